This design comes from an exercise in tuning for a short achievable clock period and few clock cycles on the open sky130 flow, not from production work. At most, simulation tests tie the RTL to the original design; equivalence was not proved. The runs stand in the order in which they began. Some may have run side by side, so a run need not build on the results above it, and the first need not be the original design. Not every run is shown, and edits may drop behaviour that the tests do not exercise. Function not checked in run 2: the RTL went through the layout flow alone. Power figures rest on the tool's default switching activity, not on a simulated workload.

--- design/flow/design.v ---
module mux (a,b,s,c);
    input [31:0] a,b;
    input s;
    output [31:0] c;
    assign c = (~s) ? a : b;
endmodule
module mux_3_by_1(a,b,c,s,d);
    input [31:0] a,b,c;
    input [1:0] s;
    output [31:0] d;
    assign d = (s == 2'b00) ? a : (s == 2'b01) ? b : (s == 2'b10) ? c : 32'h00000000;
endmodule
module pc_adder(a,b,c);
    input [31:0] a,b;
    output  [31:0] c;
    assign c = a + b;
endmodule
module program_counter(PC_NEXT, clk, PC, rst, EN);
    input clk, rst, EN;
    input [31:0] PC_NEXT;
    output reg [31:0] PC;
    always @(posedge clk or negedge rst) begin
        if (rst == 1'b0) begin
            PC <= 32'h00000000;
        end
        else if (EN) begin
            PC <= PC_NEXT;
        end
    end
endmodule
 module alu(A,B,ALUControl,Result,Zero,N,V,C);
      input [31:0] A,B;
      input [3:0]ALUControl;  
      output [31:0] Result;
      output Zero,N,V,C;
      wire [31:0] A_or_B;
      wire [31:0] A_and_B;
      wire [31:0] not_B;
      wire [31:0] mux_1;
      wire [31:0] sum;
      wire [31:0] mux_2;
      wire [31:0] slt;
      wire [31:0] sltu;
      wire cout;
      wire [31:0] A_xor_B;
      wire [31:0] sll;
      wire [31:0] srl;
      wire [31:0] sra;
      assign A_or_B = A | B;
      assign A_and_B = A & B;
      assign not_B = ~B;
      assign mux_1 = (ALUControl[0] == 1'b0) ? B : not_B;
      assign A_xor_B = A ^ B;
      assign sll = A << B[4:0];
      assign srl = A >> B[4:0];
      assign sra = $signed(A) >>> B[4:0];
      assign {cout,sum} = A + mux_1 + {31'b0,ALUControl[0]};
      assign slt = {31'b0, sum[31] ^ V};  
      assign sltu = {31'b0, ~cout};       
      assign mux_2 = (ALUControl[3:0] == 4'b0000) ? sum : 
                    (ALUControl[3:0] == 4'b0001) ? sum : 
                    (ALUControl[3:0] == 4'b0010) ? A_and_B :
                    (ALUControl[3:0] == 4'b0011) ? A_or_B :
                    (ALUControl[3:0] == 4'b0101) ? slt :
                    (ALUControl[3:0] == 4'b0111) ? sltu :
                    (ALUControl[3:0] == 4'b0100) ? A_xor_B : 
                    (ALUControl[3:0] == 4'b0110) ? sll :
                    (ALUControl[3:0] == 4'b1001) ? srl :
                    (ALUControl[3:0] == 4'b1010) ? sra : 32'h00000000;  
      assign Result = mux_2;               
      assign Zero = ~(|sum);  
      assign N = sum[31];  
      assign C = cout;  
      assign V = (A[31] ^ sum[31]) & (~(ALUControl[0] ^ A[31] ^ B[31]));  
  endmodule
module alu_decoder (
    input [6:0] op, 
    input [6:0] func7, 
    input [2:0] func3, 
    input [1:0] ALUOp, 
    output reg [3:0] ALUControl
);
    always @(*) begin
        case(ALUOp)
            2'b00: ALUControl = 4'b0000;   
            2'b01: ALUControl = 4'b0001;   
            default: begin   
                case(func3)
                    3'b000: ALUControl = ({ALUOp[0], func7[5]} == 2'b01) ? 4'b0001 : 4'b0000;  
                    3'b010: ALUControl = 4'b0101;   
                    3'b011: ALUControl = 4'b0111;   
                    3'b100: ALUControl = 4'b0100;   
                    3'b110: ALUControl = 4'b0011;   
                    3'b111: ALUControl = 4'b0010;   
                    3'b001: ALUControl = 4'b0110;   
                    3'b101: begin
                        if ((func7[5] == 1'b0)) 
                            ALUControl = 4'b1001;   
                        else 
                            ALUControl = 4'b1010;   
                    end
                    default: ALUControl = 4'b0000;   
                endcase
            end
        endcase
    end
endmodule
module main_decoder(op,RegWrite,MemWrite,ResultSrc, ALUSrc, ImmSrc, ALUOp,Branch,Jump,JumpR,func3,Load,Store);
    input [6:0] op;
    input [2:0] func3;
    output RegWrite,ALUSrc,MemWrite,Jump,JumpR;
    output [1:0] ImmSrc,ALUOp;
    output [1:0] ResultSrc;
    output reg [5:0] Branch;
    output reg [4:0] Load;
    output reg [2:0] Store;
    parameter BEQ  = 3'b000;
    parameter BNE  = 3'b001;
    parameter BLT  = 3'b100;
    parameter BGE  = 3'b101;
    parameter BLTU = 3'b110;
    parameter BGEU = 3'b111;
    parameter LB  = 3'b000;
    parameter LH  = 3'b001;
    parameter LW  = 3'b010;
    parameter LBU  = 3'b100;
    parameter LHU = 3'b101;
    parameter SB  = 3'b000;
    parameter SH  = 3'b001;
    parameter SW  = 3'b010;
    assign RegWrite = (op == 7'b0000011 | op == 7'b0110011 | op == 7'b0010011 | op == 7'b1101111 | op == 7'b1100111) ? 1'b1 : 1'b0;
    assign MemWrite = (op == 7'b0100011) ? 1'b1 : 1'b0;
    assign ResultSrc = (op == 7'b0000011) ? 2'b01 : (op == 7'b1101111 | op == 7'b1100111) ? 2'b10 : 2'b00;
    assign ALUSrc = (op == 7'b0000011 | op == 7'b0100011 | op == 7'b0010011 | op == 7'b1100111) ? 1'b1 : 1'b0;
    assign ImmSrc = (op == 7'b0100011) ? 2'b01 : (op == 7'b1100011) ? 2'b10 : (op == 7'b1101111) ? 2'b11 : 2'b00;
    assign ALUOp = (op == 7'b0110011) ? 2'b10 : (op == 7'b0010011) ? 2'b11 : (op == 7'b1100011) ? 2'b01 : 2'b00;
    assign Jump = (op == 7'b1101111) ? 1'b1 : 1'b0;
    assign JumpR = (op == 7'b1100111) ? 1'b1 : 1'b0;
  always @(*) begin
      Branch = 6'b000000;
      if (op == 7'b1100011) begin  
         case (func3)
              BEQ:  Branch[0] = 1'b1;   
              BNE:  Branch[1] = 1'b1;   
              BLT:  Branch[2] = 1'b1;   
              BGE:  Branch[3] = 1'b1;   
              BLTU: Branch[4] = 1'b1;   
              BGEU: Branch[5] = 1'b1;   
              default: Branch = 6'b000000;  
          endcase
      end
  end
  always @(*) begin
      Load = 5'b00000;
      if (op == 7'b0000011) begin  
         case (func3)
              LB:  Load[0] = 1'b1;   
              LH:  Load[1] = 1'b1;   
              LW:  Load[2] = 1'b1;   
              LBU: Load[3] = 1'b1;   
              LHU: Load[4] = 1'b1;   
              default: Load = 5'b00000;  
          endcase
      end
  end  
  always @(*) begin
      Store = 3'b000;
      if (op == 7'b0100011) begin  
         case (func3)
              SB:  Store[0] = 1'b1;   
              SH:  Store[1] = 1'b1;   
              SW:  Store[2] = 1'b1;   
              default: Store = 3'b000;  
          endcase
      end
  end
endmodule
module control_unit_top(op,RegWrite,MemWrite,ResultSrc,ALUSrc,Branch,ImmSrc,func3,func7,ALUControl,Jump,JumpR,Load,Store);
    input [6:0]op,func7;
    input [2:0]func3;
    output RegWrite,ALUSrc,MemWrite,Jump,JumpR;
    output [1:0]ImmSrc,ResultSrc;
    output [3:0]ALUControl;
    output [5:0] Branch;
    output [4:0] Load;
    output [2:0] Store;
    wire [1:0] ALUOp;
    main_decoder main (
                    .op(op),
                    .RegWrite(RegWrite),
                    .MemWrite(MemWrite),
                    .ResultSrc(ResultSrc),
                    .ALUSrc(ALUSrc), 
                    .ImmSrc(ImmSrc),
                    .ALUOp(ALUOp), 
                    .Branch(Branch),
                    .Jump(Jump),
                    .JumpR(JumpR),
                    .func3(func3),
                    .Load(Load),
                    .Store(Store)
    );
    alu_decoder alu(
                    .func3(func3),
                    .func7(func7),
                    .ALUOp(ALUOp),
                    .ALUControl(ALUControl),
                    .op(op)
    );
endmodule
module register_file(clk,rst,A1,A2,A3,WD3,WE3,RD1,RD2);
    input clk,rst,WE3;
    input [4:0] A1,A2,A3;
    input [31:0] WD3;
    output [31:0] RD1,RD2;
    reg [31:0] Registers [31:0];
    assign RD1 = (rst==1'b0) ? 32'd0 : (A1 == 5'h00) ? 32'd0 : (WE3 & (A1 == A3)) ? WD3 : Registers[A1];
    assign RD2 = (rst==1'b0) ? 32'd0 : (A2 == 5'h00) ? 32'd0 : (WE3 & (A2 == A3)) ? WD3 : Registers[A2];
    always @ (posedge clk)
    begin
        if(WE3 & (A3 != 5'h00))
            Registers[A3] <= WD3;
    end
endmodule
module sign_extend(In, ImmSrc, Imm_Ext);
    input [31:0] In;           
    input [1:0] ImmSrc;       
    output reg [31:0] Imm_Ext;  
    always @(*) begin
        case (ImmSrc)
            2'b00: Imm_Ext = {{20{In[31]}}, In[31:20]};                           
            2'b01: Imm_Ext = {{20{In[31]}}, In[31:25], In[11:7]};                 
            2'b10: Imm_Ext = {{20{In[31]}}, In[7], In[30:25], In[11:8], 1'b0};  
            2'b11: Imm_Ext = {{12{In[31]}},In[19:12],In[20],In[30:21],1'b0};     
            default: Imm_Ext = 32'b0;  
        endcase
    end
endmodule
module fetch_cycle(clk, rst, PCSrcE, PCTargetE, InstrD, PCD, PCPlus4D,EN1,EN2,FlushD,InstrAddr,InstrRData);
    input clk, rst,EN1,EN2,FlushD;
    input PCSrcE;
    input [31:0] PCTargetE;
    output [31:0] InstrD;
    output [31:0] PCD, PCPlus4D;
    output [31:0] InstrAddr;
    input [31:0] InstrRData;
    wire [31:0] PC_F, PCF, PCPlus4F;
    wire [31:0] InstrF;
    reg [31:0] InstrF_reg;
    reg [31:0] PCF_reg, PCPlus4F_reg;
    mux PC_mux (
        .a(PCPlus4F),
        .b(PCTargetE),
        .s(PCSrcE),
        .c(PC_F)
    );
    program_counter pc_reg(
        .PC_NEXT(PC_F),
        .clk(clk),
        .PC(PCF),
        .rst(rst),
        .EN(EN1)   
    );
    assign InstrAddr = PCF;
    assign InstrF = (rst == 1'b0) ? 32'h00000000 : InstrRData;
    pc_adder pc(
        .a(PCF),
        .b(32'h00000004),
        .c(PCPlus4F)
    );
    always @(posedge clk or negedge rst) begin
        if (rst == 1'b0) begin
            InstrF_reg <= 32'h00000000;
            PCF_reg <= 32'h00000000;
            PCPlus4F_reg <= 32'h00000000;
        end
        else if (FlushD) begin
            InstrF_reg <= 32'h00000000;
            PCF_reg <= 32'h00000000;
            PCPlus4F_reg <= 32'h00000000;
        end
        else if (EN2) begin   
            InstrF_reg <= InstrF;
            PCF_reg <= PCF;
            PCPlus4F_reg <= PCPlus4F;
        end
    end    
    assign InstrD = (rst == 1'b0) ? 32'h00000000 : InstrF_reg;
    assign PCD = (rst == 1'b0) ? 32'h00000000 : PCF_reg;
    assign PCPlus4D = (rst == 1'b0) ? 32'h00000000 : PCPlus4F_reg;
endmodule
module decode_cycle (clk,rst,RS1_D,RS2_D,InstrD,PCD,PCPlus4D,RegWriteW,RD_W,ResultW,RegWriteE,MemWriteE,ResultSrcE,ALUSrcE,Branch,ALUControlE,RD1_E,RD2_E,Imm_Ext_E,RD_E,PCE,PCPlus4E,RS1_E,RS2_E,FlushE,JumpE,JumpRE,LoadE,StoreE);
    input clk,FlushE,rst,RegWriteW;
    input [4:0] RD_W;
    input [31:0] InstrD,PCD,PCPlus4D,ResultW;
    input [4:0] RS1_D,RS2_D; 
    output RegWriteE,MemWriteE,ALUSrcE,JumpE,JumpRE;
    output [3:0] ALUControlE;
    output [1:0] ResultSrcE;
    output [5:0] Branch;
    output [4:0] LoadE;
    output [2:0] StoreE;
    output [4:0] RD_E,RS1_E,RS2_E;
    output [31:0] RD1_E,RD2_E,Imm_Ext_E;
    output [31:0] PCE,PCPlus4E;
    wire RegWriteD,MemWriteD,ALUSrcD,JumpD,JumpRD;
    wire [1:0] ImmSrcD,ResultSrcD;
    wire [3:0] ALUControlD;
    wire [31:0] RD1_D, RD2_D,Imm_Ext_D;
    wire [5:0] BranchD;
    wire [4:0] LoadD;
    wire [2:0] StoreD;
    reg RegWriteD_r,MemWriteD_r,ALUSrcD_r,JumpD_r,JumpRD_r;
    reg [3:0] ALUControlD_r;
    reg [1:0] ResultSrcD_r;
    reg [4:0] RD_r,RS1_D_r,RS2_D_r;
    reg [31:0] RD1_D_r,RD2_D_r,Imm_Ext_D_r;
    reg [31:0] PCD_r,PCPlus4D_r; 
    reg [5:0] BranchD_r;
    reg [4:0] LoadD_r;
    reg [2:0] StoreD_r;
    control_unit_top control (
                        .op(InstrD[6:0]),
                        .RegWrite(RegWriteD),
                        .MemWrite(MemWriteD),
                        .ResultSrc(ResultSrcD),
                        .ALUSrc(ALUSrcD),
                        .Branch(BranchD),
                        .ImmSrc(ImmSrcD),
                        .func3(InstrD[14:12]),
                        .func7(InstrD[31:25]),
                        .ALUControl(ALUControlD),
                        .Jump(JumpD),
                        .JumpR(JumpRD),
                        .Load(LoadD),
                        .Store(StoreD)                      
    );
    register_file register (
                        .clk(clk),
                        .rst(rst),
                        .A1(InstrD[19:15]),
                        .A2(InstrD[24:20]),
                        .A3(RD_W),
                        .WD3(ResultW),
                        .WE3(RegWriteW),
                        .RD1(RD1_D),
                        .RD2(RD2_D)
    );
    sign_extend sign(
                        .In(InstrD[31:0]),
                        .ImmSrc(ImmSrcD),
                        .Imm_Ext(Imm_Ext_D)
    );
    always @(posedge clk or negedge rst) begin
        if(rst == 1'b0) begin
                RegWriteD_r <= 1'b0;
                MemWriteD_r <= 1'b0;
                ResultSrcD_r <= 2'b00;
                ALUSrcD_r <= 1'b0;
                BranchD_r <= 6'b000000;
                ALUControlD_r <= 4'b0000;
                JumpD_r <= 1'b0;
                JumpRD_r <= 1'b0;
                RD1_D_r <= 32'h00000000;
                RD2_D_r <= 32'h00000000;
                Imm_Ext_D_r <= 32'h00000000;     
                RD_r <= 5'h00;               
                PCD_r <= 32'h00000000;
                PCPlus4D_r <= 32'h00000000;
                RS1_D_r <= 5'h00;
                RS2_D_r <= 5'h00;
                LoadD_r <= 5'b00000;
                StoreD_r <= 3'b000;
        end
        else if (FlushE) begin
                RegWriteD_r <= 1'b0;
                MemWriteD_r <= 1'b0;
                ResultSrcD_r <= 2'b00;
                ALUSrcD_r <= 1'b0;
                BranchD_r <= 6'b000000;
                ALUControlD_r <= 4'b0000;
                JumpD_r <= 1'b0;
                JumpRD_r <= 1'b0;
                RD1_D_r <= 32'h00000000;
                RD2_D_r <= 32'h00000000;
                Imm_Ext_D_r <= 32'h00000000;     
                RD_r <= 5'h00;               
                PCD_r <= 32'h00000000;
                PCPlus4D_r <= 32'h00000000;
                RS1_D_r <= 5'h00;
                RS2_D_r <= 5'h00;
                LoadD_r <= 5'b00000;
                StoreD_r <= 3'b000;
        end
        else begin
                RegWriteD_r <= RegWriteD;
                MemWriteD_r <= MemWriteD;
                ResultSrcD_r <= ResultSrcD;
                ALUSrcD_r <= ALUSrcD;
                BranchD_r <= BranchD;
                JumpD_r <= JumpD;
                JumpRD_r <= JumpRD;
                ALUControlD_r <= ALUControlD;
                RD1_D_r <= RD1_D;
                RD2_D_r <= RD2_D;
                Imm_Ext_D_r <= Imm_Ext_D;     
                RD_r <= InstrD[11:7];               
                PCD_r <= PCD;
                PCPlus4D_r <= PCPlus4D; 
                RS1_D_r <= InstrD[19:15];
                RS2_D_r <= InstrD[24:20];
                LoadD_r <= LoadD;
                StoreD_r <= StoreD;
        end
    end 
    assign RegWriteE = RegWriteD_r;
    assign MemWriteE = MemWriteD_r;
    assign ResultSrcE = ResultSrcD_r;
    assign ALUSrcE = ALUSrcD_r;
    assign Branch = BranchD_r;
    assign JumpE = JumpD_r;
    assign JumpRE = JumpRD_r;
    assign ALUControlE = ALUControlD_r;
    assign RD1_E = RD1_D_r;
    assign RD2_E = RD2_D_r;
    assign Imm_Ext_E = Imm_Ext_D_r;     
    assign RD_E = RD_r;               
    assign PCE = PCD_r;
    assign PCPlus4E = PCPlus4D_r;
    assign RS1_E = RS1_D_r;
    assign RS2_E = RS2_D_r;
    assign LoadE = LoadD_r;
    assign StoreE = StoreD_r;
endmodule
module execute_cycle(clk,rst,RegWriteE,MemWriteE,ResultSrcE,ALUSrcE,Branch,ALUControlE,RD1_E,RD2_E,Imm_Ext_E,RD_E,PCE,PCSrcE,PCPlus4E,PCTargetE,RegWriteM,MemWriteM,ResultSrcM,RD_M,WriteDataM,ALU_ResultM,ResultW,ForwardAE,ForwardBE,JumpE,JumpRE,LoadE,StoreE,LoadM,StoreM);
    input clk,rst,RegWriteE,MemWriteE,ALUSrcE,JumpE,JumpRE;
    input [3:0] ALUControlE;
    input [4:0] RD_E;
    input [31:0] RD1_E,RD2_E,Imm_Ext_E;
    input [31:0] PCE,PCPlus4E;
    input [31:0] ResultW;
    input [1:0] ForwardAE,ForwardBE,ResultSrcE;
    input [5:0] Branch;
    input [4:0] LoadE;
    input [2:0] StoreE;
    output RegWriteM,MemWriteM; 
    output [4:0] RD_M;
    output [31:0] ALU_ResultM,WriteDataM;
    output [31:0] PCTargetE;
    output [1:0] ResultSrcM;
    output [4:0] LoadM;
    output [2:0] StoreM;
    output reg PCSrcE;
    wire [31:0] Scr_A,Scr_B,Scr_B_interim;
    wire [31:0] Result_E;   
    wire [31:0] BranchTargetE;
    wire ZeroE,N,C,V;
    reg RegWriteE_r,MemWriteE_r;
    reg [1:0] ResultSrcE_r;
    reg [4:0] RD_E_r;
    reg [31:0] RD2_E_r,Result_E_r;   
    reg [4:0] LoadE_r;
    reg [2:0] StoreE_r;
    mux_3_by_1 srcA (
                .a(RD1_E),
                .b(ResultW),
                .c(ALU_ResultM),
                .s(ForwardAE),
                .d(Scr_A)
    );
    mux_3_by_1 srcB (
                .a(RD2_E),
                .b(ResultW),
                .c(ALU_ResultM),
                .s(ForwardBE),
                .d(Scr_B_interim)
    );
    mux alu_src_mux (
                .a(Scr_B_interim),
                .b(Imm_Ext_E),
                .s(ALUSrcE),
                .c(Scr_B)
    );
    alu alu (
                .A(Scr_A),
                .B(Scr_B),
                .ALUControl(ALUControlE),
                .Result(Result_E),
                .Zero(ZeroE),
                .N(N),
                .V(V),
                .C(C)
    );
    pc_adder branch_adder (
                .a(PCE),
                .b(Imm_Ext_E),
                .c(BranchTargetE)
    );
    assign PCTargetE = JumpRE ? {Result_E[31:1], 1'b0} : BranchTargetE;
    always @ (posedge clk or negedge rst) begin
        if (rst == 1'b0) begin
                RegWriteE_r <= 1'b0;
                MemWriteE_r <= 1'b0;
                ResultSrcE_r <= 2'b00;
                RD_E_r  <= 5'h00;
                RD2_E_r <= 32'h00000000;
                Result_E_r <= 32'h00000000;    
                LoadE_r <= 5'b00000;
                StoreE_r <= 3'b000;
        end
        else begin
                RegWriteE_r <= RegWriteE;
                MemWriteE_r <= MemWriteE;
                ResultSrcE_r <= ResultSrcE;
                RD_E_r  <= RD_E;
                RD2_E_r <= Scr_B_interim;
                Result_E_r <= (ResultSrcE == 2'b10) ? PCPlus4E : Result_E; 
                LoadE_r <= LoadE;
                StoreE_r <= StoreE;
        end
    end
always @(*) begin
    PCSrcE = 1'b0; 
    case (Branch)
        6'b000001:  
            if (ZeroE == 1'b1)
                PCSrcE = 1'b1;
        6'b000010:  
            if (ZeroE == 1'b0)
                PCSrcE = 1'b1;
        6'b000100:  
            if ((N ^ V) == 1'b1)  
                PCSrcE = 1'b1;
        6'b001000:  
            if ((N ^ V) == 1'b0)  
                PCSrcE = 1'b1;
        6'b010000:  
            if (C == 1'b0)  
                PCSrcE = 1'b1;
        6'b100000:  
            if (C == 1'b1) 
                PCSrcE = 1'b1;
        default: PCSrcE = 1'b0;
    endcase
    if (JumpE | JumpRE) begin
        PCSrcE = 1'b1; 
    end
end
    assign RegWriteM = RegWriteE_r;
    assign MemWriteM = MemWriteE_r;
    assign ResultSrcM = ResultSrcE_r; 
    assign RD_M  = RD_E_r;
    assign WriteDataM = RD2_E_r;
    assign ALU_ResultM = Result_E_r; 
    assign LoadM = LoadE_r;
    assign StoreM = StoreE_r;
endmodule
module memory_cycle(clk,rst,RegWriteM,MemWriteM,ResultSrcM,RD_M,ALU_ResultM,WriteDataM,LoadM,StoreM,RegWriteW,ResultSrcW,RD_W,ALU_ResultW,ReadDataW,LoadW,DataAddr,DataWData,DataWStrb,DataRData);
    input clk,rst,RegWriteM,MemWriteM;
    input [4:0] RD_M;
    input [31:0] ALU_ResultM,WriteDataM;
    input [1:0] ResultSrcM;
    input [4:0] LoadM;
    input [2:0] StoreM;
    output RegWriteW;
    output [4:0] RD_W;
    output[31:0] ALU_ResultW,ReadDataW;
    output [1:0] ResultSrcW;
    output [4:0] LoadW;
    output [31:0] DataAddr,DataWData;
    output [3:0] DataWStrb;
    input [31:0] DataRData;
    wire [31:0] ReadDataM;
    reg [3:0] StrbM;
    reg [31:0] WDataM;
    reg RegWriteM_r;
    reg [4:0] RD_M_r;
    reg [31:0] ALU_ResultM_r,ReadDataM_r;
    reg [1:0] ResultSrcM_r;
    reg [4:0] LoadM_r;
    always @(*) begin
        StrbM = 4'b0000;
        WDataM = WriteDataM;
        if (StoreM[0]) begin
            StrbM = 4'b0001 << ALU_ResultM[1:0];
            WDataM = {4{WriteDataM[7:0]}};
        end
        else if (StoreM[1]) begin
            StrbM = ALU_ResultM[1] ? 4'b1100 : 4'b0011;
            WDataM = {2{WriteDataM[15:0]}};
        end
        else if (StoreM[2]) begin
            StrbM = 4'b1111;
        end
    end
    assign DataAddr = ALU_ResultM;
    assign DataWData = WDataM;
    assign DataWStrb = MemWriteM ? StrbM : 4'b0000;
    assign ReadDataM = DataRData;
    always @ (posedge clk or negedge rst) begin
        if (rst == 1'b0) begin
            RegWriteM_r <= 1'b0;
            ResultSrcM_r <= 2'b00;
            RD_M_r <= 5'h00;
            ALU_ResultM_r <= 32'h00000000;
            ReadDataM_r <= 32'h00000000;
            LoadM_r <= 5'b00000;
        end
        else begin
            RegWriteM_r <= RegWriteM;
            ResultSrcM_r <= ResultSrcM;
            RD_M_r <= RD_M;
            ALU_ResultM_r <= ALU_ResultM;
            ReadDataM_r <= ReadDataM;
            LoadM_r <= LoadM;
        end
    end
    assign RegWriteW = RegWriteM_r;
    assign ResultSrcW = ResultSrcM_r;
    assign RD_W = RD_M_r;
    assign ALU_ResultW = ALU_ResultM_r;
    assign ReadDataW = ReadDataM_r;
    assign LoadW = LoadM_r;
endmodule
module write_cycle(clk,rst,ResultSrcW,ALU_ResultW,ReadDataW,LoadW,ResultW);
input clk,rst;
input [31:0] ALU_ResultW,ReadDataW;
input [1:0] ResultSrcW;
input [4:0] LoadW;
output [31:0] ResultW;
wire [31:0] ByteSel,HalfSel;
reg [31:0] LoadDataW;
assign ByteSel = ReadDataW >> {ALU_ResultW[1:0], 3'b000};
assign HalfSel = ReadDataW >> {ALU_ResultW[1], 4'b0000};
always @(*) begin
    case (LoadW)
        5'b00001: LoadDataW = {{24{ByteSel[7]}}, ByteSel[7:0]};    
        5'b00010: LoadDataW = {{16{HalfSel[15]}}, HalfSel[15:0]};  
        5'b01000: LoadDataW = {24'h000000, ByteSel[7:0]};          
        5'b10000: LoadDataW = {16'h0000, HalfSel[15:0]};           
        default:  LoadDataW = ReadDataW;                           
    endcase
end
mux_3_by_1 mux (
                .a(ALU_ResultW),
                .b(LoadDataW),
                .c(ALU_ResultW),
                .s(ResultSrcW),
                .d(ResultW)
);
endmodule
module hazard_unit(rst,RegWriteM,RegWriteW,RD_M,RD_W,RS1_E,RS2_E,ForwardAE,ForwardBE);
    input rst,RegWriteM,RegWriteW;
    input [4:0] RD_M,RD_W,RS1_E,RS2_E;
    output [1:0] ForwardAE,ForwardBE;
    assign ForwardAE = (rst == 1'b0) ? 2'b00 :
                       ((RegWriteM == 1) & (RD_M != 5'h00) & (RD_M == RS1_E)) ? 2'b10 : 
                       ((RegWriteW == 1) & (RD_W != 5'h00) & (RD_W == RS1_E)) ? 2'b01 : 2'b00;
    assign ForwardBE = (rst == 1'b0) ? 2'b00 :
                       ((RegWriteM == 1) & (RD_M != 5'h00) & (RD_M == RS2_E)) ? 2'b10 : 
                       ((RegWriteW == 1) & (RD_W != 5'h00) & (RD_W == RS2_E)) ? 2'b01 : 2'b00;
endmodule
 module stalls_hazard(ResultSrcE,RS1_D,RS2_D,RD_E,StallF,StallD);
    input [4:0] RD_E;
    input [4:0] RS1_D,RS2_D;
    output StallF,StallD;
    input [1:0] ResultSrcE;
    wire lwStall;
    assign lwStall = (ResultSrcE == 2'b01) & ((RS1_D == RD_E) | (RS2_D == RD_E));
    assign StallF = lwStall;
    assign StallD = lwStall;
endmodule
module branch_hazard(ResultSrcE,PCSrcE,RD_E,RS1_D,RS2_D,FlushD,FlushE);
    input [1:0] ResultSrcE;  
    input PCSrcE;    
    input [4:0] RD_E;  
    input [4:0] RS1_D, RS2_D;  
    output FlushD, FlushE;  
    wire lwStall;
    assign lwStall = (ResultSrcE == 2'b01) & ((RS1_D == RD_E) | (RS2_D == RD_E));
    assign FlushD = PCSrcE;
    assign FlushE = lwStall | PCSrcE;
endmodule    
module pipeline_top(clk,rst,imem_addr,imem_rdata,dmem_addr,dmem_wdata,dmem_wstrb,dmem_rdata);
    input clk,rst;
    output [31:0] imem_addr;
    input [31:0] imem_rdata;
    output [31:0] dmem_addr,dmem_wdata;
    output [3:0] dmem_wstrb;
    input [31:0] dmem_rdata;
    wire PCSrcE,RegWriteW,RegWriteE,ALUSrcE,MemWriteE,RegWriteM,MemWriteM,JumpE,JumpRE;
    wire [3:0] ALUControlE;
    wire [4:0] RD_E,RD_M,RD_W;
    wire [31:0] PCTargetE, InstrD,PCD,PCPlus4D,ResultW,RD1_E,RD2_E,Imm_Ext_E,PCE,PCPlus4E,WriteDataM,ALU_ResultM;
    wire [31:0] ALU_ResultW,ReadDataW;
    wire [4:0] RS1_E,RS2_E;
    wire [1:0] ForwardAE,ForwardBE,ResultSrcE,ResultSrcM,ResultSrcW;
    wire [5:0] Branch;
    wire [4:0] LoadE,LoadM,LoadW;
    wire [2:0] StoreE,StoreM;
    wire [4:0] RS1_D = InstrD[19:15];
    wire [4:0] RS2_D = InstrD[24:20];
    wire StallF,StallD,FlushE,FlushD;
    fetch_cycle fetch   (
                    .clk(clk),
                    .rst(rst),
                    .PCSrcE(PCSrcE),
                    .PCTargetE(PCTargetE),
                    .InstrD(InstrD),
                    .PCD(PCD),
                    .PCPlus4D(PCPlus4D),
                    .EN1(~StallF),
                    .EN2(~StallD),
                    .FlushD(FlushD),
                    .InstrAddr(imem_addr),
                    .InstrRData(imem_rdata)
    );
    decode_cycle decode  (
                    .clk(clk),
                    .rst(rst),
                    .InstrD(InstrD),
                    .PCD(PCD),
                    .PCPlus4D(PCPlus4D),
                    .RegWriteW(RegWriteW),
                    .RD_W(RD_W),
                    .ResultW(ResultW),
                    .RegWriteE(RegWriteE),
                    .MemWriteE(MemWriteE),
                    .ResultSrcE(ResultSrcE),
                    .ALUSrcE(ALUSrcE),
                    .Branch(Branch),
                    .ALUControlE(ALUControlE),
                    .RD1_E(RD1_E),
                    .RD2_E(RD2_E),
                    .Imm_Ext_E(Imm_Ext_E),
                    .RD_E(RD_E),
                    .PCE(PCE),
                    .PCPlus4E(PCPlus4E),
                    .RS1_E(RS1_E),
                    .RS2_E(RS2_E),
                    .RS1_D(RS1_D),
                    .RS2_D(RS2_D),
                    .FlushE(FlushE),
                    .JumpE(JumpE),
                    .JumpRE(JumpRE),
                    .LoadE(LoadE),
                    .StoreE(StoreE)
);
execute_cycle execute  (
                    .clk(clk),
                    .rst(rst),
                    .RegWriteE(RegWriteE),
                    .MemWriteE(MemWriteE),
                    .ResultSrcE(ResultSrcE),
                    .ALUSrcE(ALUSrcE),
                    .Branch(Branch),
                    .ALUControlE(ALUControlE),
                    .RD1_E(RD1_E),
                    .RD2_E(RD2_E),
                    .Imm_Ext_E(Imm_Ext_E),
                    .RD_E(RD_E),
                    .PCE(PCE),
                    .PCSrcE(PCSrcE),
                    .PCPlus4E(PCPlus4E),
                    .PCTargetE(PCTargetE),
                    .RegWriteM(RegWriteM),
                    .MemWriteM(MemWriteM),
                    .ResultSrcM(ResultSrcM),
                    .RD_M(RD_M),
                    .WriteDataM(WriteDataM),
                    .ALU_ResultM(ALU_ResultM),
                    .ResultW(ResultW),
                    .ForwardAE(ForwardAE),
                    .ForwardBE(ForwardBE),
                    .JumpE(JumpE),
                    .JumpRE(JumpRE),
                    .LoadE(LoadE),
                    .StoreE(StoreE),
                    .LoadM(LoadM),
                    .StoreM(StoreM)
);
memory_cycle memory   (
                    .clk(clk),
                    .rst(rst),
                    .RegWriteM(RegWriteM),
                    .MemWriteM(MemWriteM),
                    .ResultSrcM(ResultSrcM),
                    .RD_M(RD_M),
                    .ALU_ResultM(ALU_ResultM),
                    .WriteDataM(WriteDataM),
                    .LoadM(LoadM),
                    .StoreM(StoreM),
                    .RegWriteW(RegWriteW),
                    .ResultSrcW(ResultSrcW),
                    .RD_W(RD_W),
                    .ALU_ResultW(ALU_ResultW),
                    .ReadDataW(ReadDataW),
                    .LoadW(LoadW),
                    .DataAddr(dmem_addr),
                    .DataWData(dmem_wdata),
                    .DataWStrb(dmem_wstrb),
                    .DataRData(dmem_rdata)
);
write_cycle write   (
                    .clk(clk),
                    .rst(rst),
                    .ResultSrcW(ResultSrcW),
                    .ALU_ResultW(ALU_ResultW),
                    .ReadDataW(ReadDataW),
                    .LoadW(LoadW),
                    .ResultW(ResultW)
);
hazard_unit  Forwarding_block(
                    .rst(rst),
                    .RegWriteM(RegWriteM),
                    .RegWriteW(RegWriteW),
                    .RD_M(RD_M),
                    .RD_W(RD_W),
                    .RS1_E(RS1_E),
                    .RS2_E(RS2_E),
                    .ForwardAE(ForwardAE),
                    .ForwardBE(ForwardBE)
);
stalls_hazard stall (
                    .ResultSrcE(ResultSrcE),
                    .RS1_D(RS1_D),
                    .RS2_D(RS2_D),
                    .RD_E(RD_E),
                    .StallF(StallF),
                    .StallD(StallD)
);
branch_hazard branch(
                        .ResultSrcE(ResultSrcE),  
                        .PCSrcE(PCSrcE),  
                        .RD_E(RD_E),  
                        .RS1_D(RS1_D),
                        .RS2_D(RS2_D),  
                        .FlushD(FlushD),
                        .FlushE(FlushE)  
); 
endmodule
--- design/flow/run.sh ---
#!/bin/bash
# synth_recipe.tcl (not shown) runs the flow's synth.tcl, then flattens the netlist and writes it again
# the make line also repeats each setting of config.mk as NAME=value (left out here)
make -C /OpenROAD-flow-scripts/flow DESIGN_CONFIG=/design/flow/config.mk WORK_HOME=/design/flow/orfs CLKGATE_MAP_FILE= SYNTH_SCRIPT=/design/flow/synth_recipe.tcl finish
--- design/flow/config.mk ---
export PLATFORM = sky130hd
export DESIGN_NAME = pipeline_top
export DESIGN_NICKNAME = pipeline_top
export VERILOG_FILES = /design/flow/design.v
export SDC_FILE = /design/flow/constraint.sdc
export NUM_CORES = 4
export LEC_CHECK = 0
export CAP_MARGIN = 20
export CORE_MARGIN = 2
export CORE_UTILIZATION = 40
export SLEW_MARGIN = 20
--- design/flow/constraint.sdc ---
create_clock -name core_clock -period 10.0 [get_ports {clk}]
set_input_delay 2.0000 -clock core_clock [delete_from_list [all_inputs] [get_ports {clk}]]
set_output_delay 2.0000 -clock core_clock [all_outputs]
set_load 0.01 [all_outputs]
==> run_results.csv, run 1 <==
group,metric,value,unit
status,status,"finished clean",
clock_tree,path_clk_slew,0.06,ns
synthesis,synth_top_area_cell,"edfxtp_1",
synthesis,synth-seq-cells,1495,
setup_path,critPathRequiredTime,10.67,ns
routing,wire_per_inst,33.21,um
sta,maxSlewHeadroom,0.1386,
floorplan,ios,166,
clock_tree,cts.repair.resized,0,
power_and_ir_drop,ir_drop,0.0002047,V
sta,skew,0.07817,ns
sta,tightestPinTransition,1.260,ns
routing,post-route-drc-count,0,
routing,viasPerCell,6.470,
power_and_ir_drop,p_per_area,189.0,nW/um2
setup_path,cp.arrival,9.92,ns
global_route,grt_pass1_vias,57970,
sta,hold_viol,0,
synthesis,seq_area_frac_synth,0.5433,
routing,ant_nets,0,
clock_tree,clock_latency,0.86,ns
global_route,grt_pass1_wl,436600,um
setup_path,path_cells,"or4b_1, a21oi_1, a21oi_2, a211oi_1, clkinv_1, a21boi_0, inv_1, ha_1, nor2_1, o31ai_1, a21o_1, a21oi_1, a21oi_1, xnor2_1, nand3_1, a2111oi_2, nand4_1, nor4_2, and4_1, or3_4, buf_4, nand2_1, mux2_2",
setup_path,critPathCaptureType,"register",
clock_tree,post-cts-setup-buffer-count,0,
finish,largest_reg_flops,1024,
floorplan,die_area,199300,um2
synthesis,synth_edf_count,1024,
sta,clock.fmax,0.1081,GHz
global_route,antenna_found_initial,20,
finish,max_flop_register,"decode.register.Registers",
setup_path,critPathKind,"register to register",
clock_tree,cts.sinks,1495,
clock_tree,cts-buffers-inserted,162,
synthesis,dominantRegCellSynth,"edfxtp_1",
sta,worst_slack,0.7532,ns
setup_path,startpoint_type,"register",
finish,final_cells,9325,
setup_path,crit_top_cell,"a21oi_1",
routing,routed_wl,309700,um
floorplan,die_x,446.4,um
setup_path,slowest_delay,1.07,ns
finish,syn2layout_area_growth,13.58,%
clock_tree,cts_buffer_depth,3,
synthesis,ys_types,96,
sta,setup_viol,0,
synthesis,syn_area,78290,um2
placed_design,dpl.cell_count,9022,
placed_design,pre_cts_ws,0.7994,ns
finish,finalNetCount,6759,
clock_tree,htreeDepth,4,
synthesis,synth_warnings,10,
placed_design,portBuffers,165,
floorplan,die_h,446.4,um
routing,vias,60330,
clock_tree,cts_root_buf,"clkbuf_16",
sta,holdWs,0.3389,ns
setup_path,crit_fanout,84,
floorplan,rows,162,
placed_design,place_congestion,1.087,
global_route,grt_max_degree,150,
clock_tree,ctsHoldBuffers,0,
routing,firstDrtPassIters,10,
power_and_ir_drop,power_leakage,33.24,nW
synthesis,synth.avg_cell_area,12.01,um2
sta,period_share,0.9247,
sta,finalCriticalPeriod,9.247,ns
clock_tree,cts_tree,"built",
global_route,grtUsageTotal,0.3056,
placed_design,hpwl,203900,um
min_path,hp-class,"register to register",
finish,fill_cells,17610,
finish,drive_above_1_share,0.1693,
floorplan,core_area,194800,um2
sta,rsz0062_at_grt,"false",
global_route,grt-ovfl-total,0,
setup_path,slowest_stage,"a21boi_0",
synthesis,yosysTopAreaCellShare,0.3928,
routing,drtIter0Drc,8758,
sta,final-max-slew-violation-count,0,
sta,finalSetupTns,0,ns
synthesis,yosys-top-cells-area,"edfxtp_1 39%, dfrtp_1 15%, mux4_2 8.2%",
power_and_ir_drop,total_power,16.80,mW
synthesis,netlist_instances,6519,
synthesis,synthArstFlopShare,0.3151,
floorplan,start_util,0.4019,
run,maxCapViolCount,0,
[report_power, final]
group / total [mW] / leakage [nW] / internal, mW / switching (mW)
registers: 7.57 / 15.2 / 7.20 / 0.371
logic: 3.20 / 15.4 / 1.06 / 2.14
clock network: 6.03 / 2.58 / 3.41 / 2.62
total: 16.8 / 33.2 / 11.7 / 5.13
[cell type report]
class                   instances  area, um2  area share
multi-input cells            4389      33830      0.3805
repair buffers                385       3441     0.03870
diodes                          8      20.02   0.0002251
inverters                     130      488.0    0.005488
well taps                    2624       3283     0.03692
clock buffers                 211       4432     0.04984
flip-flops and latches       1495      42550      0.4786
clock inverters                83      870.8    0.009794
[path summary, 6_finish.rpt]
| path | start | endpoint | slack (ns) | cells past startpoint |
|---|---|---|---|---|
| max in group asynchronous | rst | fetch.PCPlus4F_reg[14] | 5.40 | 5 |
| max reg2reg | memory.LoadM_r[1] | fetch.pc_reg.PC[1] | 0.75 | 23 |
| min | execute.LoadE_r[0] | memory.LoadM_r[0] | 0.34 | 0 |
| max | memory.LoadM_r[1] | fetch.pc_reg.PC[1] | 0.75 | 23 |
| min in group asynchronous | rst | execute.RD2_E_r[2] | 0.98 | 1 |
| min reg2reg | execute.LoadE_r[0] | memory.LoadM_r[0] | 0.34 | 0 |
[cells in the final DEF, fill, tap and decap left out, types with 118 or more instances in the layout]
cell type	Yosys	layout
edfxtp_1	1024	1024
nand2_1	617	606
dfrtp_1	471	465
a21oi_1	438	434
nor2_1	467	432
o21ai_0	416	411
mux4_2	286	286
mux2_2	272	272
a222oi_1	214	214
buf_4	10	209
clkbuf_16	0	165
clkdlybuf4s50_1	0	164
mux2i_1	153	152
ha_1	128	128
and3_1	119	119
nand3_1	120	118
[layer usage]
metal	GRT usage	share of wire	wire length, um	vias up
li1	-	-	-	25270
met3	0.07604	0.11	33440	722
met1	0.4088	0.39	120800	30510
met5	0	0.00058	181	-
met2	0.4519	0.44	135200	3806
met4	0.1752	0.065	20050	28
[stage by stage]
stage	utilization	cell area (um2)
2_1_floorplan	-	78400
4_1_cts	0.4562	88870
6_report	0.4565	88920
3_3_place_gp	0.4289	83550
3_5_place_dp	0.4290	83570
5_1_grt	0.4564	88900
[synthesized netlist by cell type, drive strengths merged, types with 15 or more instances]
cell     instances
mux4           286
nand2b          28
nor2b           26
a311oi          20
and3           119
mux2           272
o211ai          92
a222oi         214
inv            126
a31oi           35
o21a            37
mux2i          153
a21boi          15
o21ai          422
and2            97
dfrtp          471
a21o            42
a22oi           49
nor2           467
buf            147
nand3          120
o22ai           28
nor3            60
nor4            17
ha             128
a221oi          36
o2111ai         18
edfxtp        1024
a211oi          93
a21oi          441
a221o           35
clkbuf         389
nand4           22
or3             15
nand2          617
xor2            60
xnor2           89
[critical path: cells and delay by family (launching register included)]
family          cells  cell delay [ns]
compound gates      9             3.37
simple gates        8             2.26
buf+inv             3             1.73
flops               1             0.56
fa+ha+maj           1             0.55
mux                 1             0.34
xor+xnor            1             0.23
[cells by family after synthesis]
family | share of synthesized area
other | 0.00004790
XOR/XNOR | 0.01667
multiplexers | 0.1410
AND/OR/NAND/NOR | 0.09522
buffers and inverters | 0.03281
flip-flops | 0.5433
adder cells (fa/ha/maj) | 0.02122
AO/OA/AOI/OAI | 0.1497
Testbench counts, summed over its fixed seeds: cycles 32,636.
==> run 2, diff against run 1 <==
==> design/flow/design.v (replaced) <==
module pipeline_top(clk,rst,imem_addr,imem_rdata,dmem_addr,dmem_wdata,dmem_wstrb,dmem_rdata);
    input clk,rst;
    output [31:0] imem_addr;
    input [31:0] imem_rdata;
    output [31:0] dmem_addr,dmem_wdata;
    output [3:0] dmem_wstrb;
    input [31:0] dmem_rdata;
    localparam OP_R    = 7'b0110011;
    localparam OP_I    = 7'b0010011;
    localparam OP_L    = 7'b0000011;
    localparam OP_S    = 7'b0100011;
    localparam OP_B    = 7'b1100011;
    localparam OP_JAL  = 7'b1101111;
    localparam OP_JALR = 7'b1100111;
    reg [31:0] pc_f;                         
    reg [31:0] ir_d, pc_d;                   
    reg [31:0] s1_d, s2_d;                   
    reg        v_d, pt_d;
    reg [31:0] a_x, b_x, sd_x;               
    reg [4:0]  sh_x;                         
    reg [31:0] ca_x, cb_x;                   
    reg [31:0] alt_x, link_x;                
    reg        brv_x, brlt_x, k_x, mjr_x, jr_x, lk_x, ld_x, st_x, wen_x, sub_x, sra_x;
    reg [2:0]  f3_x, aop_x;
    reg [4:0]  rd_x;
    reg [31:0] res_m, wdata_m;               
    reg [3:0]  wstrb_m;
    reg        wen_m, ld_m;
    reg [3:0]  b0_m, sg_m;                   
    reg        b1l_m, b1h_m, b1e_m, b2w_m, b2e_m;
    reg [4:0]  rd_m;
    reg [31:0] rf [0:31];                    
    wire [31:0] in_f  = imem_rdata;
    wire        f_jal = in_f[6:0] == OP_JAL;
    wire        f_bt  = (in_f[6:0] == OP_B) & (in_f[31] | (in_f[14:12] == 3'b001)) &
                        (in_f[14] | ~in_f[13]);
    wire        f_jr0 = (in_f[6:0] == OP_JALR) & (in_f[19:15] == 5'd0);
    wire [31:0] f_tj  = pc_f + {{12{in_f[31]}}, in_f[19:12], in_f[20], in_f[30:21], 1'b0};
    wire [31:0] f_tb  = pc_f + {{20{in_f[31]}}, in_f[7], in_f[30:25], in_f[11:8], 1'b0};
    wire [31:0] f_tr  = {{20{in_f[31]}}, in_f[31:21], 1'b0};
    wire [31:0] f_pc4 = pc_f + 32'd4;
    wire        f_pred = f_jal | f_bt | f_jr0;
    wire [31:0] f_next = f_jal ? f_tj : f_bt ? f_tb : f_jr0 ? f_tr : f_pc4;
    wire [31:0] f_s1  = 32'd1 << in_f[19:15];
    wire [31:0] f_s2  = 32'd1 << in_f[24:20];
    wire [6:0] op  = ir_d[6:0];
    wire [2:0] f3  = ir_d[14:12];
    wire [4:0] rs1 = ir_d[19:15];
    wire [4:0] rs2 = ir_d[24:20];
    wire [4:0] rd  = ir_d[11:7];
    wire d_r   = op == OP_R;
    wire d_i   = op == OP_I;
    wire d_l   = op == OP_L;
    wire d_s   = op == OP_S;
    wire d_b   = op == OP_B;
    wire d_jal = op == OP_JAL;
    wire d_jr  = op == OP_JALR;
    wire d_alu  = d_r | d_i;
    wire d_link = d_jal | d_jr;
    wire [31:0] immI = {{20{ir_d[31]}}, ir_d[31:20]};
    wire [31:0] immS = {{20{ir_d[31]}}, ir_d[31:25], ir_d[11:7]};
    wire [31:0] immB = {{20{ir_d[31]}}, ir_d[7], ir_d[30:25], ir_d[11:8], 1'b0};
    reg [31:0] r1, r2;
    integer i;
    always @(*) begin
        r1 = 32'd0;
        r2 = 32'd0;
        for (i = 1; i < 32; i = i + 1) begin
            r1 = r1 | ({32{s1_d[i]}} & rf[i]);
            r2 = r2 | ({32{s2_d[i]}} & rf[i]);
        end
    end
    wire [31:0] res_x;                       
    wire [31:0] res_w;                       
    wire fx1 = wen_x & (rd_x == rs1);
    wire fx2 = wen_x & (rd_x == rs2);
    wire fm1 = wen_m & (rd_m == rs1);
    wire fm2 = wen_m & (rd_m == rs2);
    wire [31:0] o1 = fx1 ? res_x : fm1 ? res_w : r1;
    wire [31:0] o2 = fx2 ? res_x : fm2 ? res_w : r2;
    wire use1  = d_r | d_i | d_l | d_s | d_b | d_jr;
    wire use2  = d_r | d_s | d_b;
    wire stall = v_d & ld_x & ((use1 & fx1) | (use2 & fx2));
    wire [31:0] bsub = sub_x ? ~b_x : b_x;
    wire [32:0] sum  = {1'b0, a_x} + {1'b0, bsub} + {32'd0, sub_x};
    wire        ltu  = ~sum[32];
    wire        lt   = (a_x[31] ^ b_x[31]) ? a_x[31] : ~sum[32];
    wire [31:0] sll  = a_x << sh_x;
    wire [31:0] srx  = $signed({sra_x & a_x[31], a_x}) >>> sh_x;
    reg  [31:0] alu;
    always @(*) begin
        case (aop_x)
            3'b000: alu = sum[31:0];
            3'b001: alu = sll;
            3'b010: alu = {31'd0, lt};
            3'b011: alu = {31'd0, ltu};
            3'b100: alu = a_x ^ b_x;
            3'b101: alu = srx;
            3'b110: alu = a_x | b_x;
            default: alu = a_x & b_x;
        endcase
    end
    assign res_x = lk_x ? link_x : alu;
    wire        c_eq  = ca_x == cb_x;
    wire        c_lt  = ca_x < cb_x;
    wire        mis   = mjr_x | (brv_x & ((brlt_x ? c_lt : c_eq) ^ k_x));
    wire [31:0] x_tgt = jr_x ? {sum[31:1], 1'b0} : alt_x;
    reg [3:0]  st_strb;
    reg [31:0] st_data;
    always @(*) begin
        case (f3_x)
            3'b000: begin st_strb = 4'b0001 << sum[1:0];            st_data = {4{sd_x[7:0]}};  end
            3'b001: begin st_strb = sum[1] ? 4'b1100 : 4'b0011;     st_data = {2{sd_x[15:0]}}; end
            3'b010: begin st_strb = 4'b1111;                        st_data = sd_x;            end
            default: begin st_strb = 4'b0000;                       st_data = sd_x;            end
        endcase
    end
    wire       lb   = ~f3_x[1] & ~f3_x[0] & ~(f3_x == 3'b110);    
    wire       lh   = ~f3_x[1] &  f3_x[0] & ~(f3_x == 3'b111);    
    wire       lsgn = ~f3_x[2];
    wire [3:0] a1h  = 4'b0001 << sum[1:0];
    wire [3:0] l_b0 = ~ld_x ? 4'b0000 : lb ? a1h : lh ? (sum[1] ? 4'b0100 : 4'b0001) : 4'b0001;
    wire [3:0] l_sg = (ld_x & lsgn & lb) ? a1h : (ld_x & lsgn & lh) ? (sum[1] ? 4'b1000 : 4'b0010) : 4'b0000;
    wire [7:0] in0 = dmem_rdata[7:0];
    wire [7:0] in1 = dmem_rdata[15:8];
    wire [7:0] in2 = dmem_rdata[23:16];
    wire [7:0] in3 = dmem_rdata[31:24];
    wire       sgn = |(sg_m & {in3[7], in2[7], in1[7], in0[7]});
    wire       rr  = ~ld_m;
    wire [7:0] w0  = ({8{b0_m[0]}} & in0) | ({8{b0_m[1]}} & in1) | ({8{b0_m[2]}} & in2) |
                     ({8{b0_m[3]}} & in3) | ({8{rr}} & res_m[7:0]);
    wire [7:0] w1  = ({8{b1l_m}} & in1) | ({8{b1h_m}} & in3) | ({8{b1e_m}} & {8{sgn}}) |
                     ({8{rr}} & res_m[15:8]);
    wire [15:0] w2 = ({16{b2w_m}} & dmem_rdata[31:16]) | ({16{b2e_m}} & {16{sgn}}) |
                     ({16{rr}} & res_m[31:16]);
    assign res_w = {w2, w1, w0};
    always @(posedge clk) begin
        if (wen_m)
            rf[rd_m] <= res_w;
    end
    wire go_d = v_d & ~stall & ~mis;         
    wire sgnb = d_b & f3[2] & ~f3[1];        
    always @(posedge clk or negedge rst) begin
        if (rst == 1'b0) begin
            pc_f    <= 32'd0;
            v_d     <= 1'b0;
            wen_x   <= 1'b0;
            brv_x   <= 1'b0;
            mjr_x   <= 1'b0;
            st_x    <= 1'b0;
            wen_m   <= 1'b0;
            wstrb_m <= 4'b0000;
        end else begin
            if (mis)
                pc_f <= x_tgt;
            else if (!stall)
                pc_f <= f_next;
            if (mis)
                v_d <= 1'b0;
            else if (!stall)
                v_d <= 1'b1;
            wen_x   <= go_d & (d_alu | d_l | d_link) & (rd != 5'd0);
            brv_x   <= go_d & d_b & (f3[2] | ~f3[1]);
            mjr_x   <= go_d & d_jr & ~pt_d;
            st_x    <= go_d & d_s;
            wen_m   <= wen_x;
            wstrb_m <= st_x ? st_strb : 4'b0000;
        end
    end
    always @(posedge clk) begin
        if (!stall) begin
            ir_d <= in_f;
            pc_d <= pc_f;
            pt_d <= f_pred;
            s1_d <= f_s1;
            s2_d <= f_s2;
        end
        a_x    <= o1;
        b_x    <= (d_r | d_b) ? o2 : d_s ? immS : immI;
        sh_x   <= d_r ? o2[4:0] : d_i ? immI[4:0] : 5'd0;
        sd_x   <= o2;
        ca_x   <= {o1[31] ^ sgnb, o1[30:0]};
        cb_x   <= {o2[31] ^ sgnb, o2[30:0]};
        alt_x  <= pt_d ? (pc_d + 32'd4) : (pc_d + immB);
        link_x <= pc_d + 32'd4;
        brlt_x <= f3[2];
        k_x    <= f3[0] ^ pt_d;
        jr_x   <= d_jr;
        lk_x   <= d_link;
        ld_x   <= go_d & d_l;
        sub_x  <= d_b | (d_alu & ((f3 == 3'b010) | (f3 == 3'b011))) | (d_r & ir_d[30] & (f3 == 3'b000));
        sra_x  <= ir_d[30];
        f3_x   <= f3;
        aop_x  <= d_alu ? f3 : 3'b000;
        rd_x   <= rd;
        res_m   <= res_x;
        wdata_m <= st_data;
        ld_m    <= ld_x;
        b0_m    <= l_b0;
        sg_m    <= l_sg;
        b1l_m   <= ld_x & ~lb & ~(lh & sum[1]);
        b1h_m   <= ld_x & lh & sum[1];
        b1e_m   <= ld_x & lb;
        b2w_m   <= ld_x & ~lb & ~lh;
        b2e_m   <= ld_x & (lb | lh);
        rd_m    <= rd_x;
    end
    assign imem_addr  = pc_f;
    assign dmem_addr  = res_m;
    assign dmem_wdata = wdata_m;
    assign dmem_wstrb = wstrb_m;
endmodule
==> design/flow/flow/run.sh (new file) <==
#!/bin/bash
set -euo pipefail
sed -i '/^export SETUP_SLACK_MARGIN/d' config.mk
echo "export SETUP_SLACK_MARGIN = 6.5" >> config.mk
bash standard.sh > flow.log 2>&1
==> design/flow/standard.sh (new file) <==
#!/bin/bash
# synth_recipe.tcl (not shown) runs the flow's synth.tcl, then flattens the netlist and writes it again
# the make line also repeats each setting of config.mk as NAME=value (left out here)
make -C /OpenROAD-flow-scripts/flow DESIGN_CONFIG=/design/flow/config.mk WORK_HOME=/design/flow/orfs CLKGATE_MAP_FILE= SYNTH_SCRIPT=/design/flow/synth_recipe.tcl "${@:-finish}"
--- a/design/flow/config.mk
+++ b/design/flow/config.mk
@@ -9,3 +9,4 @@
 export CORE_MARGIN = 2
 export CORE_UTILIZATION = 40
 export SLEW_MARGIN = 20
+export SETUP_SLACK_MARGIN = 6.5
removed: design/flow/run.sh
==> run 2 against run 1 <==
Against the previous run: still clean on timing, DRC and antenna; worst hold slack improved by 0.0096 ns; sequential cell count fell by 68; non-clock buffer count increased by 258; area after synthesis is 10% lower; die area is 10% lower; synthesized cell count down 9.6%; fmax rose by 140%; via count is 6.3% higher; clock-buffer cell count is 21 lower; final cell count decreased by 6.2%; cell area fell by 3.2%; critical path depth down 16; critical path type is now input pin to register; highest routed layer unchanged.
==> run_results.csv, run 2 <==
group,metric,value,unit
power_and_ir_drop,power_leakage,30.40,nW
synthesis,synth_warnings,1,
synthesis,yosysTopAreaCellShare,0.4780,
routing,routed_wl,364700,um
power_and_ir_drop,p_per_area,233.9,nW/um2
sta,holdWs,0.3485,ns
power_and_ir_drop,ir_drop,0.0001627,V
setup_path,critPathKind,"input pin to register",
clock_tree,htreeDepth,4,
routing,firstDrtPassIters,12,
placed_design,hpwl,216500,um
sta,skew,0.05085,ns
finish,max_flop_register,"rf",
clock_tree,cts.sinks,1427,
global_route,antenna_found_initial,23,
floorplan,die_x,423.2,um
setup_path,critPathCaptureType,"register",
clock_tree,cts_tree,"built",
synthesis,synth-seq-cells,1427,
routing,wire_per_inst,41.70,um
synthesis,synth.avg_cell_area,11.92,um2
placed_design,place_congestion,1.011,
sta,tightestPinTransition,1.348,ns
synthesis,synthArstFlopShare,0.02943,
floorplan,start_util,0.4035,
placed_design,pre_cts_ws,4.389,ns
synthesis,synth_adder_area_share,0.03709,
global_route,grt_max_degree,80,
global_route,grtUsageTotal,0.3883,
synthesis,dominantRegCellSynth,"edfxtp_1",
setup_path,cp.arrival,4.58,ns
synthesis,syn_area,70290,um2
synthesis,synth-simple-area-share,0.08994,
global_route,grt-ovfl-total,0,
setup_path,crit_fanout,33,
synthesis,synth.most_common_cell,"edfxtp_1",
sta,period_share,0.3872,
synthesis,synth_edf_count,1119,
global_route,grt.busiest_layer,"met1",
finish,finalNetCount,6564,
finish,syn2layout_area_growth,22.44,%
routing,drtIter0Drc,14280,
floorplan,rows,153,
finish,largest_reg_flops,992,
sta,maxSlewHeadroom,0.09443,
synthesis,synth_mux_area_frac,0.03740,
clock_tree,ctsHoldBuffers,0,
synthesis,synth_compound_gate_area_share,0.2093,
clock_tree,cts_buffer_depth,3,
clock_tree,cts_root_buf,"clkbuf_16",
synthesis,synth_commonest_cells,"1119 x edfxtp_1, 407 x a22oi_1, 347 x nor2_1",
sta,clock.fmax,0.2583,GHz
sta,finalSetupTns,0,ns
floorplan,die_h,423.2,um
routing,ant_nets,0,
synthesis,netlist_instances,5896,
floorplan,ios,166,
sta,setup_viol,0,
synthesis,synth_top_area_cell,"edfxtp_1",
global_route,grt_pass1_vias,58970,
run,maxCapViolCount,0,
sta,final-max-slew-violation-count,0,
placed_design,dpl.cell_count,8195,
synthesis,post_synth_xor_area_fraction,0.02430,
min_path,hp-class,"register to register",
synthesis,synth_top_family_by_area,"compound AO/OA/AOI/OAI gates",
global_route,met3_usage,0.1498,
clock_tree,clock_latency,0.84,ns
floorplan,die_area,179100,um2
sta,worst_slack,6.128,ns
finish,layout_commonest_cell,"edfxtp_1",
routing,vias,64150,
floorplan,core_area,174200,um2
finish,fill_cells,15360,
sta,rsz0062_at_grt,"true",
clock_tree,path_clk_slew,0.06,ns
synthesis,ys_types,95,
setup_path,startpoint_type,"input pin",
synthesis,yosys-top-cells-area,"edfxtp_1 48%, dfxtp_1 7.6%, a22oi_1 4.3%",
global_route,met1_usage,0.5309,
routing,viasPerCell,7.335,
placed_design,portBuffers,165,
sta,hold_viol,0,
routing,post-route-drc-count,0,
finish,drive_above_1_share,0.2214,
global_route,grt_pass1_wl,485400,um
finish,final_cells,8745,
status,status,"finished clean",
sta,finalCriticalPeriod,3.872,ns
setup_path,critPathRequiredTime,10.71,ns
clock_tree,cts-buffers-inserted,154,
synthesis,seq_area_frac_synth,0.5687,
finish,final_cell_mix,"1119 x edfxtp_1, 401 x a22oi_1, 401 x buf_4",
global_route,grtUsageMet2,0.5192,
==> run 2: path summary, 6_finish.rpt <==
kind | from | to | slack, ns | cells past startpoint
min | pc_d[0] | link_x[0] | 0.35 | 0
max in group asynchronous | rst | pc_f[13] | 8.19 | 2
min in group asynchronous | rst | wstrb_m[1] | 1.28 | 2
max reg2reg | s2_d[15] | b_x[24] | 6.24 | 8
min reg2reg | pc_d[0] | link_x[0] | 0.35 | 0
max | dmem_rdata[28] | b_x[12] | 6.13 | 7
==> run 2: cells by family (layout without fill, tap and decap cells) <==
group	after synthesis	count (layout)
buffers and inverters	606	1118
other	0	7
adders and majority gates	206	206
DFF	1427	1427
muxes	173	173
and+or+nand+nor	1312	1314
AOI/OAI and AO/OA	1977	1980
xor gates and xnor gates	195	195
==> run 2: worst max-delay path, cell delays in order <==
cell and delay, ns:
clkdlybuf4s50_1 0.77, a222oi_1 0.61, nand2_1 0.24, buf_6 0.24, o22ai_4 0.26, mux2i_1 0.18
o21a_1 0.22
==> run 2: metal layers <==
| layer | wire length, um | vias up |
|---|---|---|
| met5 | 194 | - |
| met4 | 28210 | 24 |
| met3 | 61580 | 1625 |
| met2 | 141300 | 6626 |
| met1 | 133300 | 31390 |
| li1 | - | 24480 |
==> run 2: repair_timing <==
item,4_1_cts,5_1_grt
cloned,7,6
buffers inserted,165,88
gates resized for setup,773,277
setup endpoints to repair,479,198
pin swaps,148,144
==> run 2: per-stage QoR <==
stage                     area (um2)  power, mW  utilization
after detailed placement       75630      12.79       0.4341
final                          86070      20.13       0.4941
after global routing           86060      20.60       0.4940
after CTS                      84040      19.38       0.4824
after floorplan                70830      10.59            -
after global placement         75620      12.76       0.4341
==> run 2: report_power, final <==
part | internal, mW | leakage, nW | switching, mW
registers | 7.37 | 13.1 | 0.499
clock network | 3.43 | 2.53 | 2.56
logic | 2.37 | 14.8 | 3.89
==> run 2: area by class of cell <==
class	instances	area [um2]	area share
diodes	7	17.52	0.0002035
clock buffers	190	4085	0.04746
clock inverters	87	1144	0.01329
inverters	198	765.7	0.008897
multi-input cells	3868	31420	0.3651
flip-flops and latches	1427	40080	0.4657
well taps	2325	2909	0.03380
repair buffers	643	5645	0.06559
==> run 3, diff against run 2 <==
==> design/flow/design.v (replaced) <==
module pipeline_top(clk,rst,imem_addr,imem_rdata,dmem_addr,dmem_wdata,dmem_wstrb,dmem_rdata);
    input clk,rst;
    output [31:0] imem_addr;
    input [31:0] imem_rdata;
    output [31:0] dmem_addr,dmem_wdata;
    output [3:0] dmem_wstrb;
    input [31:0] dmem_rdata;
    localparam OP_R    = 7'b0110011;
    localparam OP_I    = 7'b0010011;
    localparam OP_L    = 7'b0000011;
    localparam OP_S    = 7'b0100011;
    localparam OP_B    = 7'b1100011;
    localparam OP_JAL  = 7'b1101111;
    localparam OP_JALR = 7'b1100111;
    reg [31:0] pc_f;                         
    reg [31:0] ir_d, pc_d;                   
    reg        v_d, pt_d;
    reg [31:0] a_x, b_x, sd_x;               
    reg [31:0] tgt_x, link_x;                
    reg        v_x, pt_x;
    reg        br_x, jr_x, lk_x, ld_x, st_x, wen_x, sub_x, sra_x;
    reg [2:0]  f3_x, aop_x;
    reg [4:0]  rd_x;
    reg [31:0] res_m, wdata_m;               
    reg [3:0]  wstrb_m;
    reg        wen_m, ld_m;
    reg [2:0]  f3_m;
    reg [4:0]  rd_m;
    reg [31:0] rf [0:31];                    
    wire [31:0] in_f  = imem_rdata;
    wire        f_jal = in_f[6:0] == OP_JAL;
    wire        f_bt  = (in_f[6:0] == OP_B) & (in_f[31] | (in_f[14:12] == 3'b001));
    wire        f_jr0 = (in_f[6:0] == OP_JALR) & (in_f[19:15] == 5'd0);
    wire [31:0] f_tj  = pc_f + {{12{in_f[31]}}, in_f[19:12], in_f[20], in_f[30:21], 1'b0};
    wire [31:0] f_tb  = pc_f + {{20{in_f[31]}}, in_f[7], in_f[30:25], in_f[11:8], 1'b0};
    wire [31:0] f_tr  = {{20{in_f[31]}}, in_f[31:21], 1'b0};
    wire [31:0] f_pc4 = pc_f + 32'd4;
    wire        f_pred = f_jal | f_bt | f_jr0;
    wire [31:0] f_next = f_jal ? f_tj : f_bt ? f_tb : f_jr0 ? f_tr : f_pc4;
    wire [6:0] op  = ir_d[6:0];
    wire [2:0] f3  = ir_d[14:12];
    wire [4:0] rs1 = ir_d[19:15];
    wire [4:0] rs2 = ir_d[24:20];
    wire [4:0] rd  = ir_d[11:7];
    wire d_r   = op == OP_R;
    wire d_i   = op == OP_I;
    wire d_l   = op == OP_L;
    wire d_s   = op == OP_S;
    wire d_b   = op == OP_B;
    wire d_jal = op == OP_JAL;
    wire d_jr  = op == OP_JALR;
    wire d_alu  = d_r | d_i;
    wire d_link = d_jal | d_jr;
    wire [31:0] immI = {{20{ir_d[31]}}, ir_d[31:20]};
    wire [31:0] immS = {{20{ir_d[31]}}, ir_d[31:25], ir_d[11:7]};
    wire [31:0] immB = {{20{ir_d[31]}}, ir_d[7], ir_d[30:25], ir_d[11:8], 1'b0};
    wire [31:0] r1 = (rs1 == 5'd0) ? 32'd0 : rf[rs1];
    wire [31:0] r2 = (rs2 == 5'd0) ? 32'd0 : rf[rs2];
    wire [31:0] res_x;                       
    wire [31:0] res_w;                       
    wire fx1 = wen_x & (rd_x == rs1);
    wire fx2 = wen_x & (rd_x == rs2);
    wire fm1 = wen_m & (rd_m == rs1);
    wire fm2 = wen_m & (rd_m == rs2);
    wire [31:0] o1 = fx1 ? res_x : fm1 ? res_w : r1;
    wire [31:0] o2 = fx2 ? res_x : fm2 ? res_w : r2;
    wire use1  = d_r | d_i | d_l | d_s | d_b | d_jr;
    wire use2  = d_r | d_s | d_b;
    wire stall = v_d & ld_x & ((use1 & fx1) | (use2 & fx2));
    wire [31:0] bsub = sub_x ? ~b_x : b_x;
    wire [32:0] sum  = {1'b0, a_x} + {1'b0, bsub} + {32'd0, sub_x};
    wire        ltu  = ~sum[32];
    wire        lt   = (a_x[31] ^ b_x[31]) ? a_x[31] : ~sum[32];
    wire        eq   = a_x == b_x;
    wire [31:0] sll  = a_x << b_x[4:0];
    wire [31:0] srx  = $signed({sra_x & a_x[31], a_x}) >>> b_x[4:0];
    reg  [31:0] alu;
    always @(*) begin
        case (aop_x)
            3'b000: alu = sum[31:0];
            3'b001: alu = sll;
            3'b010: alu = {31'd0, lt};
            3'b011: alu = {31'd0, ltu};
            3'b100: alu = a_x ^ b_x;
            3'b101: alu = srx;
            3'b110: alu = a_x | b_x;
            default: alu = a_x & b_x;
        endcase
    end
    assign res_x = lk_x ? link_x : alu;
    reg bt;
    always @(*) begin
        case (f3_x)
            3'b000:  bt = eq;
            3'b001:  bt = ~eq;
            3'b100:  bt = lt;
            3'b101:  bt = ~lt;
            3'b110:  bt = ltu;
            3'b111:  bt = ~ltu;
            default: bt = 1'b0;
        endcase
    end
    wire        mis   = v_x & ((br_x & (bt ^ pt_x)) | (jr_x & ~pt_x));
    wire [31:0] x_tgt = jr_x ? {sum[31:1], 1'b0} : bt ? tgt_x : link_x;
    reg [3:0]  st_strb;
    reg [31:0] st_data;
    always @(*) begin
        case (f3_x)
            3'b000: begin st_strb = 4'b0001 << sum[1:0];            st_data = {4{sd_x[7:0]}};  end
            3'b001: begin st_strb = sum[1] ? 4'b1100 : 4'b0011;     st_data = {2{sd_x[15:0]}}; end
            3'b010: begin st_strb = 4'b1111;                        st_data = sd_x;            end
            default: begin st_strb = 4'b0000;                       st_data = sd_x;            end
        endcase
    end
    wire [31:0] ldb = dmem_rdata >> {res_m[1:0], 3'b000};
    wire [31:0] ldh = dmem_rdata >> {res_m[1], 4'b0000};
    reg  [31:0] ldv;
    always @(*) begin
        case (f3_m)
            3'b000:  ldv = {{24{ldb[7]}}, ldb[7:0]};
            3'b001:  ldv = {{16{ldh[15]}}, ldh[15:0]};
            3'b100:  ldv = {24'd0, ldb[7:0]};
            3'b101:  ldv = {16'd0, ldh[15:0]};
            default: ldv = dmem_rdata;
        endcase
    end
    assign res_w = ld_m ? ldv : res_m;
    always @(posedge clk) begin
        if (wen_m)
            rf[rd_m] <= res_w;
    end
    wire go_d = v_d & ~stall & ~mis;         
    always @(posedge clk or negedge rst) begin
        if (rst == 1'b0) begin
            pc_f    <= 32'd0;
            v_d     <= 1'b0;
            v_x     <= 1'b0;
            wen_x   <= 1'b0;
            wen_m   <= 1'b0;
            wstrb_m <= 4'b0000;
        end else begin
            if (mis)
                pc_f <= x_tgt;
            else if (!stall)
                pc_f <= f_next;
            if (mis)
                v_d <= 1'b0;
            else if (!stall)
                v_d <= 1'b1;
            v_x     <= go_d;
            wen_x   <= go_d & (d_alu | d_l | d_link) & (rd != 5'd0);
            wen_m   <= wen_x;
            wstrb_m <= (v_x & st_x) ? st_strb : 4'b0000;
        end
    end
    always @(posedge clk) begin
        if (!stall) begin
            ir_d <= in_f;
            pc_d <= pc_f;
            pt_d <= f_pred;
        end
        a_x    <= o1;
        b_x    <= (d_r | d_b) ? o2 : d_s ? immS : immI;
        sd_x   <= o2;
        tgt_x  <= pc_d + immB;
        link_x <= pc_d + 32'd4;
        pt_x   <= pt_d;
        br_x   <= d_b;
        jr_x   <= d_jr;
        lk_x   <= d_link;
        ld_x   <= d_l;
        st_x   <= d_s;
        sub_x  <= d_b | (d_alu & ((f3 == 3'b010) | (f3 == 3'b011))) | (d_r & ir_d[30] & (f3 == 3'b000));
        sra_x  <= ir_d[30];
        f3_x   <= f3;
        aop_x  <= d_alu ? f3 : 3'b000;
        rd_x   <= rd;
        res_m   <= res_x;
        wdata_m <= st_data;
        ld_m    <= ld_x;
        f3_m    <= f3_x;
        rd_m    <= rd_x;
    end
    assign imem_addr  = pc_f;
    assign dmem_addr  = res_m;
    assign dmem_wdata = wdata_m;
    assign dmem_wstrb = wstrb_m;
endmodule
==> design/flow/run.sh (new file) <==
#!/bin/bash
# synth_recipe.tcl (not shown) runs the flow's synth.tcl, then flattens the netlist and writes it again
# the make line also repeats each setting of config.mk as NAME=value (left out here)
make -C /OpenROAD-flow-scripts/flow DESIGN_CONFIG=/design/flow/config.mk WORK_HOME=/design/flow/orfs CLKGATE_MAP_FILE= SYNTH_SCRIPT=/design/flow/synth_recipe.tcl finish
--- a/design/flow/config.mk
+++ b/design/flow/config.mk
@@ -8,5 +8,5 @@
 export CAP_MARGIN = 20
 export CORE_MARGIN = 2
 export CORE_UTILIZATION = 40
+export SETUP_SLACK_MARGIN = 5
 export SLEW_MARGIN = 20
-export SETUP_SLACK_MARGIN = 6.5
removed: design/flow/flow/run.sh
removed: design/flow/standard.sh
==> run 3 against run 2 <==
Against the previous run: still clean on timing, DRC and antenna; synthesized cell count decreased by 13%; register-to-register slack worse by 1.1 ns; combinational power shrank 27%; critical path depth grew 4; non-clock buffer count is 343 lower; first-iteration DRC count shrank 57%; critical endpoint unchanged; highest routed layer is now met4.
==> run_results.csv, run 3 <==
group,metric,value,unit
status,status,"finished clean",
clock_tree,cts_tree,"built",
placed_design,hpwl,166200,um
placed_design,pre_cts_ws,4.136,ns
run,maxCapViolCount,0,
synthesis,netlist_instances,5144,
routing,vias,50030,
sta,final-max-slew-violation-count,0,
global_route,grtUsageMet2,0.4455,
synthesis,synthArstFlopShare,0.02878,
finish,largest_reg_flops,1024,
setup_path,startpoint_type,"input pin",
finish,layout_commonest_cell,"edfxtp_1",
setup_path,slowest_stage,"o211ai_1",
setup_path,crit_top_cell,"o21ai_0",
synthesis,synth_edf_count,1089,
global_route,antenna_found_initial,5,
floorplan,rows,157,
setup_path,cp.arrival,5.72,ns
synthesis,syn_area,73710,um2
sta,maxSlewHeadroom,0.1357,
global_route,met3_usage,0.05280,
floorplan,core_area,183100,um2
clock_tree,clock_latency,0.82,ns
finish,max_flop_register,"rf",
setup_path,critPathKind,"input pin to register",
setup_path,r2r_cells,13,
global_route,grt_max_degree,111,
finish,drive_above_1_share,0.2329,
synthesis,ys_types,85,
power_and_ir_drop,p_per_area,217.4,nW/um2
routing,wire_per_inst,33.14,um
sta,clock.fmax,0.1982,GHz
finish,syn2layout_area_growth,13.77,%
synthesis,yosys-top-cells-area,"edfxtp_1 44%, mux4_2 21%, dfxtp_1 7.1%",
sta,tightestPinTransition,1.291,ns
synthesis,yosysTopAreaCellShare,0.4436,
routing,viasPerCell,6.382,
finish,fill_cells,16030,
synthesis,synth_warnings,1,
clock_tree,cts_buffer_depth,3,
placed_design,portBuffers,165,
power_and_ir_drop,ir_drop,0.0001909,V
sta,worst_slack,4.956,ns
routing,firstDrtPassIters,7,
sta,rsz0062_at_grt,"true",
global_route,grt_pass1_wl,366200,um
sta,period_share,0.5044,
global_route,grtUsageTotal,0.2746,
clock_tree,cts-buffers-inserted,150,
power_and_ir_drop,total_power,18.23,mW
clock_tree,ctsHoldBuffers,0,
placed_design,dpl.cell_count,7555,
setup_path,slowest_delay,1.02,ns
routing,routed_wl,259700,um
synthesis,seq_area_frac_synth,0.5281,
finish,finalNetCount,5489,
floorplan,die_x,433.3,um
routing,ant_nets,0,
synthesis,synth.avg_cell_area,14.33,um2
synthesis,synth-seq-cells,1390,
global_route,grt-ovfl-total,0,
routing,drtIter0Drc,6104,
sta,skew,0.04360,ns
synthesis,synth_top_area_cell,"edfxtp_1",
clock_tree,cts_root_buf,"clkbuf_16",
synthesis,synth.most_common_cell,"edfxtp_1",
min_path,hp-class,"register to register",
routing,post-route-drc-count,0,
synthesis,synth_commonest_cells,"1089 x edfxtp_1, 703 x mux4_2, 362 x nor2_1",
setup_path,crit_fanout,8,
floorplan,ios,166,
placed_design,place_congestion,0.9643,
clock_tree,path_clk_slew,0.06,ns
sta,finalSetupTns,0,ns
setup_path,critPathRequiredTime,10.68,ns
setup_path,critPathCaptureType,"register",
floorplan,die_h,433.3,um
global_route,grt_pass1_vias,49640,
clock_tree,htreeDepth,4,
floorplan,die_area,187700,um2
floorplan,start_util,0.4026,
sta,hold_viol,0,
setup_path,path_cells,"clkdlybuf4s50_1, mux4_2, nor2b_1, nor3b_1, buf_4, a21oi_1, o211ai_1, o21ai_2, o221ai_1, o21ai_0, o21ai_0",
sta,setup_viol,0,
finish,final_cell_mix,"1089 x edfxtp_1, 703 x mux4_2, 325 x nor2_1",
global_route,grt.busiest_layer,"met2",
min_path,holdPathStages,0,
sta,finalCriticalPeriod,5.044,ns
synthesis,dominantRegCellSynth,"edfxtp_1",
global_route,met1_usage,0.3437,
power_and_ir_drop,power_leakage,28.75,nW
clock_tree,cts.sinks,1390,
finish,final_cells,7838,
[run 3: final cells by class]
cell class,count,area [um2],share of cell area
Inverter,158,613.1,0.007311
Multi-Input combinational cell,3248,33220,0.3961
Tap cell,2464,3083,0.03676
Clock buffer,180,3991,0.04760
Clock inverter,96,1204,0.01435
Sequential cell,1390,38970,0.4648
Antenna cell,2,5.005,0.00005968
Timing Repair Buffer,300,2768,0.03300
[run 3: path summary, 6_finish.rpt]
kind | slack [ns] | from | endpoint
hold reg to reg | 0.34 | pc_d[0] | link_x[0]
hold / removal | 0.34 | pc_d[0] | link_x[0]
setup / recovery | 4.96 | dmem_rdata[23] | b_x[12]
setup reg to reg | 5.17 | sub_x | b_x[0]
max in group asynchronous | 8.22 | rst | v_x
min in group asynchronous | 1.31 | rst | pc_f[28]
[run 3: per-stage QoR]
step | hold slack [ns] | area (um2) | utilization
5_1_grt | 0.3509 | 83860 | 0.4580
3_5_place_dp | 0.3335 | 78500 | 0.4288
6_report | 0.3441 | 83860 | 0.4580
4_1_cts | 0.3484 | 83720 | 0.4573
2_1_floorplan | 0.3232 | 73710 | -
3_3_place_gp | 0.3308 | 78490 | 0.4287
[run 3: cell families after synthesis]
family / synth area share
XOR/XNOR: 0.02115
AND/OR/NAND/NOR: 0.05967
multiplexers: 0.2426
AO/OA/AOI/OAI: 0.09129
adder cells (fa/ha/maj): 0.03011
flip-flops: 0.5281
buffers and inverters: 0.02704
[run 3: repair_timing]
| action | in CTS | in global routing |
|---|---|---|
| pin swaps | 1 | 3 |
| buffers inserted | 2 | 3 |
| setup endpoints to repair | 58 | 161 |
| gates resized for setup | 3 | 25 |
| cloned | 0 | 0 |
| hold endpoints to repair | 0 | 0 |
[run 3: power by group]
part | total, mW | internal [mW] | leakage, nW | switching (mW)
clock network | 5.84 | 3.38 | 2.53 | 2.46
registers | 7.81 | 7.13 | 12.6 | 0.676
logic | 4.58 | 1.78 | 13.7 | 2.79
[run 3: layer usage]
metal,vias to the layer above,wire [um]
met4,0,17280
met5,-,0
met2,2587,124600
li1,20900,-
met1,25960,95720
met3,580,22100
[run 3: critical path, delay by kind of cell]
kind | cells | cell delay [ns]
and+or+nand+nor | 2 | 0.55
buffers and inverters | 2 | 0.70
muxes | 1 | 0.23
AOI/OAI and AO/OA | 6 | 2.22
Testbench counts for the RTL of run 3, summed over its fixed seeds: cycles 28,722.
==> run 4, diff against run 3 <==
==> design/flow/design.v (replaced) <==
module ks_add #(parameter W = 32) (a, b, ci, s, co);
    input  [W-1:0] a, b;
    input          ci;
    output [W-1:0] s;
    output         co;
    localparam L = (W + 1 <= 2) ? 1 : (W + 1 <= 4) ? 2 : (W + 1 <= 8) ? 3 :
                   (W + 1 <= 16) ? 4 : (W + 1 <= 32) ? 5 : (W + 1 <= 64) ? 6 : 7;
    wire [W:0] g [0:L];
    wire [W:0] p [0:L];
    assign g[0] = {a & b, ci};
    assign p[0] = {a ^ b, 1'b0};
    genvar l, j;
    generate
        for (l = 0; l < L; l = l + 1) begin : lvl
            for (j = 0; j <= W; j = j + 1) begin : pos
                if (j >= (1 << l)) begin : comb
                    assign g[l+1][j] = g[l][j] | (p[l][j] & g[l][j-(1<<l)]);
                    assign p[l+1][j] = p[l][j] & p[l][j-(1<<l)];
                end else begin : pass
                    assign g[l+1][j] = g[l][j];
                    assign p[l+1][j] = p[l][j];
                end
            end
        end
    endgenerate
    assign s  = p[0][W:1] ^ g[L][W-1:0];
    assign co = g[L][W];
endmodule
module pipeline_top(clk,rst,imem_addr,imem_rdata,dmem_addr,dmem_wdata,dmem_wstrb,dmem_rdata);
    input clk,rst;
    output [31:0] imem_addr;
    input [31:0] imem_rdata;
    output [31:0] dmem_addr,dmem_wdata;
    output [3:0] dmem_wstrb;
    input [31:0] dmem_rdata;
    localparam OP_R    = 7'b0110011;
    localparam OP_I    = 7'b0010011;
    localparam OP_L    = 7'b0000011;
    localparam OP_S    = 7'b0100011;
    localparam OP_B    = 7'b1100011;
    localparam OP_JAL  = 7'b1101111;
    localparam OP_JALR = 7'b1100111;
    reg [31:0] pc_f;                         
    reg [31:0] ir_d, pc_d;                   
    reg [31:0] s1_d, s2_d;                   
    reg        v_d, pt_d, far_d;
    reg        fs_d, fc_d, fj_d;                
    reg [6:0]  fj7_d;                           
    reg [31:0] a_x, b_x, sd_x;               
    reg [4:0]  sh_x;                         
    reg [31:0] ca_x, cb_x;                   
    reg [31:0] alt_x, link_x;                
    reg        brv_x, brlt_x, k_x, mjr_x, jr_x, ld_x, st_x, wen_x, sub_x, sra_x;
    reg [2:0]  f3_x;
    reg [8:0]  rs_x;                         
    reg [4:0]  rd_x;
    reg [31:0] res_m, wdata_m;               
    reg [3:0]  wstrb_m;
    reg        wen_m, ld_m;
    reg [3:0]  b0_m, sg_m;                   
    reg        b1l_m, b1h_m, b1e_m, b2w_m, b2e_m;
    reg [4:0]  rd_m;
    reg [31:0] rf [0:31];                    
    wire [31:0] in_f  = imem_rdata;
    wire        f_jal = in_f[6:0] == OP_JAL;
    wire        f_bt  = (in_f[6:0] == OP_B) & (in_f[31] | (in_f[14:12] == 3'b001)) &
                        (in_f[14] | ~in_f[13]);
    wire        f_jr0 = (in_f[6:0] == OP_JALR) & (in_f[19:15] == 5'd0);
    wire [13:0] tjl, tbl;
    ks_add #(13) f_addj (.a(pc_f[12:0]), .b({in_f[12], in_f[20], in_f[30:21], 1'b0}), .ci(1'b0),
                         .s(tjl[12:0]), .co(tjl[13]));
    ks_add #(13) f_addb (.a(pc_f[12:0]), .b({in_f[31], in_f[7], in_f[30:25], in_f[11:8], 1'b0}), .ci(1'b0),
                         .s(tbl[12:0]), .co(tbl[13]));
    wire [31:0] f_tj  = {pc_f[31:13], tjl[12:0]};
    wire [31:0] f_tb  = {pc_f[31:13], tbl[12:0]};
    wire        f_jok = in_f[31] ? ((in_f[19:13] == 7'h7f) & tjl[13]) : ((in_f[19:13] == 7'h00) & ~tjl[13]);
    wire        f_bok = tbl[13] == in_f[31];
    wire [31:0] f_tr  = {{20{in_f[31]}}, in_f[31:21], 1'b0};
    wire [31:0] f_pc4 = pc_f + 32'd4;
    wire        f_pred = f_jal | f_bt | f_jr0;
    wire        f_far  = (f_jal & ~f_jok) | (f_bt & ~f_bok);
    wire [31:0] f_next = f_jal ? f_tj : f_bt ? f_tb : f_jr0 ? f_tr : f_pc4;
    wire [31:0] f_s1  = 32'd1 << in_f[19:15];
    wire [31:0] f_s2  = 32'd1 << in_f[24:20];
    wire [6:0] op  = ir_d[6:0];
    wire [2:0] f3  = ir_d[14:12];
    wire [4:0] rs1 = ir_d[19:15];
    wire [4:0] rs2 = ir_d[24:20];
    wire [4:0] rd  = ir_d[11:7];
    wire d_r   = op == OP_R;
    wire d_i   = op == OP_I;
    wire d_l   = op == OP_L;
    wire d_s   = op == OP_S;
    wire d_b   = op == OP_B;
    wire d_jal = op == OP_JAL;
    wire d_jr  = op == OP_JALR;
    wire d_alu  = d_r | d_i;
    wire d_link = d_jal | d_jr;
    wire [31:0] immI = {{20{ir_d[31]}}, ir_d[31:20]};
    wire [31:0] immS = {{20{ir_d[31]}}, ir_d[31:25], ir_d[11:7]};
    wire [31:0] immB = {{20{ir_d[31]}}, ir_d[7], ir_d[30:25], ir_d[11:8], 1'b0};
    reg [31:0] r1, r2;
    integer i;
    always @(*) begin
        r1 = 32'd0;
        r2 = 32'd0;
        for (i = 1; i < 32; i = i + 1) begin
            r1 = r1 | ({32{s1_d[i]}} & rf[i]);
            r2 = r2 | ({32{s2_d[i]}} & rf[i]);
        end
    end
    wire [31:0] res_x;                       
    wire [31:0] res_w;                       
    wire fx1 = wen_x & (rd_x == rs1);
    wire fx2 = wen_x & (rd_x == rs2);
    wire fm1 = wen_m & (rd_m == rs1);
    wire fm2 = wen_m & (rd_m == rs2);
    wire [31:0] o1 = fx1 ? res_x : fm1 ? res_w : r1;
    wire [31:0] o2 = fx2 ? res_x : fm2 ? res_w : r2;
    wire use1  = d_r | d_i | d_l | d_s | d_b | d_jr;
    wire use2  = d_r | d_s | d_b;
    wire stall = v_d & ld_x & ((use1 & fx1) | (use2 & fx2));
    wire [32:0] sum;
    ks_add #(32) x_add (.a(a_x), .b(b_x), .ci(sub_x), .s(sum[31:0]), .co(sum[32]));
    wire        ltu  = ~sum[32];
    wire        lt   = (a_x[31] == b_x[31]) ? a_x[31] : ~sum[32];
    wire [31:0] sll  = a_x << sh_x;
    wire [31:0] srx  = $signed({sra_x & a_x[31], a_x}) >>> sh_x;
    assign res_x = ({32{rs_x[0]}} & sum[31:0]) |
                   ({32{rs_x[1]}} & sll) |
                   ({32{rs_x[2]}} & {31'd0, lt}) |
                   ({32{rs_x[3]}} & {31'd0, ltu}) |
                   ({32{rs_x[4]}} & (a_x ^ b_x)) |
                   ({32{rs_x[5]}} & srx) |
                   ({32{rs_x[6]}} & (a_x | b_x)) |
                   ({32{rs_x[7]}} & (a_x & b_x)) |
                   ({32{rs_x[8]}} & link_x);
    wire        c_eq  = ca_x == cb_x;
    wire [31:0] c_dif;
    wire        c_ge;
    ks_add #(32) x_cmp (.a(ca_x), .b(~cb_x), .ci(1'b1), .s(c_dif), .co(c_ge));
    wire        c_lt  = ~c_ge;
    wire        mis   = mjr_x | (brv_x & ((brlt_x ? c_lt : c_eq) ^ k_x));
    wire [31:0] x_tgt = jr_x ? {sum[31:1], 1'b0} : alt_x;
    reg [3:0]  st_strb;
    reg [31:0] st_data;
    always @(*) begin
        case (f3_x)
            3'b000: begin st_strb = 4'b0001 << sum[1:0];            st_data = {4{sd_x[7:0]}};  end
            3'b001: begin st_strb = sum[1] ? 4'b1100 : 4'b0011;     st_data = {2{sd_x[15:0]}}; end
            3'b010: begin st_strb = 4'b1111;                        st_data = sd_x;            end
            default: begin st_strb = 4'b0000;                       st_data = sd_x;            end
        endcase
    end
    wire       lb   = ~f3_x[1] & ~f3_x[0] & ~(f3_x == 3'b110);    
    wire       lh   = ~f3_x[1] &  f3_x[0] & ~(f3_x == 3'b111);    
    wire       lsgn = ~f3_x[2];
    wire [3:0] a1h  = 4'b0001 << sum[1:0];
    wire [3:0] l_b0 = ~ld_x ? 4'b0000 : lb ? a1h : lh ? (sum[1] ? 4'b0100 : 4'b0001) : 4'b0001;
    wire [3:0] l_sg = (ld_x & lsgn & lb) ? a1h : (ld_x & lsgn & lh) ? (sum[1] ? 4'b1000 : 4'b0010) : 4'b0000;
    wire [7:0] in0 = dmem_rdata[7:0];
    wire [7:0] in1 = dmem_rdata[15:8];
    wire [7:0] in2 = dmem_rdata[23:16];
    wire [7:0] in3 = dmem_rdata[31:24];
    wire       sgn = |(sg_m & {in3[7], in2[7], in1[7], in0[7]});
    wire       rr  = ~ld_m;
    wire [7:0] w0  = ({8{b0_m[0]}} & in0) | ({8{b0_m[1]}} & in1) | ({8{b0_m[2]}} & in2) |
                     ({8{b0_m[3]}} & in3) | ({8{rr}} & res_m[7:0]);
    wire [7:0] w1  = ({8{b1l_m}} & in1) | ({8{b1h_m}} & in3) | ({8{b1e_m}} & {8{sgn}}) |
                     ({8{rr}} & res_m[15:8]);
    wire [15:0] w2 = ({16{b2w_m}} & dmem_rdata[31:16]) | ({16{b2e_m}} & {16{sgn}}) |
                     ({16{rr}} & res_m[31:16]);
    assign res_w = {w2, w1, w0};
    always @(posedge clk) begin
        if (wen_m)
            rf[rd_m] <= res_w;
    end
    wire go_d = v_d & ~stall & ~mis;         
    wire        redir   = go_d & far_d;
    wire [18:0] far_ext = fj_d ? {{12{fs_d}}, fj7_d} : {19{fs_d}};
    wire [18:0] far_hi  = pc_f[31:13] + far_ext + {18'd0, fc_d};
    wire [31:0] far_tgt = {far_hi, pc_f[12:0]};
    wire sgnb = d_b & f3[2] & ~f3[1];        
    wire d_sub = (d_alu & ((f3 == 3'b010) | (f3 == 3'b011))) | (d_r & ir_d[30] & (f3 == 3'b000));
    always @(posedge clk or negedge rst) begin
        if (rst == 1'b0) begin
            pc_f    <= 32'd0;
            v_d     <= 1'b0;
            wen_x   <= 1'b0;
            brv_x   <= 1'b0;
            mjr_x   <= 1'b0;
            st_x    <= 1'b0;
            wen_m   <= 1'b0;
            wstrb_m <= 4'b0000;
        end else begin
            if (mis)
                pc_f <= x_tgt;
            else if (redir)
                pc_f <= far_tgt;
            else if (!stall)
                pc_f <= f_next;
            if (mis | redir)
                v_d <= 1'b0;
            else if (!stall)
                v_d <= 1'b1;
            wen_x   <= go_d & (d_alu | d_l | d_link) & (rd != 5'd0);
            brv_x   <= go_d & d_b & (f3[2] | ~f3[1]);
            mjr_x   <= go_d & d_jr & ~pt_d;
            st_x    <= go_d & d_s;
            wen_m   <= wen_x;
            wstrb_m <= st_x ? st_strb : 4'b0000;
        end
    end
    always @(posedge clk) begin
        if (!stall) begin
            ir_d <= in_f;
            pc_d <= pc_f;
            pt_d <= f_pred;
            far_d <= f_far;
            fs_d  <= in_f[31];
            fc_d  <= f_jal ? tjl[13] : tbl[13];
            fj_d  <= f_jal;
            fj7_d <= in_f[19:13];
            s1_d <= f_s1;
            s2_d <= f_s2;
        end
        a_x    <= o1;
        b_x    <= {32{d_sub}} ^ (d_r ? o2 : d_s ? immS : immI);
        sh_x   <= d_r ? o2[4:0] : d_i ? immI[4:0] : 5'd0;
        sd_x   <= o2;
        ca_x   <= {o1[31] ^ sgnb, o1[30:0]};
        cb_x   <= {o2[31] ^ sgnb, o2[30:0]};
        alt_x  <= pt_d ? (pc_d + 32'd4) : (pc_d + immB);
        link_x <= pc_d + 32'd4;
        brlt_x <= f3[2];
        k_x    <= f3[0] ^ pt_d;
        jr_x   <= d_jr;
        rs_x   <= d_link ? 9'b100000000 : ~d_alu ? 9'b000000001 : (9'b000000001 << f3);
        ld_x   <= go_d & d_l;
        sub_x  <= d_sub;
        sra_x  <= ir_d[30];
        f3_x   <= f3;
        rd_x   <= rd;
        res_m   <= res_x;
        wdata_m <= st_data;
        ld_m    <= ld_x;
        b0_m    <= l_b0;
        sg_m    <= l_sg;
        b1l_m   <= ld_x & ~lb & ~(lh & sum[1]);
        b1h_m   <= ld_x & lh & sum[1];
        b1e_m   <= ld_x & lb;
        b2w_m   <= ld_x & ~lb & ~lh;
        b2e_m   <= ld_x & (lb | lh);
        rd_m    <= rd_x;
    end
    assign imem_addr  = pc_f;
    assign dmem_addr  = res_m;
    assign dmem_wdata = wdata_m;
    assign dmem_wstrb = wstrb_m;
endmodule
==> design/flow/flow/run.sh (new file) <==
#!/bin/bash
set -euo pipefail
sed -i '/^export SETUP_SLACK_MARGIN/d' config.mk
echo "export SETUP_SLACK_MARGIN = 6.5" >> config.mk
bash standard.sh > flow.log 2>&1
==> design/flow/standard.sh (new file) <==
#!/bin/bash
# synth_recipe.tcl (not shown) runs the flow's synth.tcl, then flattens the netlist and writes it again
# the make line also repeats each setting of config.mk as NAME=value (left out here)
make -C /OpenROAD-flow-scripts/flow DESIGN_CONFIG=/design/flow/config.mk WORK_HOME=/design/flow/orfs CLKGATE_MAP_FILE= SYNTH_SCRIPT=/design/flow/synth_recipe.tcl "${@:-finish}"
--- a/design/flow/config.mk
+++ b/design/flow/config.mk
@@ -8,5 +8,5 @@
 export CAP_MARGIN = 20
 export CORE_MARGIN = 2
 export CORE_UTILIZATION = 40
-export SETUP_SLACK_MARGIN = 5
 export SLEW_MARGIN = 20
+export SETUP_SLACK_MARGIN = 6.5
removed: design/flow/run.sh
==> run 4 against run 3 <==
Against the previous run: combinational power rose by 8.7%; sequential power rose by 2%; largest power group unchanged; register-to-register slack improved by 1.1 ns; clock power rose by 3%; first-iteration DRC count rose by 100%; synthesized cell count rose by 8.2%; final cell count rose by 5.1%; area after synthesis fell by 7.1%; sequential share of layout area rose by 3.0 points; global-route usage rose by 11 points; clock skew rose by 0.023 ns.
==> run_results.csv, run 4 <==
group,metric,value,unit
status,status,"finished clean",
routing,drtIter0Drc,12490,
synthesis,yosysTopAreaCellShare,0.4922,
sta,rsz0062_at_grt,"true",
global_route,met1_usage,0.4431,
global_route,grtUsageMet2,0.5608,
synthesis,netlist_instances,5565,
sta,setup_viol,0,
clock_tree,cts_buffer_depth,3,
setup_path,critPathKind,"register to register",
setup_path,crit_fanout,23,
finish,fin_area,81560,um2
synthesis,synth_top_area_cell,"edfxtp_1",
setup_path,cp.arrival,4.56,ns
sta,clock.fmax,0.2653,GHz
synthesis,synth_commonest_cells,"1122 x edfxtp_1, 403 x a22oi_1, 307 x clkbuf_1",
setup_path,timing.rr.end,"b_x[11]",
power_and_ir_drop,p_seq_frac,0.419,
clock_tree,cts_root_buf,"clkbuf_16",
global_route,antenna_found_initial,20,
floorplan,die_area,174500,um2
sta,maxSlewHeadroom,0.1301,
finish,layout_commonest_cell,"edfxtp_1",
finish,finalNetCount,6110,
clock_tree,clock_latency,0.86,ns
synthesis,synth-seq-cells,1435,
global_route,grt_max_degree,70,
min_path,min_to,"link_x[0]",
global_route,grt-ovfl-total,0,
routing,viasPerCell,7.370,
power_and_ir_drop,switching_share,0.3353,
finish,drive_above_1_share,0.1944,
power_and_ir_drop,ir_drop,0.0001377,V
finish,largest_reg_flops,992,
synthesis,synthArstFlopShare,0.02927,
floorplan,die_x,417.7,um
placed_design,place_area,73640,um2
power_and_ir_drop,switching_power,6.353,mW
floorplan,rows,151,
routing,ant_nets,0,
synthesis,synth.most_common_cell,"edfxtp_1",
min_path,holdPathStages,0,
routing,routed_wl,347800,um
setup_path,ff2ff_setup_slack,6.23,ns
sta,hold_viol,0,
routing,firstDrtPassIters,11,
clock_tree,cts-buffers-inserted,154,
routing,wire_per_inst,42.21,um
floorplan,ios,166,
synthesis,ys_types,89,
global_route,grt_pass1_wl,463100,um
power_and_ir_drop,power_leakage,28.64,nW
global_route,grt.busiest_layer,"met2",
setup_path,critPathCaptureType,"register",
floorplan,start_util,0.4035,
sta,finalCriticalPeriod,3.770,ns
placed_design,portBuffers,165,
synthesis,dominantRegCellSynth,"edfxtp_1",
synthesis,synth_warnings,3,
finish,final_cells,8240,
global_route,grt_pass1_vias,56560,
finish,fill_cells,14990,
finish,max_flop_register,"rf",
min_path,hp-start,"pc_d[0]",
sta,skew,0.06637,ns
power_and_ir_drop,clkPwrFrac,0.318,
run,maxCapViolCount,0,
min_path,hp-class,"register to register",
setup_path,critPathRequiredTime,10.79,ns
global_route,grtUsageTotal,0.3834,
global_route,met3_usage,0.1653,
sta,period_share,0.3770,
sta,tightestPinTransition,1.295,ns
clock_tree,htreeDepth,4,
setup_path,r2r_cells,10,
power_and_ir_drop,pwr-share-comb,0.263,
clock_tree,cts_tree,"built",
setup_path,startpoint_type,"register",
placed_design,place_congestion,1.045,
floorplan,die_h,417.7,um
floorplan,core_area,169700,um2
clock_tree,path_clk_slew,0.06,ns
finish,multi_input_area,28090,um2
sta,finalSetupTns,0,ns
synthesis,yosys-top-cells-area,"edfxtp_1 49%, dfxtp_1 7.9%, a22oi_1 4.4%",
power_and_ir_drop,p_int,12.60,mW
finish,final_cell_mix,"1122 x edfxtp_1, 401 x a22oi_1, 328 x buf_4",
finish,syn2layout_area_growth,19.14,%
placed_design,dpl.cell_count,7768,
finish,regArea,40390,um2
clock_tree,cts.sinks,1435,
sta,final-max-slew-violation-count,0,
synthesis,syn_area,68460,um2
routing,vias,60730,
placed_design,hpwl,205400,um
synthesis,synth_edf_count,1122,
setup_path,rr_startpoint,"s2_d[24]",
clock_tree,ctsHoldBuffers,0,
power_and_ir_drop,p_per_area,232.3,nW/um2
routing,post-route-drc-count,0,
synthesis,seq_area_frac_synth,0.5868,
synthesis,synth.avg_cell_area,12.30,um2
-- run 4: cell types whose count changed in the layout (fill, tap and decap cells not counted), sizes merged, moves of 52 or more --
cell and delta:
a222oi +76, buf +257, a22oi +379, a22o +247
a221oi +271, o211ai +52, nand3 +69, clkdlybuf4s50 -137
mux4 -642, a21oi -61, nand4 +131, nor2 -70
-- run 4: per-stage QoR --
| stage | worst slack (ns) | hold WS, ns | util | total power, mW |
|---|---|---|---|---|
| floorplan | 6.073 | 0.3233 | - | 10.24 |
| global placement | 4.795 | 0.3277 | 0.4340 | 12.25 |
| detailed placement | 4.738 | 0.3410 | 0.4341 | 12.29 |
| CTS | 6.401 | 0.3800 | 0.4756 | 18.53 |
| global route | 6.317 | 0.3846 | 0.4805 | 19.39 |
| finish | 6.230 | 0.3721 | 0.4807 | 18.95 |
-- run 4: cell families (layout without fill, tap and decap cells) --
logic type,after synthesis,count (layout),share of synthesized area
simple gates,1145,1155,0.08049
other cells,0,15,0
compound gates,1887,1893,0.2062
flops,1435,1435,0.5868
fa+ha+maj,169,169,0.03155
buf+inv,553,979,0.03142
xor+xnor,186,186,0.02380
mux,190,190,0.03977
-- run 4: how the worst max path moves through the flow --
stage | from | endpoint | slack (ns) | cells after the start
6_report | s2_d[24] | b_x[11] | 6.23 | 10
5_1_grt | ca_x[20] | b_x[30] | 6.32 | 13
3_3_place_gp | imem_rdata[16] | pc_f[11] | 4.80 | 10
4_1_cts | ca_x[3] | b_x[19] | 6.40 | 13
3_5_place_dp | imem_rdata[16] | pc_f[11] | 4.74 | 10
2_1_floorplan | imem_rdata[21] | far_d | 6.07 | 11
-- run 4: final cells by class --
class | instances | share of cell area
Sequential cell | 1435 | 0.4952
Multi-Input combinational cell | 3593 | 0.3444
Antenna cell | 15 | 0.0004602
Clock buffer | 196 | 0.05239
Timing Repair Buffer | 517 | 0.05231
Inverter | 173 | 0.008284
Tap cell | 2218 | 0.03403
Timing Repair inverter | 1 | 0.00006136
Clock inverter | 92 | 0.01287
-- run 4: power groups by stage --
stage | combinational, mW | clock (mW) | sequential [mW]
after floorplan | 2.40 | 0 | 7.84
after global placement | 4.11 | 0 | 8.14
after CTS | 4.60 | 6.01 | 7.92
after detailed placement | 4.15 | 0 | 8.14
after global routing | 5.20 | 6.25 | 7.95
final | 4.98 | 6.02 | 7.95
-- run 4: repair_timing --
| item | 4_1_cts | 5_1_grt |
|---|---|---|
| resized for setup | 570 | 154 |
| gates cloned | 12 | 8 |
| endpoints found under the setup margin | 671 | 125 |
| setup buffers | 101 | 48 |
| pin swaps | 53 | 58 |
-- run 4: worst max-delay path: stages (launching register included) --
cell      delay, ns
edfxtp_1       0.86
buf_4          0.54
a22o_1         0.28
a221oi_1       0.26
nand4_1        0.16
nor3_1         0.82
nand2_1        0.16
o211ai_1       0.15
o21ai_1        0.13
o21ai_1        0.19
xnor2_1        0.14
-- run 4: routing by layer --
metal	part of all wire	up-vias
met5	0.0016	-
met1	0.32	29500
met4	0.098	26
met3	0.16	1908
met2	0.42	6138
li1	-	23160
Testbench counts for the RTL of run 4, summed over its fixed seeds: cycles 28,722.

## static timing again, ports no longer ideal
The flow's constraints put no driver on any port. The routed layouts listed below were extracted and timed again, unchanged, in two steps.
Step 1 sets driving cells, clkbuf_16 on the clock port and buf_2 on the other inputs (assumed; they add their load-dependent delay and slew).
Step 2 times the ports against the registers' clock, not the clock port: input delays grow and output delays shrink by t, the midpoint of the rising clock arrivals with the driver on.
a / b / c = no drivers / after step 1 / after step 2; a / b = the first two.
run | t (ns) | setup WS [ns] | worst slew at a driven data input, ns
run 1 | 0.901 | 0.753 / 0.753 / 0.363 | 0.20
run 2 | 0.897 | 6.128 / 6.072 / 5.288 | 0.08
run 3 | 0.887 | 4.956 / 5.004 / 4.117 | 0.08
run 4 | 0.917 | 6.230 / 6.230 / 5.589 | 0.08
After both steps setup and hold are still met in every run listed. For run 2, which loses most, drivers alone change the setup slack by -0.056 ns; drivers and shift together by -0.840 ns.
